What follows belongs to an exercise in optimizing a design on an open flow for small area; a production flow would make more cautious choices.
The RTL was checked by simulation tests, not by an equivalence proof against the original design.
Order is by start time. A run may have started before the one above it ended, and the first run may already hold edits.
Not every run is shown, and edits may drop behaviour that the tests do not exercise.
No activity file was given, so power comes from the tool's default toggle rates.

<file path="design.v">
module Register_sync_rw #(
     parameter WIDTH=8)
    (
	  input  clk, reset,we,
	  input	[WIDTH-1:0] DATA,
	  output reg [WIDTH-1:0] OUT
    );
always@(posedge clk) begin
	if (reset == 1'b1)
		OUT<={WIDTH{1'b0}};
	else if(we==1'b1)	
		OUT<=DATA;
end
endmodule	 
module Decoder_4to16
    (
	  input [3:0] IN,
      output reg [15:0] OUT
    );
always @(*) begin
	case(IN)
		4'h0:OUT=16'h0001;
		4'h1:OUT=16'h0002;
		4'h2:OUT=16'h0004;
		4'h3:OUT=16'h0008;
		4'h4:OUT=16'h0010;
		4'h5:OUT=16'h0020;
		4'h6:OUT=16'h0040;
		4'h7:OUT=16'h0080;
		4'h8:OUT=16'h0100;
		4'h9:OUT=16'h0200;
		4'ha:OUT=16'h0400;
		4'hb:OUT=16'h0800;
		4'hc:OUT=16'h1000;
		4'hd:OUT=16'h2000;
		4'he:OUT=16'h4000;
		4'hf:OUT=16'h8000;
	endcase
end
endmodule
module Mux_16to1 #(parameter WIDTH=4)
    (
	  input [3:0] select,
	  input [WIDTH-1:0] input_0, input_1, input_2, input_3, input_4, input_5, input_6, input_7, input_8, input_9, input_10, input_11, input_12, input_13, input_14, input_15,
      output reg [WIDTH-1:0] output_value
    );
always@(*) begin
	case(select)
		4'b0000:output_value = input_0;
		4'b0001:output_value = input_1;
		4'b0010:output_value = input_2;
		4'b0011:output_value = input_3;
		4'b0100:output_value = input_4;
		4'b0101:output_value = input_5;
		4'b0110:output_value = input_6;
		4'b0111:output_value = input_7;
		4'b1000:output_value = input_8;
		4'b1001:output_value = input_9;
		4'b1010:output_value = input_10;
		4'b1011:output_value = input_11;
		4'b1100:output_value = input_12;
		4'b1101:output_value = input_13;
		4'b1110:output_value = input_14;
		4'b1111:output_value = input_15;
		default: output_value = {WIDTH{1'b0}};
	endcase
end
endmodule
module Register_file #(parameter WIDTH=32)
    (
	  input clk, write_enable, reset,
	  input [3:0] Source_select_0, Source_select_1, Destination_select,
	  input	[WIDTH-1:0] DATA, Reg_15,
	  output reg [WIDTH-1:0] out_0, out_1
    );
wire [WIDTH-1:0] Reg_Out [14:0];
wire [14:0] Reg_enable;
genvar i;
generate
    for (i = 0 ; i < 15 ; i = i + 1) begin : registers
        Register_sync_rw #(WIDTH) Reg (.clk(clk),.reset(reset),.we(Reg_enable[i]& write_enable),.DATA(DATA),.OUT(Reg_Out[i]));
    end
endgenerate
Decoder_4to16 dec (.IN(Destination_select),.OUT(Reg_enable));
Mux_16to1 #(WIDTH) mux_0 (.select(Source_select_0),
	.input_0 (Reg_Out[0]),
	.input_1 (Reg_Out[1]),
	.input_2 (Reg_Out[2]),
	.input_3 (Reg_Out[3]),
	.input_4 (Reg_Out[4]),
	.input_5 (Reg_Out[5]),
	.input_6 (Reg_Out[6]),
	.input_7 (Reg_Out[7]),
	.input_8 (Reg_Out[8]),
	.input_9 (Reg_Out[9]),
	.input_10(Reg_Out[10]),
	.input_11(Reg_Out[11]),
	.input_12(Reg_Out[12]),
	.input_13(Reg_Out[13]),
	.input_14(Reg_Out[14]),
	.input_15(Reg_15),
	.output_value(out_0)
    );
Mux_16to1 #(WIDTH) mux_1 (.select(Source_select_1),
	.input_0 (Reg_Out[0]),
	.input_1 (Reg_Out[1]),
	.input_2 (Reg_Out[2]),
	.input_3 (Reg_Out[3]),
	.input_4 (Reg_Out[4]),
	.input_5 (Reg_Out[5]),
	.input_6 (Reg_Out[6]),
	.input_7 (Reg_Out[7]),
	.input_8 (Reg_Out[8]),
	.input_9 (Reg_Out[9]),
	.input_10(Reg_Out[10]),
	.input_11(Reg_Out[11]),
	.input_12(Reg_Out[12]),
	.input_13(Reg_Out[13]),
	.input_14(Reg_Out[14]),
	.input_15(Reg_15),
	.output_value(out_1)
    );
endmodule
</file>
<file path="run.sh">
#!/bin/bash
# synth_recipe.tcl (not shown) runs the flow's synth.tcl, then flattens the netlist and writes it again
# the make line also repeats each setting of config.mk as NAME=value (left out here)
make -C /OpenROAD-flow-scripts/flow DESIGN_CONFIG=/design/flow/config.mk WORK_HOME=/design/flow/orfs CLKGATE_MAP_FILE= SYNTH_SCRIPT=/design/flow/synth_recipe.tcl finish
</file>
<file path="config.mk">
export PLATFORM = sky130hd
export DESIGN_NAME = Register_file
export DESIGN_NICKNAME = Register_file
export VERILOG_FILES = /design/flow/design.v
export SDC_FILE = /design/flow/constraint.sdc
export NUM_CORES = 4
export LEC_CHECK = 0
export CAP_MARGIN = 20
export CORE_MARGIN = 2
export CORE_UTILIZATION = 25
export PLACE_DENSITY = 0.5
export SLEW_MARGIN = 20
</file>
<file path="constraint.sdc">
create_clock -name core_clock -period 8.0 [get_ports {clk}]
set_input_delay 1.6000 -clock core_clock [delete_from_list [all_inputs] [get_ports {clk}]]
set_output_delay 1.6000 -clock core_clock [all_outputs]
set_load 0.01 [all_outputs]
</file>
==> key figures, run 1 <==
Run status
  – Status: finished clean

STA
  – Clock skew: 0 ns
  – Final setup viols: 0
  – Unrepaired setup endpoints after global routing: no
  – Final period util: 0.831
  – Fin. max-slew vios: 0
  – Relative slew slack: 0.139
  – Fin. Hold Viols: 0
  – Setup_tns: 0 ns
  – Period minus WS final: 6.65 ns
  – Final worst setup slack: 1.35 ns
  – Worst-margin pin slew: between 1 and 1.5 ns
  – Max Freq: around 0.15 GHz

Floorplan
  – Core area: a little under 100000 sq um
  – Die area: 101000 sq um
  – # IOs: 143
  – Die height: 318 um
  – Die X: 318 um
  – Initial Utilization: 0.251
  – Row cnt: roughly 120

Pwr
  – Pwr dens: 200 nW/um^2
  – Worst vdd ir: around 160 uV
  – Leak: 9.36 nW

Critical path
  – Crit Path Category: in2out
  – Setup crit start kind: input pin
  – Critical path peak fanout: 34
  – Critical Path AT: 5.05 ns
  – Worst EP required: around 6.4 ns
  – FF-to-FF Start: registers[0].Reg.OUT[0]
  – CP startpoint: Source_select_0[3]
  – Crit. End Element: output port

Final layout
  – Most frequent cells in the layout: nand2_1 (1028), a21oi_1 (508), dfxtp_1 (480)
  – Max reg flops: 480
  – Register name with the most flops: registers.Reg.OUT
  – Nets: 3330
  – Commonest non-fill, non-tap cell in the layout: nand2_1
  – Fin cells: 4583
  – Area growth, synth to finish: 18.2%
  – Biggest registers after layout: registers.Reg.OUT (480)
  – Share of cells above drive strength 1: 0.0856

Logic synthesis
  – Mean Syn Cell Area: around 7.5 sq um
  – Synth warn: 5
  – Adder-cell share of the synthesized area: 0
  – Post-Synthesis Cells: around 3.3k
  – Post-synth top area share: 0.389
  – Synth Flop Type: dfxtp_1
  – Post-synthesis compound-gate area fraction: 0.305
  – Post-synthesis mux area share: 0.0429
  – Synthesized cell area: 24700 sq um
  – Post-Synth XOR/XNOR Area: 0
  – Seq/Total Area, Yosys: 0.389
  – Synth cell types: 50
  – Cell taking the most area after synthesis: dfxtp_1
  – Flops & latches, synth: 480
  – Mapped Nets: about 3.4k
  – Main combinational cell family by area after synthesis: compound AO/OA/AOI/OAI gates
  – Post-synth EDFFs: 0
  – Largest cells by area after synthesis: dfxtp_1 (39%), nand2_1 (16%), a21oi_1 (10%)
  – Simple-Gate Fraction of Synth Area: 0.203
  – FFs w/ async S/R, synth: 0

Clock tree
  – Clock root cell: clkbuf_16
  – CTS max path bufs: 3
  – Clk latency of the worst-skew pair: between 0.6 and 0.7 ns
  – Postcts setup bufs: 0
  – CTS tree: done
  – CTS H-tree depth: 2
  – Clk slew on worst S/H paths: 0.06 ns
  – Num CTS Buffers: 53
  – Clk sinks: 480
  – Post-CTS sizing: 0
  – Post-CTS Hold Buffers: 0

Global routing
  – Pin count of the biggest net entering global routing: 165
  – GR Util All Layers: 0.255
  – Grt ovf: 0
  – Wire length of the first global-routing pass: about 190000 um
  – Vias in the first global route: 25.3k
  – Initial antenna violation count: 5

Detailed routing
  – Post-DR vias/cell: 5.88
  – Wire per inst: between 20 and 30 um
  – Iteration-0 DRC Markers: 4041
  – Residual DRC count: 0
  – Final WL: 136000 um
  – Antenna Nets Post-Route: 0
  – Total vias in the final route: 27.0k
  – First-pass iteration count of the detailed router: 9

Placement
  – Final HPWL DP: slightly above 80000 um
  – Worst slack at placement: ~1.5 ns
  – Post-Place Cells: 4482
  – Placer Congestion: around 0.94
  – Port bufs: 142

Job
  – Max-Cap Viols: 0

Worst hold path
  – Hold/Removal Path Class: reg2reg
  – Hold Crit Start: registers[8].Reg.OUT[27]
-- where the power goes --
part           total (mW)  switching, mW  leakage [nW]  internal [mW]
Combinational       0.742          0.526          4.58          0.215
Sequential           2.45         0.0264          3.87           2.42
Clock                2.66           1.12         0.908           1.54
Total                5.85           1.67          9.36           4.17
-- cells by family (layout without fill, tap and decap cells) --
| logic type | count (synthesis) | after routing |
|---|---|---|
| AND/OR/NAND/NOR | 1243 | 1243 |
| other | 0 | 3 |
| flip-flops | 480 | 480 |
| multiplexers | 102 | 102 |
| buffers and inverters | 341 | 341 |
| AO/OA/AOI/OAI | 1127 | 1127 |
-- synth_stat cells, types with 8 or more instances --
master and n:
a211oi_1 10, a21o_1 20, a21oi_1 508, a221oi_1 129
a222oi_1 20, a22o_1 79, a22oi_1 113, a31oi_1 9
a32oi_1 10, and3_1 8, buf_2 84, clkbuf_1 235
dfxtp_1 480, mux2_2 30, mux2i_1 72, nand2_1 1039
nand2b_1 34, nand3_1 17, nor2_1 64, nor2b_1 42
nor3_1 8, o21ai_0 44, o221ai_1 21, o22a_1 47
o22ai_1 44, o2bb2ai_1 27, o32ai_1 25
-- area by class of cell --
cell class	instances	area (sq um)
diodes	3	7.51
clock buffers	80	1600
clock inverters	17	239
fillers	10558	69000
inverters	5	18.8
multi-input cells	2472	13900
flip-flops and latches	480	9610
well taps	1287	1610
repair buffers	239	2210
-- worst max-delay path, cell delays in order --
cell and delay [ns]:
buf_2 0.68, nand3_1 0.82, nor2_4 0.71, a21o_1 0.20
o22a_1 0.38, clkdlybuf4s50_1 0.62
-- per-layer routing --
| metal | vias up | share of wire | global-route usage |
|---|---|---|---|
| met4 | 4 | 0.062 | 0.135 |
| li1 | 11671 | - | - |
| met2 | 1922 | 0.43 | 0.389 |
| met1 | 12870 | 0.40 | 0.337 |
| met5 | - | 0.00020 | 0 |
| met3 | 492 | 0.11 | 0.0528 |
-- path summary, 6_finish.rpt --
path / endpoint / slack [ns] / depth (start not counted)
max reg2reg: registers[0].Reg.OUT[0] / 7.25 / 2
max: out_0[31] / 1.35 / 6
min: registers[8].Reg.OUT[27] / 0.46 / 2
min reg2reg: registers[8].Reg.OUT[27] / 0.46 / 2
-- per-stage QoR --
step | util | hold WS, ns | instance area, sq um | total power [mW]
2_1_floorplan | - | 0.439 | 24700 | 2.84
3_3_place_gp | 0.277 | 0.453 | 27200 | 3.21
3_5_place_dp | 0.278 | 0.453 | 27300 | 3.21
4_1_cts | 0.297 | 0.461 | 29100 | 5.83
5_1_grt | 0.297 | 0.482 | 29200 | 5.96
6_report | 0.297 | 0.465 | 29200 | 5.85
==> inputs of run 2 (changes only) <==
==> design.v (replaced) <==
module Aoi222 (input a0, b0, a1, b1, a2, b2, output y);
assign y = ~((a0 & b0) | (a1 & b1) | (a2 & b2));
endmodule
module Oai21 (input a0, a1, b, output y);
assign y = ~((a0 | a1) & b);
endmodule
module Inv (input a, output y);
assign y = ~a;
endmodule
module Nand2 (input a, b, output y);
assign y = ~(a & b);
endmodule
module Nor2 (input a, b, output y);
assign y = ~(a | b);
endmodule
module Nand3 (input a, b, c, output y);
assign y = ~(a & b & c);
endmodule
module And3 (input a, b, c, output y);
assign y = a & b & c;
endmodule
module Nand4 (input a, b, c, d, output y);
assign y = ~(a & b & c & d);
endmodule
module Decoder_4to16 #(parameter HAS_EN=0, HAS_RST=0)
    (
	  input [3:0] IN,
	  input EN, RST_N,
      output [15:0] OUT
    );
wire [3:0] inv;
wire [3:0] lo_n, hi_n;    
genvar j, k;
generate
    for (j = 0; j < 4; j = j + 1) begin : iv
        Inv u (.a(IN[j]), .y(inv[j]));
    end
    for (j = 0; j < 4; j = j + 1) begin : pre
        Nand2 ul (.a(j & 1 ? IN[0] : inv[0]), .b(j & 2 ? IN[1] : inv[1]), .y(lo_n[j]));
        if (HAS_EN) begin : e
            Nand3 uh (.a(j & 1 ? IN[2] : inv[2]), .b(j & 2 ? IN[3] : inv[3]), .c(EN), .y(hi_n[j]));
        end else begin : ne
            Nand2 uh (.a(j & 1 ? IN[2] : inv[2]), .b(j & 2 ? IN[3] : inv[3]), .y(hi_n[j]));
        end
    end
    for (k = 0; k < 16; k = k + 1) begin : o
        if (HAS_RST) begin : r
            Oai21 u (.a0(lo_n[k % 4]), .a1(hi_n[k / 4]), .b(RST_N), .y(OUT[k]));
        end else begin : nr
            Nor2 u (.a(lo_n[k % 4]), .b(hi_n[k / 4]), .y(OUT[k]));
        end
    end
endgenerate
endmodule
module Mux_16to1 #(parameter WIDTH=4)
    (
	  input [15:0] sel,
	  input [16*WIDTH-1:0] in,
      output [WIDTH-1:0] out
    );
genvar b, g;
generate
    for (b = 0; b < WIDTH; b = b + 1) begin : bits
        wire [5:0] t;
        for (g = 0; g < 5; g = g + 1) begin : grp
            Aoi222 u (.a0(sel[3*g]),   .b0(in[(3*g)*WIDTH + b]),
                      .a1(sel[3*g+1]), .b1(in[(3*g+1)*WIDTH + b]),
                      .a2(sel[3*g+2]), .b2(in[(3*g+2)*WIDTH + b]), .y(t[g]));
        end
        Nand2 u15 (.a(sel[15]), .b(in[15*WIDTH + b]), .y(t[5]));
        wire t012;
        And3  ua (.a(t[0]), .b(t[1]), .c(t[2]), .y(t012));
        Nand4 uo (.a(t012), .b(t[3]), .c(t[4]), .d(t[5]), .y(out[b]));
    end
endgenerate
endmodule
module Register_file #(parameter WIDTH=32)
    (
	  input clk, write_enable, reset,
	  input [3:0] Source_select_0, Source_select_1, Destination_select,
	  input	[WIDTH-1:0] DATA, Reg_15,
	  output [WIDTH-1:0] out_0, out_1
    );
wire [WIDTH-1:0] wdata = DATA & {WIDTH{~reset}};
wire [15:0] dest, sel0, sel1;
Decoder_4to16 #(0, 0) dsel0 (.IN(Source_select_0), .EN(1'b1), .RST_N(1'b1), .OUT(sel0));
Decoder_4to16 #(0, 0) dsel1 (.IN(Source_select_1), .EN(1'b1), .RST_N(1'b1), .OUT(sel1));
wire reset_n;
Inv urn (.a(reset), .y(reset_n));
Decoder_4to16 #(1, 1) dec (.IN(Destination_select), .EN(write_enable), .RST_N(reset_n), .OUT(dest));
wire [16*WIDTH-1:0] rd;    
assign rd[15*WIDTH +: WIDTH] = Reg_15;
genvar i;
generate
    for (i = 0 ; i < 15 ; i = i + 1) begin : registers
        wire we = dest[i];
        reg [WIDTH-1:0] OUT;
        always @(posedge clk)
            if (we) OUT <= wdata;
        assign rd[i*WIDTH +: WIDTH] = OUT;
    end
endgenerate
Mux_16to1 #(WIDTH) mux_0 (.sel(sel0), .in(rd), .out(out_0));
Mux_16to1 #(WIDTH) mux_1 (.sel(sel1), .in(rd), .out(out_1));
endmodule
--- a/config.mk
+++ b/config.mk
@@ -9,4 +9,6 @@
 export CORE_MARGIN = 2
-export CORE_UTILIZATION = 25
-export PLACE_DENSITY = 0.5
+export CORE_UTILIZATION = 50
+export PLACE_DENSITY = 0.65
 export SLEW_MARGIN = 20
+export SYNTH_HIERARCHICAL = 1
+export SYNTH_MINIMUM_KEEP_SIZE = 0
==> run 2 against run 1 <==
Net effect:
- non-clock buffer count is 37 lower
- first-iteration DRC count is 14% lower
- core utilization is 32 points higher
- flip-flop and latch count stayed put
- highest routed layer is now met4
==> key figures, run 2 <==
Floorplan
  – # IOs: 143 (unchanged)
  – Die height: 200 um (was 318 um)
  – Row cnt: 71 (was 115)
  – Initial Utilization: 0.509 (was 0.251)
  – Core area: 37800 sq um (was 98100 sq um)
  – Die X: 200 um (was 318 um)
  – Die area: 40000 sq um (was 101000 sq um)

Critical path
  – Setup crit start kind: input pin (unchanged)
  – Critical Path AT: 4.79 ns (was 5.05 ns)
  – Crit. End Element: output port (unchanged)
  – Critical path peak fanout: 15 (was 34)
  – Worst EP required: 6.40 ns (about the same)
  – Crit Path Category: in2out (unchanged)

Final layout
  – Nets: 1439 (was 3330)
  – Max reg flops: 480 (unchanged)
  – Filler cells: 2789 (was 10.6k)
  – Register name with the most flops: registers.OUT (was registers.Reg.OUT)
  – Storage cell area: 14400 sq um (was 9610 sq um)
  – Most frequent cells in the layout: edfxtp_1 (480), a222oi_1 (320), clkdlybuf4s50_1 (141) (was nand2_1 (1028), a21oi_1 (508), dfxtp_1 (480))
  – Commonest non-fill, non-tap cell in the layout: edfxtp_1 (was nand2_1)
  – Biggest registers after layout: registers.OUT (480) (was registers.Reg.OUT (480))
  – ANT cells: 0 (was 3)
  – Area growth, synth to finish: 21.8% (was 18.2%)
  – Area of the multi-input gates: 5010 sq um (was 13900 sq um)
  – Share of cells above drive strength 1: 0.120 (was 0.0856)
  – Fin cells: 1901 (was 4583)

Clock tree
  – CTS tree: done (unchanged)
  – Clk sinks: 480 (unchanged)
  – Post-CTS sizing: 0 (unchanged)
  – CTS H-tree depth: 2 (unchanged)
  – Postcts setup bufs: 0 (unchanged)
  – Clk slew on worst S/H paths: 0.06 ns (about the same)
  – Num CTS Buffers: 48 (was 53)
  – Clock root cell: clkbuf_16 (unchanged)
  – Post-CTS Hold Buffers: 0 (unchanged)
  – CTS max path bufs: 3 (unchanged)

Placement
  – Final HPWL DP: 37100 um (was 80800 um)
  – Post-Place Cells: 1821 (was 4482)
  – Port bufs: 142 (unchanged)
  – Worst slack at placement: 1.72 ns (was 1.51 ns)
  – Placer Congestion: 0.814 (was 0.943)

Logic synthesis
  – Synth warn: 7 (was 5)
  – Mean Syn Cell Area: 17.3 sq um (was 7.49 sq um)
  – Post-Synthesis Cells: 1111 (was 3293)
  – Mapped Nets: 1190 (was 3372)
  – Synthesized cell area: 19200 sq um (was 24700 sq um)

STA
  – WHS: 1.90 ns (was 0.465 ns)
  – Final period util: 0.798 (was 0.831)
  – Max Freq: 0.157 GHz (was 0.150 GHz)
  – Final setup viols: 0 (unchanged)
  – Period minus WS final: 6.39 ns (was 6.65 ns)
  – Fin. max-slew vios: 0 (unchanged)
  – Relative slew slack: 0.264 (was 0.139)
  – Fin. Hold Viols: 0 (unchanged)
  – Worst-margin pin slew: 1.10 ns (was 1.29 ns)
  – Final worst setup slack: 1.61 ns (was 1.35 ns)
  – Unrepaired setup endpoints after global routing: no (unchanged)
  – Setup_tns: 0 ns (unchanged)

Pwr
  – Net Switching: 1.35 mW (was 1.67 mW)
  – Clock share of power: 0.359 (was 0.454)
  – Reg power frac: 0.538 (was 0.419)
  – Total power: 5.83 mW (was 5.85 mW)
  – Internal power: 4.47 mW (was 4.17 mW)
  – Worst vdd ir: 206 uV (was 157 uV)
  – Sw frac: 0.232 (was 0.286)
  – Pwr dens: 249 nW/um^2 (was 200 nW/um^2)
  – Gate power share: 0.103 (was 0.127)
  – Leak: 7.40 nW (was 9.36 nW)

Detailed routing
  – Total vias in the final route: 14.6k (was 27.0k)
  – Final WL: 64300 um (was 136000 um)
  – Wire per inst: 33.8 um (was 29.6 um)
  – Antenna Nets Post-Route: 0 (unchanged)
  – Residual DRC count: 0 (unchanged)
  – Post-DR vias/cell: 7.67 (was 5.88)
  – Iteration-0 DRC Markers: 3474 (was 4041)
  – First-pass iteration count of the detailed router: 10 (was 9)

Global routing
  – Initial antenna violation count: 1 (was 5)
  – GR Util All Layers: 0.319 (was 0.255)
  – Wire length of the first global-routing pass: 91600 um (was 189000 um)
  – Grt ovf: 0 (unchanged)
  – Vias in the first global route: 14.1k (was 25.3k)
  – Pin count of the biggest net entering global routing: 34 (was 165)

Job
  – Max-Cap Viols: 0 (unchanged)

Worst hold path
  – Hold/Removal Path Class: in2reg (was reg2reg)

Run status
  – Status: finished clean (unchanged)
## run 2: per-stage QoR
step / area [sq um] / util
floorplan: 19200 / -
global placement: 22000 / 0.582
detailed placement: 22000 / 0.582
CTS: 23400 / 0.620
global route: 23400 / 0.620
finish: 23400 / 0.620
## run 2: worst paths after layout
check / start / to / slack, ns / cells past startpoint
max: Source_select_0[2] / out_0[21] / 1.61 / 9
min: DATA[9] / registers[9].OUT[9] / 1.90 / 2
## run 2: routing by layer
layer	wire length, um	vias up	part of all wire	GRT usage
li1	-	5851	-	-
met3	10600	168	0.17	0.0825
met5	0	-	0	0
met2	28200	1369	0.44	0.472
met1	23600	7195	0.37	0.466
met4	1960	0	0.030	0.0996
## run 2: final cells by class
class,count,area share
sequential,480,0.615
multi-input combinational,615,0.214
timing repair buffer,202,0.0802
clock buffer,57,0.0536
tap,511,0.0273
clock inverter,23,0.00748
inverter,13,0.00208
## run 2: power groups by stage
stage / Sequential, mW / Combinational [mW] / Clock, mW
detailed placement: 3.18 / 0.589 / 0
finish: 3.13 / 0.602 / 2.09
global placement: 3.16 / 0.585 / 0
global route: 3.15 / 0.630 / 2.19
floorplan: 3.15 / 0.261 / 0
CTS: 3.13 / 0.593 / 2.10
## run 2: worst max-delay path, cell delays in order
cell	delay, ns
clkdlybuf4s50_1	0.45
inv_1	0.10
nand2_1	0.18
nor2_2	0.90
buf_4	0.35
a222oi_1	0.12
and3_1	0.24
nand4_1	0.24
clkdlybuf4s50_1	0.60
==> inputs of run 3 (changes only) <==
--- a/design.v
+++ b/design.v
@@ -3,7 +3,7 @@
 endmodule
-module Oai21 (input a0, a1, b, output y);
-assign y = ~((a0 | a1) & b);
-endmodule
 module Inv (input a, output y);
 assign y = ~a;
+endmodule
+module And2 (input a, b, output y);
+assign y = a & b;
 endmodule
@@ -24,3 +24,3 @@
 endmodule
-module Decoder_4to16 #(parameter HAS_EN=0, HAS_RST=0)
+module Decoder_4to16 #(parameter HAS_EN=0)
     (
@@ -31,3 +31,3 @@
 wire [3:0] inv;
-wire [3:0] lo_n, hi_n;    
+wire [3:0] lo, hi;    
 genvar j, k;
@@ -38,14 +38,13 @@
     for (j = 0; j < 4; j = j + 1) begin : pre
-        Nand2 ul (.a(j & 1 ? IN[0] : inv[0]), .b(j & 2 ? IN[1] : inv[1]), .y(lo_n[j]));
-        if (HAS_EN) begin : e
-            Nand3 uh (.a(j & 1 ? IN[2] : inv[2]), .b(j & 2 ? IN[3] : inv[3]), .c(EN), .y(hi_n[j]));
-        end else begin : ne
-            Nand2 uh (.a(j & 1 ? IN[2] : inv[2]), .b(j & 2 ? IN[3] : inv[3]), .y(hi_n[j]));
-        end
+        Nor2 ul (.a(j & 1 ? inv[0] : IN[0]), .b(j & 2 ? inv[1] : IN[1]), .y(lo[j]));
+        Nor2 uh (.a(j & 1 ? inv[2] : IN[2]), .b(j & 2 ? inv[3] : IN[3]), .y(hi[j]));
     end
     for (k = 0; k < 16; k = k + 1) begin : o
-        if (HAS_RST) begin : r
-            Oai21 u (.a0(lo_n[k % 4]), .a1(hi_n[k / 4]), .b(RST_N), .y(OUT[k]));
-        end else begin : nr
-            Nor2 u (.a(lo_n[k % 4]), .b(hi_n[k / 4]), .y(OUT[k]));
+        wire n;
+        if (HAS_EN) begin : e
+            Nand3 u  (.a(lo[k % 4]), .b(hi[k / 4]), .c(EN), .y(n));
+            Nand2 ud (.a(n), .b(RST_N), .y(OUT[k]));
+        end else begin : ne
+            Nand2 u  (.a(lo[k % 4]), .b(hi[k / 4]), .y(n));
+            Inv   ud (.a(n), .y(OUT[k]));
         end
@@ -83,18 +82,24 @@
     );
-wire [WIDTH-1:0] wdata = DATA & {WIDTH{~reset}};
+wire [WIDTH-1:0] wdata;
+wire [14:0] we;
 wire [15:0] dest, sel0, sel1;
-Decoder_4to16 #(0, 0) dsel0 (.IN(Source_select_0), .EN(1'b1), .RST_N(1'b1), .OUT(sel0));
-Decoder_4to16 #(0, 0) dsel1 (.IN(Source_select_1), .EN(1'b1), .RST_N(1'b1), .OUT(sel1));
 wire reset_n;
 Inv urn (.a(reset), .y(reset_n));
-Decoder_4to16 #(1, 1) dec (.IN(Destination_select), .EN(write_enable), .RST_N(reset_n), .OUT(dest));
+genvar i;
+generate
+    for (i = 0; i < WIDTH; i = i + 1) begin : wd
+        And2 u (.a(DATA[i]), .b(reset_n), .y(wdata[i]));
+    end
+endgenerate
+Decoder_4to16 #(0) dsel0 (.IN(Source_select_0), .EN(1'b1), .RST_N(1'b1), .OUT(sel0));
+Decoder_4to16 #(0) dsel1 (.IN(Source_select_1), .EN(1'b1), .RST_N(1'b1), .OUT(sel1));
+Decoder_4to16 #(1) dec (.IN(Destination_select), .EN(write_enable), .RST_N(reset_n), .OUT(dest));
+assign we = dest[14:0];
 wire [16*WIDTH-1:0] rd;    
 assign rd[15*WIDTH +: WIDTH] = Reg_15;
-genvar i;
 generate
     for (i = 0 ; i < 15 ; i = i + 1) begin : registers
-        wire we = dest[i];
         reg [WIDTH-1:0] OUT;
         always @(posedge clk)
-            if (we) OUT <= wdata;
+            if (we[i]) OUT <= wdata;
         assign rd[i*WIDTH +: WIDTH] = OUT;
==> flow/run.sh (new file) <==
#!/bin/bash
# The standard layout (standard.sh, standard synthesis included), with three changes:
#  - port buffers are the smallest buffer, buf_1, instead of the delay buffer buffer_ports picks;
#  - clock tree synthesis uses clkbuf_8 with larger sink clusters and no dummy loads;
#  - everything else is the ORFS default.
# Each make run's full output goes to a log file in the work folder; ORFS's own per-step logs
# are under orfs/logs/.
set -euo pipefail
CTS="-sink_clustering_enable -repair_clock_nets -dont_use_dummy_load -buf_list sky130_fd_sc_hd__clkbuf_8 -sink_clustering_size 16 -sink_clustering_max_diameter 60"
bash standard.sh \
  "BUFFER_PORTS_ARGS=-buffer_cell sky130_fd_sc_hd__buf_1" \
  "CTS_ARGS=$CTS" \
  finish > standard_flow.log 2>&1
==> standard.sh (new file) <==
#!/bin/bash
# synth_recipe.tcl (not shown) runs the flow's synth.tcl, then flattens the netlist and writes it again
# the make line also repeats each setting of config.mk as NAME=value (left out here)
make -C /OpenROAD-flow-scripts/flow DESIGN_CONFIG=/design/flow/config.mk WORK_HOME=/design/flow/orfs CLKGATE_MAP_FILE= SYNTH_SCRIPT=/design/flow/synth_recipe.tcl "${@:-finish}"
--- a/config.mk
+++ b/config.mk
@@ -9,4 +9,4 @@
 export CORE_MARGIN = 2
-export CORE_UTILIZATION = 50
-export PLACE_DENSITY = 0.65
+export CORE_UTILIZATION = 70
+export PLACE_DENSITY = 0.8
 export SLEW_MARGIN = 20
removed: run.sh
==> run 3 against run 2 <==
Net effect:
- count of clock-buffer cells in the layout is 21 lower
- via count is 2.2% higher
- global-route usage is 10 points higher
==> key figures, run 3 <==
Run status
  – Status: finished clean (unchanged)

Logic synthesis
  – Synth warn: 7 (unchanged)
  – Post-Synthesis Cells: 1155 (was 1111)
  – Mapped Nets: 1234 (was 1190)
  – Mean Syn Cell Area: 16.8 sq um (was 17.3 sq um)
  – Synthesized cell area: 19400 sq um (was 19200 sq um)

Clock tree
  – Clk slew on worst S/H paths: 0.09 ns (was 0.06 ns)
  – CTS max path bufs: 3 (unchanged)
  – Num CTS Buffers: 36 (was 48)
  – Clock root cell: clkbuf_8 (was clkbuf_16)
  – Post-CTS sizing: 0 (unchanged)
  – Clk sinks: 480 (unchanged)
  – CTS H-tree depth: 2 (unchanged)
  – CTS tree: done (unchanged)
  – Post-CTS Hold Buffers: 0 (unchanged)
  – Postcts setup bufs: 0 (unchanged)

Critical path
  – Slowest-stage cell, CP: clkinv_1 (was nor2_2)
  – Setup crit start kind: input pin (unchanged)
  – CP most frequent cell: buf_1 (was clkdlybuf4s50_1)
  – Worst stage delay on the critical path: 0.52 ns (was 0.90 ns)
  – Crit. End Element: output port (unchanged)
  – Critical path peak fanout: 20 (was 15)
  – Crit Path Category: in2out (unchanged)
  – CP Cell Sequence: buf_1 -> nor2_1 -> nand2_1 -> clkinv_1 -> buf_4 -> a222oi_1 -> nand4_1 -> buf_1 (was clkdlybuf4s50_1 -> inv_1 -> nand2_1 -> nor2_2 -> buf_4 -> a222oi_1 -> and3_1 -> nand4_1 -> clkdlybuf4s50_1)
  – Critical Path AT: 3.75 ns (was 4.79 ns)
  – Worst EP required: 6.40 ns (about the same)

Global routing
  – Wire length of the first global-routing pass: 88000 um (was 91600 um)
  – Pin count of the biggest net entering global routing: 48 (was 34)
  – GR Util All Layers: 0.423 (was 0.319)
  – Vias in the first global route: 14.4k (was 14.1k)
  – Grt ovf: 0 (unchanged)
  – Initial antenna violation count: 0 (was 1)

Floorplan
  – Row cnt: 60 (was 71)
  – Initial Utilization: 0.717 (was 0.509)
  – Core area: 27000 sq um (was 37800 sq um)
  – # IOs: 143 (unchanged)
  – Die X: 170 um (was 200 um)
  – Die height: 170 um (was 200 um)
  – Die area: 29000 sq um (was 40000 sq um)

Detailed routing
  – Iteration-0 DRC Markers: 4337 (was 3474)
  – Antenna Nets Post-Route: 0 (unchanged)
  – Final WL: 61800 um (was 64300 um)
  – Post-DR vias/cell: 8.84 (was 7.67)
  – Wire per inst: 36.7 um (was 33.8 um)
  – Residual DRC count: 0 (unchanged)
  – First-pass iteration count of the detailed router: 11 (was 10)
  – Total vias in the final route: 14.9k (was 14.6k)

Worst hold path
  – Hold/Removal Path Class: in2reg (unchanged)
  – Hold-critical path depth: 2 (unchanged)

Placement
  – Placed instance area: 20500 sq um (was 22000 sq um)
  – Placer Congestion: 0.808 (was 0.814)
  – Port bufs: 142 (unchanged)
  – Final HPWL DP: 29900 um (was 37100 um)

Final layout
  – Biggest registers after layout: registers.OUT (480) (unchanged)
  – Area growth, synth to finish: 8.40% (was 21.8%)
  – Filler cells: 1539 (was 2789)
  – Final Cell Area: 21000 sq um (was 23400 sq um)
  – Nets: 1425 (was 1439)
  – ANT cells: 0 (unchanged)
  – Most frequent cells in the layout: edfxtp_1 (480), a222oi_1 (320), buf_1 (142) (was edfxtp_1 (480), a222oi_1 (320), clkdlybuf4s50_1 (141))
  – Share of cells above drive strength 1: 0.0647 (was 0.120)
  – Commonest non-fill, non-tap cell in the layout: edfxtp_1 (unchanged)
  – Register name with the most flops: registers.OUT (unchanged)
  – Max reg flops: 480 (unchanged)

STA
  – Fin. Hold Viols: 0 (unchanged)
  – Setup_tns: 0 ns (unchanged)
  – Fin. max-slew vios: 0 (unchanged)
  – Final setup viols: 0 (unchanged)
  – Max Freq: 0.187 GHz (was 0.157 GHz)
  – Final period util: 0.669 (was 0.798)
  – Unrepaired setup endpoints after global routing: no (unchanged)
  – Period minus WS final: 5.35 ns (was 6.39 ns)
  – Worst-margin pin slew: 1.24 ns (was 1.10 ns)
  – Relative slew slack: 0.171 (was 0.264)

Pwr
  – Pwr dens: 226 nW/um^2 (was 249 nW/um^2)
  – Leak: 6.57 nW (was 7.40 nW)
  – Worst vdd ir: 192 uV (was 206 uV)

Job
  – Max-Cap Viols: 0 (unchanged)
-- run 3: layout make-up --
cell class	count	area [sq um]	area share
tap	341	427	0.0203
sequential	480	14400	0.687
inverter	45	170	0.00810
multi-input combinational	630	4840	0.230
timing repair buffer	153	653	0.0311
clock buffer	36	495	0.0236
-- run 3: worst max-delay path: cells and delay by family --
family | cells | cell delay (ns)
and+or+nand+nor | 3 | 0.34
AOI/OAI and AO/OA | 1 | 0.46
buffers and inverters | 4 | 1.33
-- run 3: where the power goes --
part	internal [mW]	switching, mW	total (mW)
logic	0.143	0.341	0.483
clock network	0.406	0.715	1.12
registers	3.02	0.115	3.13
-- run 3: per-layer routing --
layer | vias to the layer above | wire (um) | global-route usage
met5 | - | 164 | 0.0452
met4 | 5 | 2540 | 0.182
met3 | 234 | 12100 | 0.148
met2 | 1858 | 27500 | 0.625
met1 | 7015 | 19500 | 0.577
li1 | 5787 | - | -
-- run 3: path summary, 6_finish.rpt --
check	startpoint	end
min	DATA[16]	registers[14].OUT[16]
max	Source_select_0[0]	out_0[6]
-- run 3: through the flow --
step                      worst slack, ns  instances  total power [mW]  hold WS, ns  utilization
after floorplan                      3.52       1155              3.41         2.04            -
after global placement               2.88       1646              3.60         2.16        0.756
after detailed placement             2.82       1648              3.64         2.17        0.757
after CTS                            2.81       1684              4.69         1.58        0.776
after global routing                 2.60       1685              4.85         1.63        0.777
final                                2.65       1685              4.74         1.59        0.777
==> inputs of run 4 (changes only) <==
--- a/design.v
+++ b/design.v
@@ -2,2 +2,5 @@
 assign y = ~((a0 & b0) | (a1 & b1) | (a2 & b2));
+endmodule
+module Aoi31 (input a0, a1, a2, b, output y);
+assign y = ~((a0 & a1 & a2) | b);
 endmodule
@@ -24,11 +27,5 @@
 endmodule
-module Decoder_4to16 #(parameter HAS_EN=0)
-    (
-	  input [3:0] IN,
-	  input EN, RST_N,
-      output [15:0] OUT
-    );
+module Predecode_4 (input [3:0] IN, output [3:0] lo, hi);    
 wire [3:0] inv;
-wire [3:0] lo, hi;    
-genvar j, k;
+genvar j;
 generate
@@ -41,11 +38,34 @@
     end
+endgenerate
+endmodule
+module Decoder_4to16
+    (
+	  input [3:0] IN,
+      output [15:0] OUT
+    );
+wire [3:0] lo, hi;
+Predecode_4 pd (.IN(IN), .lo(lo), .hi(hi));
+genvar k;
+generate
     for (k = 0; k < 16; k = k + 1) begin : o
         wire n;
-        if (HAS_EN) begin : e
-            Nand3 u  (.a(lo[k % 4]), .b(hi[k / 4]), .c(EN), .y(n));
-            Nand2 ud (.a(n), .b(RST_N), .y(OUT[k]));
-        end else begin : ne
-            Nand2 u  (.a(lo[k % 4]), .b(hi[k / 4]), .y(n));
-            Inv   ud (.a(n), .y(OUT[k]));
-        end
+        Nand2 u  (.a(lo[k % 4]), .b(hi[k / 4]), .y(n));
+        Inv   ud (.a(n), .y(OUT[k]));
+    end
+endgenerate
+endmodule
+module Decoder_write
+    (
+	  input [3:0] IN,
+	  input EN, RST,
+      output [14:0] OUT
+    );
+wire [3:0] lo, hi;
+Predecode_4 pd (.IN(IN), .lo(lo), .hi(hi));
+genvar k;
+generate
+    for (k = 0; k < 15; k = k + 1) begin : o
+        wire n;
+        Aoi31 u  (.a0(lo[k % 4]), .a1(hi[k / 4]), .a2(EN), .b(RST), .y(n));
+        Inv   ud (.a(n), .y(OUT[k]));
     end
@@ -84,3 +104,3 @@
 wire [14:0] we;
-wire [15:0] dest, sel0, sel1;
+wire [15:0] sel0, sel1;
 wire reset_n;
@@ -93,6 +113,5 @@
 endgenerate
-Decoder_4to16 #(0) dsel0 (.IN(Source_select_0), .EN(1'b1), .RST_N(1'b1), .OUT(sel0));
-Decoder_4to16 #(0) dsel1 (.IN(Source_select_1), .EN(1'b1), .RST_N(1'b1), .OUT(sel1));
-Decoder_4to16 #(1) dec (.IN(Destination_select), .EN(write_enable), .RST_N(reset_n), .OUT(dest));
-assign we = dest[14:0];
+Decoder_4to16 dsel0 (.IN(Source_select_0), .OUT(sel0));
+Decoder_4to16 dsel1 (.IN(Source_select_1), .OUT(sel1));
+Decoder_write dec (.IN(Destination_select), .EN(write_enable), .RST(reset), .OUT(we));
 wire [16*WIDTH-1:0] rd;    
==> flow/run.sh (replaced) <==
#!/bin/bash
# The standard layout (standard.sh, standard synthesis included), with these changes:
#  - port buffers are the smallest buffer, buf_1, instead of the delay buffer buffer_ports picks;
#  - clock tree synthesis uses clkbuf_8 with larger sink clusters and no dummy loads;
#  - after global routing, gates off the critical paths are downsized (RECOVER_POWER);
#  - everything else is the ORFS default.
# The make run's full output goes to standard_flow.log in the work folder; ORFS's own per-step
# logs are under orfs/logs/.
set -euo pipefail
CTS="-sink_clustering_enable -repair_clock_nets -dont_use_dummy_load -buf_list sky130_fd_sc_hd__clkbuf_8 -sink_clustering_size 16 -sink_clustering_max_diameter 60"
bash standard.sh \
  "BUFFER_PORTS_ARGS=-buffer_cell sky130_fd_sc_hd__buf_1" \
  "CTS_ARGS=$CTS" \
  "RECOVER_POWER=100" \
  finish > standard_flow.log 2>&1
==> run 4 against run 3 <==
Net effect:
- the layout now fails its checks (max-capacitance violations, max-slew violations)
- flip-flop and latch count unchanged
- count of clock-buffer cells in the layout unchanged
- via count down 0.38%
- setup slack worse by 0.61 ns
==> key figures, run 4 <==
Pwr
  – Worst vdd ir: 172 uV (was 192 uV)
  – Total power: 4.74 mW (about the same)
  – Gate power share: 0.100 (was 0.102)
  – Pwr dens: 225 nW/um^2 (was 226 nW/um^2)
  – Clock share of power: 0.238 (was 0.237)
  – Reg power frac: 0.661 (about the same)
  – Internal power: 3.57 mW (about the same)
  – Net Switching: 1.17 mW (about the same)
  – Leak: 6.65 nW (was 6.57 nW)
  – Sw frac: 0.247 (about the same)

Detailed routing
  – Total vias in the final route: 14.8k (was 14.9k)
  – Final WL: 60800 um (was 61800 um)
  – Residual DRC count: 0 (unchanged)
  – Routed length on met2: 27100 um (was 27500 um)
  – Wire per inst: 35.0 um (was 36.7 um)
  – Max Used Layer: met4 (was met5)
  – Post-DR vias/cell: 8.53 (was 8.84)
  – First-pass iteration count of the detailed router: 14 (was 11)
  – DR WL met3: 11600 um (was 12100 um)
  – Met1 WL: 19300 um (was 19500 um)
  – Iteration-0 DRC Markers: 4437 (was 4337)
  – Antenna Nets Post-Route: 0 (unchanged)

Logic synthesis
  – Most common library cells after synthesis: edfxtp_1 (480), a222oi_1 (320), nand2_1 (96)
  – Synth warn: 7 (unchanged)
  – Post-synth top area share: 0.743
  – Cell with the most instances after synthesis: edfxtp_1
  – Adder-cell share of the synthesized area: 0
  – Post-Synthesis Cells: 1155 (unchanged)
  – Post-Synth XOR/XNOR Area: 0
  – Simple-Gate Fraction of Synth Area: 0.0749
  – Cell taking the most area after synthesis: edfxtp_1
  – FFs w/ async S/R, synth: 0
  – Synthesized cell area: 19400 sq um (about the same)
  – Main combinational cell family by area after synthesis: compound AO/OA/AOI/OAI gates
  – Post-synthesis mux area share: 0
  – Mean Syn Cell Area: 16.8 sq um (about the same)
  – Post-synthesis compound-gate area fraction: 0.170
  – Synth cell types: 9
  – Post-synth EDFFs: 480
  – Flops & latches, synth: 480
  – Synth Flop Type: edfxtp_1
  – Mapped Nets: 1234 (unchanged)
  – Seq/Total Area, Yosys: 0.743
  – Largest cells by area after synthesis: edfxtp_1 (74%), a222oi_1 (17%), and3_1 (2.1%)

Clock tree
  – CTS max path bufs: 3 (unchanged)
  – Clk sinks: 480 (unchanged)
  – Clk slew on worst S/H paths: 0.10 ns (was 0.09 ns)
  – CTS H-tree depth: 2 (unchanged)
  – CTS tree: done (unchanged)
  – Post-CTS Hold Buffers: 0 (unchanged)
  – Post-CTS sizing: 0 (unchanged)
  – Clock root cell: clkbuf_8 (unchanged)
  – Postcts setup bufs: 0 (unchanged)
  – Num CTS Buffers: 36 (unchanged)

Global routing
  – Wire length of the first global-routing pass: 87500 um (was 88000 um)
  – GR Util All Layers: 0.418 (was 0.423)
  – Grt ovf: 0 (unchanged)
  – Pin count of the biggest net entering global routing: 33 (was 48)
  – Initial antenna violation count: 1 (was 0)
  – Vias in the first global route: 14.3k (was 14.4k)

Placement
  – Port bufs: 142 (unchanged)
  – Placer Congestion: 0.833 (was 0.808)
  – Post-Place Cells: 1704 (was 1648)
  – Worst slack at placement: 2.80 ns (was 2.82 ns)
  – Placed instance area: 20600 sq um (was 20500 sq um)
  – Final HPWL DP: 32400 um (was 29900 um)

Final layout
  – Area growth, synth to finish: 8.75% (was 8.40%)
  – Most frequent cells in the layout: edfxtp_1 (480), a222oi_1 (320), buf_1 (140) (was edfxtp_1 (480), a222oi_1 (320), buf_1 (142))
  – Max reg flops: 480 (unchanged)
  – Core Util, Final: 0.778 (was 0.777)
  – Commonest non-fill, non-tap cell in the layout: edfxtp_1 (unchanged)
  – Final Cell Area: 21100 sq um (was 21000 sq um)
  – Filler cells: 1586 (was 1539)
  – Share of cells above drive strength 1: 0.0482 (was 0.0647)
  – Biggest registers after layout: registers.OUT (480) (unchanged)
  – ANT cells: 0 (unchanged)
  – Fin cells: 1740 (was 1685)
  – Nets: 1449 (was 1425)
  – Register name with the most flops: registers.OUT (unchanged)

Critical path
  – Crit. End Element: output port (unchanged)
  – Critical Path AT: 4.37 ns (was 3.75 ns)
  – Worst EP required: 6.40 ns (about the same)
  – Critical path peak fanout: 32 (was 20)
  – Crit Path Category: in2out (unchanged)
  – Setup crit start kind: input pin (unchanged)

STA
  – WHS: 1.70 ns (was 1.59 ns)
  – Fin. Hold Viols: 0 (unchanged)
  – Unrepaired setup endpoints after global routing: no (unchanged)
  – Setup_tns: 0 ns (unchanged)
  – Max Freq: 0.168 GHz (was 0.187 GHz)
  – Period minus WS final: 5.97 ns (was 5.35 ns)
  – Final worst setup slack: 2.03 ns (was 2.65 ns)
  – Relative slew slack: -0.799 (was 0.171)
  – Fin. max-slew vios: 464 (was 0)
  – Final setup viols: 0 (unchanged)
  – Worst-margin pin slew: 2.70 ns (was 1.24 ns)
  – Final period util: 0.746 (was 0.669)

Floorplan
  – Initial Utilization: 0.715 (was 0.717)
  – Row cnt: 60 (unchanged)
  – Die area: 29000 sq um (about the same)
  – Die height: 170 um (about the same)
  – Die X: 170 um (about the same)
  – Core area: 27100 sq um (was 27000 sq um)
  – # IOs: 143 (unchanged)

Run status
  – Status: failed layout checks (was finished clean)
  – Layout violations: max-capacitance violations, max-slew violations

Worst hold path
  – Hold-critical path depth: 2 (unchanged)
  – Hold/Removal Path Class: in2reg (unchanged)

Job
  – Max-Cap Viols: 15 (was 0)
run 4: power by group through the flow:
stage	sequential, mW	clock (mW)	combinational, mW
2_1_floorplan	3.14	0	0.262
3_3_place_gp	3.16	0	0.452
3_5_place_dp	3.18	0	0.460
4_1_cts	3.12	1.12	0.461
5_1_grt	3.16	1.20	0.495
6_report	3.14	1.13	0.476
run 4: area by class of cell:
type	count	area (sq um)	share of cell area
clock buffers	36	495	0.0235
inverters	60	225	0.0107
multi-input cells	615	4750	0.225
flip-flops and latches	480	14400	0.684
well taps	372	465	0.0221
repair buffers	177	736	0.0349
run 4: cells by family after synthesis:
group / count (synthesis)
flops: 480
compound gates: 335
simple gates: 280
buf+inv: 60
run 4: layer usage:
metal	up-vias	track usage
met2	1763	0.623
met5	-	0
met3	222	0.117
met4	0	0.191
met1	7026	0.587
li1	5832	-
run 4: modules after synthesis, one instance, submodules excluded, excerpt:
module         flops+latches  times used  area, sq um  cells inside
And3                       0          64         6.26             1
And2                       0          32         6.26             1
Nand4                      0          64         6.26             1
Nand2                      0          96         3.75             1
Register_file            480           1        14400           480
Aoi222                     0         320         10.0             1
Inv                        0          60         3.75             1
Aoi31                      0          15         6.26             1
Nor2                       0          24         3.75             1
run 4: worst paths after layout:
kind / start / to
min: DATA[2] / registers[14].OUT[2]
max: Source_select_1[1] / out_1[12]
run 4: worst max-delay path, stage by stage:
cell and delay, ns:
buf_1 0.11, inv_1 0.07, nor2_1 0.28, nand2_1 0.09, inv_1 1.29, a222oi_1 0.31
and3_1 0.31, nand4_1 0.10, buf_1 0.17
==> inputs of run 5 (changes only) <==
--- a/design.v
+++ b/design.v
@@ -2,5 +2,2 @@
 assign y = ~((a0 & b0) | (a1 & b1) | (a2 & b2));
-endmodule
-module Aoi31 (input a0, a1, a2, b, output y);
-assign y = ~((a0 & a1 & a2) | b);
 endmodule
@@ -27,5 +24,11 @@
 endmodule
-module Predecode_4 (input [3:0] IN, output [3:0] lo, hi);    
+module Decoder_4to16 #(parameter HAS_EN=0)
+    (
+	  input [3:0] IN,
+	  input EN, RST_N,
+      output [15:0] OUT
+    );
 wire [3:0] inv;
-genvar j;
+wire [3:0] lo, hi;    
+genvar j, k;
 generate
@@ -38,34 +41,11 @@
     end
-endgenerate
-endmodule
-module Decoder_4to16
-    (
-	  input [3:0] IN,
-      output [15:0] OUT
-    );
-wire [3:0] lo, hi;
-Predecode_4 pd (.IN(IN), .lo(lo), .hi(hi));
-genvar k;
-generate
     for (k = 0; k < 16; k = k + 1) begin : o
         wire n;
-        Nand2 u  (.a(lo[k % 4]), .b(hi[k / 4]), .y(n));
-        Inv   ud (.a(n), .y(OUT[k]));
-    end
-endgenerate
-endmodule
-module Decoder_write
-    (
-	  input [3:0] IN,
-	  input EN, RST,
-      output [14:0] OUT
-    );
-wire [3:0] lo, hi;
-Predecode_4 pd (.IN(IN), .lo(lo), .hi(hi));
-genvar k;
-generate
-    for (k = 0; k < 15; k = k + 1) begin : o
-        wire n;
-        Aoi31 u  (.a0(lo[k % 4]), .a1(hi[k / 4]), .a2(EN), .b(RST), .y(n));
-        Inv   ud (.a(n), .y(OUT[k]));
+        if (HAS_EN) begin : e
+            Nand3 u  (.a(lo[k % 4]), .b(hi[k / 4]), .c(EN), .y(n));
+            Nand2 ud (.a(n), .b(RST_N), .y(OUT[k]));
+        end else begin : ne
+            Nand2 u  (.a(lo[k % 4]), .b(hi[k / 4]), .y(n));
+            Inv   ud (.a(n), .y(OUT[k]));
+        end
     end
@@ -104,3 +84,3 @@
 wire [14:0] we;
-wire [15:0] sel0, sel1;
+wire [15:0] dest, sel0, sel1;
 wire reset_n;
@@ -113,5 +93,6 @@
 endgenerate
-Decoder_4to16 dsel0 (.IN(Source_select_0), .OUT(sel0));
-Decoder_4to16 dsel1 (.IN(Source_select_1), .OUT(sel1));
-Decoder_write dec (.IN(Destination_select), .EN(write_enable), .RST(reset), .OUT(we));
+Decoder_4to16 #(0) dsel0 (.IN(Source_select_0), .EN(1'b1), .RST_N(1'b1), .OUT(sel0));
+Decoder_4to16 #(0) dsel1 (.IN(Source_select_1), .EN(1'b1), .RST_N(1'b1), .OUT(sel1));
+Decoder_4to16 #(1) dec (.IN(Destination_select), .EN(write_enable), .RST_N(reset_n), .OUT(dest));
+assign we = dest[14:0];
 wire [16*WIDTH-1:0] rd;    
==> flow/run.sh (replaced) <==
#!/bin/bash
# The standard layout (standard.sh, standard synthesis included), with three changes:
#  - port buffers are the smallest buffer, buf_1, instead of the delay buffer buffer_ports picks;
#  - clock tree synthesis uses clkbuf_8 with larger sink clusters (18 sinks, 70 um) and no dummy loads;
#  - everything else is the ORFS default.
# Each make run's full output goes to a log file in the work folder; ORFS's own per-step logs
# are under orfs/logs/.
set -euo pipefail
CTS="-sink_clustering_enable -repair_clock_nets -dont_use_dummy_load -buf_list sky130_fd_sc_hd__clkbuf_8 -sink_clustering_size 18 -sink_clustering_max_diameter 70"
bash standard.sh \
  "BUFFER_PORTS_ARGS=-buffer_cell sky130_fd_sc_hd__buf_1" \
  "CTS_ARGS=$CTS" \
  finish > standard_flow.log 2>&1
==> run 5 against run 4 <==
Net effect:
- now clean on timing, DRC and antenna
- setup slack better by 0.65 ns
- cell count shrank 3.3%
- total power down 2.0%
- clock power decreased by 9%
- combinational power is 2% higher
- non-clock buffer count shrank 21
- sequential share of layout area rose by 0.34 points
- synthesized cell count stayed put
- maximum frequency rose by 12%
- critical path type unchanged
- largest cell class unchanged
- largest power group unchanged
==> key figures, run 5 <==
STA
  – Relative slew slack: 0.212 (was -0.799)
  – Worst-margin pin slew: 1.18 ns (was 2.70 ns)
  – Fin. max-slew vios: 0 (was 464)
  – Setup_tns: 0 ns (unchanged)
  – Max Freq: 0.188 GHz (was 0.168 GHz)
  – Fin. Hold Viols: 0 (unchanged)
  – Final worst setup slack: 2.69 ns (was 2.03 ns)
  – Final period util: 0.664 (was 0.746)
  – Period minus WS final: 5.31 ns (was 5.97 ns)
  – Unrepaired setup endpoints after global routing: no (unchanged)
  – WHS: 1.52 ns (was 1.70 ns)
  – Final setup viols: 0 (unchanged)

Pwr
  – Pwr dens: 222 nW/um^2 (was 225 nW/um^2)
  – Worst vdd ir: 151 uV (was 172 uV)
  – Leak: 6.56 nW (was 6.65 nW)

Worst hold path
  – Hold-critical path depth: 2 (unchanged)
  – Hold Crit Start: DATA[16] (was DATA[2])
  – Hold/Removal Path Class: in2reg (unchanged)
  – WHS Endpoint: registers[1].OUT[16] (was registers[14].OUT[2])

Critical path
  – Setup crit start kind: input pin (unchanged)
  – Critical path peak fanout: 20 (was 32)
  – Critical Path AT: 3.71 ns (was 4.37 ns)
  – Crit. End Element: output port (unchanged)
  – Slowest-stage cell, CP: buf_4 (was inv_1)
  – CP Cell Sequence: buf_1 -> inv_1 -> nor2_1 -> nand2_1 -> clkinv_1 -> buf_4 -> a222oi_1 -> nand4_1 -> buf_1 (was buf_1 -> inv_1 -> nor2_1 -> nand2_1 -> inv_1 -> a222oi_1 -> and3_1 -> nand4_1 -> buf_1)
  – Worst stage delay on the critical path: 0.51 ns (was 1.29 ns)
  – Crit Path Category: in2out (unchanged)
  – Worst EP required: 6.40 ns (about the same)
  – CP most frequent cell: buf_1

Floorplan
  – Die X: 170 um (about the same)
  – Core area: 27000 sq um (was 27100 sq um)
  – Row cnt: 60 (unchanged)
  – # IOs: 143 (unchanged)
  – Die area: 29000 sq um (about the same)
  – Die height: 170 um (about the same)
  – Initial Utilization: 0.717 (was 0.715)

Global routing
  – Grt ovf: 0 (unchanged)
  – GR Util All Layers: 0.418 (about the same)
  – Wire length of the first global-routing pass: 87300 um (was 87500 um)
  – Vias in the first global route: 14.3k (about the same)
  – Pin count of the biggest net entering global routing: 48 (was 33)
  – Initial antenna violation count: 0 (was 1)

Final layout
  – Final Cell Area: 21000 sq um (was 21100 sq um)
  – Nets: 1422 (was 1449)
  – Fin cells: 1682 (was 1740)
  – Share of cells above drive strength 1: 0.0626 (was 0.0482)
  – Register name with the most flops: registers.OUT (unchanged)
  – Most frequent cells in the layout: edfxtp_1 (480), a222oi_1 (320), buf_1 (142) (was edfxtp_1 (480), a222oi_1 (320), buf_1 (140))
  – Max reg flops: 480 (unchanged)
  – Commonest non-fill, non-tap cell in the layout: edfxtp_1 (unchanged)
  – Biggest registers after layout: registers.OUT (480) (unchanged)
  – Area growth, synth to finish: 8.32% (was 8.75%)
  – Filler cells: 1530 (was 1586)
  – ANT cells: 0 (unchanged)

Clock tree
  – Clk slew on worst S/H paths: 0.11 ns (was 0.10 ns)
  – CTS max path bufs: 3 (unchanged)
  – Clock root cell: clkbuf_8 (unchanged)
  – Post-CTS Hold Buffers: 0 (unchanged)
  – Post-CTS sizing: 0 (unchanged)
  – CTS H-tree depth: 1 (was 2)
  – Num CTS Buffers: 30 (was 36)
  – Clk sinks: 480 (unchanged)
  – Postcts setup bufs: 0 (unchanged)
  – CTS tree: done (unchanged)

Detailed routing
  – Residual DRC count: 0 (unchanged)
  – Wire per inst: 36.3 um (was 35.0 um)
  – Total vias in the final route: 14.8k (about the same)
  – Post-DR vias/cell: 8.78 (was 8.53)
  – Antenna Nets Post-Route: 0 (unchanged)
  – First-pass iteration count of the detailed router: 14 (unchanged)
  – Final WL: 61100 um (was 60800 um)
  – Iteration-0 DRC Markers: 4312 (was 4437)

Logic synthesis
  – Mean Syn Cell Area: 16.8 sq um (about the same)
  – Post-Synthesis Cells: 1155 (unchanged)
  – Synthesized cell area: 19400 sq um (about the same)
  – Synth warn: 7 (unchanged)
  – Mapped Nets: 1234 (unchanged)

Placement
  – Port bufs: 142 (unchanged)
  – Worst slack at placement: 2.82 ns (was 2.80 ns)
  – Post-Place Cells: 1648 (was 1704)
  – Placed instance area: 20500 sq um (was 20600 sq um)
  – Placer Congestion: 0.808 (was 0.833)
  – Final HPWL DP: 29900 um (was 32400 um)

Run status
  – Status: finished clean (was failed layout checks)

Job
  – Max-Cap Viols: 0 (was 15)
==> run 5: cell count changes in the layout (fill, tap and decap cells not counted), moves of 8 or more <==
cell,delta
and2_0,-32
and2_1,+32
inv_1,-30
clkbuf_1,-18
inv_2,+16
a31oi_1,-15
nand3_1,+15
buf_4,-11
nand2_2,+8
==> run 5: stage by stage <==
stage	total power, mW	util
finish	4.65	0.776
global route	4.76	0.776
CTS	4.60	0.772
detailed placement	3.64	0.757
global placement	3.60	0.756
floorplan	3.41	-
==> run 5: cell type report <==
| type | count | area, sq um | share of cell area |
|---|---|---|---|
| Sequential cell | 480 | 14400 | 0.687 |
| Multi-Input combinational cell | 630 | 4840 | 0.230 |
| Timing Repair Buffer | 156 | 721 | 0.0344 |
| Tap cell | 341 | 427 | 0.0203 |
| Clock buffer | 30 | 413 | 0.0197 |
| Inverter | 45 | 170 | 0.00811 |
==> run 5: worst max-delay path: cells and delay by family <==
kind | cells | cell delay [ns]
AO/OA/AOI/OAI | 1 | 0.47
buffers and inverters | 5 | 1.34
AND/OR/NAND/NOR | 3 | 0.30
==> run 5: layer usage <==
| layer | track usage | part of all wire | up-vias |
|---|---|---|---|
| met5 | 0.0417 | 0.00065 | - |
| met4 | 0.180 | 0.042 | 2 |
| met3 | 0.134 | 0.20 | 236 |
| met2 | 0.619 | 0.44 | 1772 |
| met1 | 0.579 | 0.32 | 6972 |
| li1 | - | - | 5781 |
==> run 5: how the worst max path moves through the flow <==
stage	to	start	cells past startpoint
after floorplan	out_0[0]	Source_select_0[1]	7
after global placement	out_1[15]	Source_select_1[3]	9
after detailed placement	out_0[26]	Source_select_0[2]	9
after CTS	out_1[31]	Source_select_1[1]	9
after global routing	out_1[15]	Source_select_1[1]	9
final	out_0[26]	Source_select_0[2]	9
==> run 5: where the power goes <==
| group | total (mW) | switching, mW | leakage (nW) | internal, mW |
|---|---|---|---|---|
| sequential | 3.13 | 0.114 | 4.65 | 3.02 |
| combinational | 0.485 | 0.339 | 1.69 | 0.147 |
| clock | 1.03 | 0.697 | 0.216 | 0.335 |
==> inputs of run 6 (changes only) <==
==> flow/run.sh (replaced) <==
#!/bin/bash
# The standard layout (standard.sh, standard synthesis included), with three changes:
#  - port buffers are the smallest buffer, buf_1, instead of the delay buffer buffer_ports picks;
#  - clock tree synthesis uses clkbuf_8 with larger sink clusters and no dummy loads;
#  - everything else is the ORFS default.
# Each make run's full output goes to a log file in the work folder; ORFS's own per-step logs
# are under orfs/logs/.
set -euo pipefail
CTS="-sink_clustering_enable -repair_clock_nets -dont_use_dummy_load -buf_list sky130_fd_sc_hd__clkbuf_8 -sink_clustering_size 16 -sink_clustering_max_diameter 60"
bash standard.sh \
  "BUFFER_PORTS_ARGS=-buffer_cell sky130_fd_sc_hd__buf_1" \
  "CTS_ARGS=$CTS" \
  finish > standard_flow.log 2>&1
--- a/config.mk
+++ b/config.mk
@@ -7,3 +7,3 @@
 export LEC_CHECK = 0
-export CAP_MARGIN = 20
+export CAP_MARGIN = 10
 export CORE_MARGIN = 2
@@ -11,3 +11,3 @@
 export PLACE_DENSITY = 0.8
-export SLEW_MARGIN = 20
+export SLEW_MARGIN = 10
 export SYNTH_HIERARCHICAL = 1
==> run 6 against run 5 <==
Net effect:
- still clean on timing, DRC and antenna
- via count up 0.48%
- synthesized area unchanged
- non-clock buffer count down 6
- critical path depth unchanged
- sequential power about the same
- combinational power down 2%
- global-route usage up 0.18 points
- critical endpoint is now out_0[21]
==> key figures, run 6 <==
Run status
  – Status: finished clean (unchanged)

Pwr
  – Leak: 6.54 nW (was 6.56 nW)
  – Reg power frac: 0.662 (was 0.673)
  – Worst vdd ir: 197 uV (was 151 uV)
  – Pwr dens: 226 nW/um^2 (was 222 nW/um^2)
  – Internal power: 3.56 mW (was 3.50 mW)
  – Gate power share: 0.101 (was 0.104)
  – Net Switching: 1.17 mW (was 1.15 mW)
  – Sw frac: 0.247 (about the same)
  – Total power: 4.73 mW (was 4.65 mW)
  – Clock share of power: 0.237 (was 0.222)

Clock tree
  – Clk sinks: 480 (unchanged)
  – Post-CTS sizing: 0 (unchanged)
  – Postcts setup bufs: 0 (unchanged)
  – Clk slew on worst S/H paths: 0.09 ns (was 0.11 ns)
  – Num CTS Buffers: 36 (was 30)
  – Post-CTS Hold Buffers: 0 (unchanged)
  – CTS max path bufs: 3 (unchanged)
  – CTS H-tree depth: 2 (was 1)
  – CTS tree: done (unchanged)
  – Clock root cell: clkbuf_8 (unchanged)

STA
  – WHS: 1.59 ns (was 1.52 ns)
  – Max Freq: 0.188 GHz (about the same)
  – Unrepaired setup endpoints after global routing: no (unchanged)
  – Relative slew slack: 0.132 (was 0.212)
  – Fin. max-slew vios: 0 (unchanged)
  – Fin. Hold Viols: 0 (unchanged)
  – Final setup viols: 0 (unchanged)
  – Setup_tns: 0 ns (unchanged)
  – Final period util: 0.666 (was 0.664)
  – Period minus WS final: 5.33 ns (was 5.31 ns)
  – Worst-margin pin slew: 1.30 ns (was 1.18 ns)

Placement
  – Placer Congestion: 0.808 (unchanged)
  – Final HPWL DP: 29600 um (was 29900 um)
  – Port bufs: 142 (unchanged)
  – Post-Place Cells: 1646 (was 1648)

Final layout
  – Most frequent cells in the layout: edfxtp_1 (480), a222oi_1 (320), buf_1 (142) (unchanged)
  – Area growth, synth to finish: 8.00% (was 8.32%)
  – Storage cell area: 14400 sq um (unchanged)
  – Register name with the most flops: registers.OUT (unchanged)
  – Biggest registers after layout: registers.OUT (480) (unchanged)
  – Fin cells: 1682 (unchanged)
  – Nets: 1422 (unchanged)
  – Filler cells: 1553 (was 1530)
  – Area of the multi-input gates: 4820 sq um (was 4840 sq um)
  – Max reg flops: 480 (unchanged)
  – Share of cells above drive strength 1: 0.0626 (unchanged)
  – ANT cells: 0 (unchanged)
  – Commonest non-fill, non-tap cell in the layout: edfxtp_1 (unchanged)

Critical path
  – Setup crit start kind: input pin (unchanged)
  – Critical Path AT: 3.73 ns (was 3.71 ns)
  – Crit. End Element: output port (unchanged)
  – Critical path peak fanout: 32 (was 20)
  – Crit Path Category: in2out (unchanged)
  – Worst EP required: 6.40 ns (about the same)
  – CP most frequent cell: buf_1 (unchanged)
  – Worst stage delay on the critical path: 0.71 ns (was 0.51 ns)
  – Slowest-stage cell, CP: inv_2 (was buf_4)
  – CP Cell Sequence: buf_1 -> inv_1 -> nor2_1 -> nand2_1 -> inv_2 -> a222oi_1 -> and3_1 -> nand4_1 -> buf_1 (was buf_1 -> inv_1 -> nor2_1 -> nand2_1 -> clkinv_1 -> buf_4 -> a222oi_1 -> nand4_1 -> buf_1)

Global routing
  – Vias in the first global route: 14.4k (was 14.3k)
  – Grt ovf: 0 (unchanged)
  – Wire length of the first global-routing pass: 87200 um (was 87300 um)
  – Initial antenna violation count: 0 (unchanged)
  – Pin count of the biggest net entering global routing: 48 (unchanged)
  – GR Util All Layers: 0.420 (was 0.418)

Worst hold path
  – Hold/Removal Path Class: in2reg (unchanged)

Floorplan
  – # IOs: 143 (unchanged)
  – Core area: 27000 sq um (unchanged)
  – Die X: 170 um (unchanged)
  – Die height: 170 um (unchanged)
  – Row cnt: 60 (unchanged)
  – Die area: 29000 sq um (unchanged)
  – Initial Utilization: 0.717 (unchanged)

Detailed routing
  – Final WL: 61000 um (was 61100 um)
  – Post-DR vias/cell: 8.82 (was 8.78)
  – Total vias in the final route: 14.8k (about the same)
  – Iteration-0 DRC Markers: 4459 (was 4312)
  – Residual DRC count: 0 (unchanged)
  – First-pass iteration count of the detailed router: 14 (unchanged)
  – Wire per inst: 36.3 um (about the same)
  – Antenna Nets Post-Route: 0 (unchanged)

Logic synthesis
  – Synth warn: 7 (unchanged)
  – Post-Synthesis Cells: 1155 (unchanged)
  – Synthesized cell area: 19400 sq um (unchanged)
  – Mean Syn Cell Area: 16.8 sq um (unchanged)
  – Mapped Nets: 1234 (unchanged)

Job
  – Max-Cap Viols: 0 (unchanged)
-- run 6: area by class of cell --
type / instances / share of cell area
clock buffer: 36 / 0.0237
inverter: 45 / 0.00807
multi-input combinational: 630 / 0.230
sequential: 480 / 0.689
tap: 341 / 0.0204
timing repair buffer: 150 / 0.0284
-- run 6: worst paths after layout --
path	startpoint	end	slack, ns	depth (start not counted)
max	Source_select_0[1]	out_0[21]	2.67	9
min	DATA[9]	registers[11].OUT[9]	1.59	2
-- run 6: layer usage --
| layer | track usage | share of wire | vias to the layer above |
|---|---|---|---|
| met3 | 0.140 | 0.20 | 251 |
| met4 | 0.178 | 0.040 | 2 |
| met1 | 0.586 | 0.32 | 7000 |
| met2 | 0.617 | 0.44 | 1803 |
| met5 | 0 | 0.00033 | - |
| li1 | - | - | 5778 |
-- run 6: through the flow --
stage | area, sq um | util | worst slack [ns]
final | 20900 | 0.774 | 2.67
after global routing | 20900 | 0.774 | 2.61
after detailed placement | 20400 | 0.756 | 2.82
after CTS | 20900 | 0.774 | 2.81
after global placement | 20400 | 0.756 | 2.88
after floorplan | 19400 | - | 3.52
-- run 6: critical path: cells and delay by family --
kind | cells | cell delay, ns
buffers and inverters | 4 | 1.06
AOI/OAI and AO/OA | 1 | 0.30
and+or+nand+nor | 4 | 0.75
-- run 6: power groups by stage --
stage / clock network [mW] / registers (mW) / logic (mW)
after floorplan: 0 / 3.15 / 0.261
after global placement: 0 / 3.16 / 0.446
after detailed placement: 0 / 3.18 / 0.454
after CTS: 1.11 / 3.12 / 0.456
after global routing: 1.20 / 3.15 / 0.495
final: 1.12 / 3.13 / 0.477
==> inputs of run 7 (changes only) <==
--- a/flow/run.sh
+++ b/flow/run.sh
@@ -3,3 +3,3 @@
 #  - port buffers are the smallest buffer, buf_1, instead of the delay buffer buffer_ports picks;
-#  - clock tree synthesis uses clkbuf_8 with larger sink clusters and no dummy loads;
+#  - clock tree synthesis uses clkbuf_8 with larger sink clusters (18 sinks, 70 um) and no dummy loads;
 #  - everything else is the ORFS default.
@@ -8,3 +8,3 @@
 set -euo pipefail
-CTS="-sink_clustering_enable -repair_clock_nets -dont_use_dummy_load -buf_list sky130_fd_sc_hd__clkbuf_8 -sink_clustering_size 16 -sink_clustering_max_diameter 60"
+CTS="-sink_clustering_enable -repair_clock_nets -dont_use_dummy_load -buf_list sky130_fd_sc_hd__clkbuf_8 -sink_clustering_size 18 -sink_clustering_max_diameter 70"
 bash standard.sh \
==> run 7 against run 6 <==
Net effect:
- total power shrank 1.8%
- non-clock buffer count unchanged
- maximum frequency decreased by 0.82%
- count of clock-buffer cells in the layout fell by 6
- design area is 0.39% lower
- die area stayed put
- flip-flop and latch count is the same
- largest power group unchanged
==> key figures, run 7 <==
Final layout
  – Share of cells above drive strength 1: 0.0584 (was 0.0626)
  – Biggest registers after layout: registers.OUT (480) (unchanged)
  – Core Util, Final: 0.771 (was 0.774)
  – Commonest non-fill, non-tap cell in the layout: edfxtp_1 (unchanged)
  – Filler cells: 1554 (was 1553)
  – Nets: 1416 (was 1422)
  – Area growth, synth to finish: 7.58% (was 8.00%)
  – Max reg flops: 480 (unchanged)
  – ANT cells: 0 (unchanged)
  – Fin cells: 1676 (was 1682)
  – Register name with the most flops: registers.OUT (unchanged)
  – Most frequent cells in the layout: edfxtp_1 (480), a222oi_1 (320), buf_1 (142) (unchanged)

STA
  – Final setup viols: 0 (unchanged)
  – Final period util: 0.672 (was 0.666)
  – Setup_tns: 0 ns (unchanged)
  – Fin. max-slew vios: 0 (unchanged)
  – Unrepaired setup endpoints after global routing: no (unchanged)
  – Relative slew slack: 0.151 (was 0.132)
  – Max Freq: 0.186 GHz (was 0.188 GHz)
  – Worst-margin pin slew: 1.27 ns (was 1.30 ns)
  – Fin. Hold Viols: 0 (unchanged)
  – Period minus WS final: 5.37 ns (was 5.33 ns)

Placement
  – Port bufs: 142 (unchanged)
  – Post-Place Cells: 1646 (unchanged)
  – Placer Congestion: 0.808 (unchanged)
  – Final HPWL DP: 29600 um (unchanged)

Detailed routing
  – First-pass iteration count of the detailed router: 10 (was 14)
  – Antenna Nets Post-Route: 0 (unchanged)
  – Residual DRC count: 0 (unchanged)
  – Post-DR vias/cell: 8.88 (was 8.82)
  – Final WL: 60900 um (was 61000 um)
  – Total vias in the final route: 14.9k (was 14.8k)
  – Wire per inst: 36.3 um (about the same)
  – Iteration-0 DRC Markers: 4462 (was 4459)

Clock tree
  – Postcts setup bufs: 0 (unchanged)
  – Clk sinks: 480 (unchanged)
  – CTS max path bufs: 3 (unchanged)
  – CTS tree: done (unchanged)
  – Clk slew on worst S/H paths: 0.11 ns (was 0.09 ns)
  – Post-CTS Hold Buffers: 0 (unchanged)
  – Post-CTS sizing: 0 (unchanged)
  – Num CTS Buffers: 30 (was 36)
  – Clock root cell: clkbuf_8 (unchanged)
  – CTS H-tree depth: 1 (was 2)

Critical path
  – Worst EP required: 6.40 ns (about the same)
  – Crit. End Element: output port (unchanged)
  – Critical Path AT: 3.77 ns (was 3.73 ns)
  – Crit Path Category: in2out (unchanged)
  – Setup crit start kind: input pin (unchanged)
  – Critical path peak fanout: 20 (was 32)

Pwr
  – Total power: 4.65 mW (was 4.73 mW)
  – Pwr dens: 223 nW/um^2 (was 226 nW/um^2)
  – Leak: 6.50 nW (was 6.54 nW)
  – Worst vdd ir: 195 uV (was 197 uV)

Floorplan
  – Row cnt: 60 (unchanged)
  – Die height: 170 um (unchanged)
  – Initial Utilization: 0.717 (unchanged)
  – Core area: 27000 sq um (unchanged)
  – Die area: 29000 sq um (unchanged)
  – Die X: 170 um (unchanged)
  – # IOs: 143 (unchanged)

Worst hold path
  – Hold/Removal Path Class: in2reg (unchanged)
  – Hold-critical path depth: 2 (unchanged)

Global routing
  – Grt ovf: 0 (unchanged)
  – Initial antenna violation count: 0 (unchanged)
  – GR Util All Layers: 0.416 (was 0.420)
  – Wire length of the first global-routing pass: 86600 um (was 87200 um)
  – Pin count of the biggest net entering global routing: 48 (unchanged)
  – Vias in the first global route: 14.3k (was 14.4k)

Run status
  – Status: finished clean (unchanged)

Logic synthesis
  – Synthesized cell area: 19400 sq um (unchanged)
  – Mapped Nets: 1234 (unchanged)
  – Post-Synthesis Cells: 1155 (unchanged)
  – Mean Syn Cell Area: 16.8 sq um (unchanged)
  – Synth warn: 7 (unchanged)

Job
  – Max-Cap Viols: 0 (unchanged)
run 7: stage by stage:
step / setup WS (ns) / hold WS (ns) / area (sq um)
6_report: 2.63 / 1.50 / 20800
5_1_grt: 2.61 / 1.55 / 20800
4_1_cts: 2.81 / 1.51 / 20800
3_5_place_dp: 2.82 / 2.17 / 20400
3_3_place_gp: 2.88 / 2.16 / 20400
2_1_floorplan: 3.52 / 2.04 / 19400
run 7: report_power, final:
part           total (mW)  internal (mW)  switching (mW)
clock                1.04          0.335           0.705
combinational       0.477          0.139           0.338
sequential           3.13           3.02           0.114
total                4.65           3.49            1.16
run 7: area by class of cell:
class	instances	area (sq um)	area share
clock buffers	30	413	0.0198
inverters	45	169	0.00811
multi-input cells	630	4820	0.231
flip-flops and latches	480	14400	0.692
well taps	341	427	0.0205
repair buffers	150	593	0.0285
run 7: worst paths after layout:
path                            from             endpoint  slack (ns)
hold / removal               DATA[9]  registers[3].OUT[9]        1.50
setup / recovery  Source_select_0[3]             out_0[6]        2.63
run 7: per-layer routing:
metal	vias up	share of wire	global-route usage	wire length, um
li1	5765	-	-	-
met1	7033	0.32	0.581	19500
met2	1844	0.44	0.615	26700
met3	246	0.20	0.138	12300
met4	0	0.041	0.168	2490
met5	-	0	0	0
run 7: critical path, cell delays in order:
cell and delay (ns):
buf_1 0.10, inv_1 0.07, nor2_1 0.07, nand2_1 0.07
clkinv_1 0.52, buf_4 0.52, a222oi_1 0.48, nand4_1 0.15
buf_1 0.16
==> inputs of run 8 (changes only) <==
--- a/config.mk
+++ b/config.mk
@@ -7,3 +7,3 @@
 export LEC_CHECK = 0
-export CAP_MARGIN = 10
+export CAP_MARGIN = 3
 export CORE_MARGIN = 2
@@ -11,3 +11,3 @@
 export PLACE_DENSITY = 0.8
-export SLEW_MARGIN = 10
+export SLEW_MARGIN = 3
 export SYNTH_HIERARCHICAL = 1
==> run 8 against run 7 <==
Net effect:
- maximum frequency rose by 0.86%
- routed wire length rose by 0.22%
- non-clock buffer count did not move
- clock power barely moved
- setup slack improved by 0.046 ns
- die area did not move
- total power barely moved
- synthesized cell count did not move
- sequential share of layout area barely moved
- design area barely moved
==> key figures, run 8 <==
Run status
  – Status: finished clean (unchanged)

Final layout
  – Share of cells above drive strength 1: 0.0584 (unchanged)
  – Fin cells: 1677 (was 1676)
  – Most frequent cells in the layout: edfxtp_1 (480), a222oi_1 (320), buf_1 (142) (unchanged)
  – Register name with the most flops: registers.OUT (unchanged)
  – Nets: 1416 (unchanged)
  – Area growth, synth to finish: 7.56% (was 7.58%)
  – Commonest non-fill, non-tap cell in the layout: edfxtp_1 (unchanged)
  – Biggest registers after layout: registers.OUT (480) (unchanged)
  – Max reg flops: 480 (unchanged)

Clock tree
  – CTS max path bufs: 3 (unchanged)
  – Postcts setup bufs: 0 (unchanged)
  – CTS tree: done (unchanged)
  – CTS H-tree depth: 1 (unchanged)
  – Clk slew on worst S/H paths: 0.10 ns (was 0.11 ns)
  – Clk sinks: 480 (unchanged)
  – Clock root cell: clkbuf_8 (unchanged)
  – Post-CTS sizing: 0 (unchanged)
  – Num CTS Buffers: 30 (unchanged)
  – Post-CTS Hold Buffers: 0 (unchanged)

Detailed routing
  – Iteration-0 DRC Markers: 4392 (was 4462)
  – Wire per inst: 36.4 um (was 36.3 um)
  – Total vias in the final route: 14.9k (about the same)
  – Antenna Nets Post-Route: 0 (unchanged)
  – First-pass iteration count of the detailed router: 13 (was 10)
  – Final WL: 61000 um (was 60900 um)
  – Post-DR vias/cell: 8.90 (was 8.88)
  – Residual DRC count: 0 (unchanged)

Pwr
  – Worst vdd ir: 202 uV (was 195 uV)
  – Total power: 4.65 mW (about the same)
  – Net Switching: 1.15 mW (was 1.16 mW)
  – Reg power frac: 0.674 (about the same)
  – Sw frac: 0.248 (was 0.249)
  – Clock share of power: 0.223 (was 0.224)
  – Pwr dens: 223 nW/um^2 (about the same)
  – Gate power share: 0.103 (about the same)
  – Internal power: 3.49 mW (about the same)
  – Leak: 6.49 nW (was 6.50 nW)

Placement
  – Post-Place Cells: 1646 (unchanged)
  – Placer Congestion: 0.808 (unchanged)
  – Port bufs: 142 (unchanged)
  – Worst slack at placement: 2.82 ns (unchanged)
  – Final HPWL DP: 29600 um (unchanged)

Global routing
  – Vias in the first global route: 14.3k (unchanged)
  – Initial antenna violation count: 0 (unchanged)
  – Grt ovf: 0 (unchanged)
  – GR Util All Layers: 0.416 (unchanged)
  – Pin count of the biggest net entering global routing: 48 (unchanged)
  – Wire length of the first global-routing pass: 86600 um (unchanged)

Logic synthesis
  – Mapped Nets: 1234 (unchanged)
  – Synthesized cell area: 19400 sq um (unchanged)
  – Synth warn: 7 (unchanged)
  – Mean Syn Cell Area: 16.8 sq um (unchanged)
  – Post-Synthesis Cells: 1155 (unchanged)

STA
  – Final worst setup slack: 2.67 ns (was 2.63 ns)
  – Fin. max-slew vios: 0 (unchanged)
  – Max Freq: 0.188 GHz (was 0.186 GHz)
  – Setup_tns: 0 ns (unchanged)
  – Relative slew slack: 0.0853 (was 0.151)
  – Final setup viols: 0 (unchanged)
  – Worst-margin pin slew: 1.37 ns (was 1.27 ns)
  – Period minus WS final: 5.33 ns (was 5.37 ns)
  – Final period util: 0.666 (was 0.672)
  – Unrepaired setup endpoints after global routing: no (unchanged)
  – Fin. Hold Viols: 0 (unchanged)

Floorplan
  – Initial Utilization: 0.717 (unchanged)
  – Row cnt: 60 (unchanged)
  – Die X: 170 um (unchanged)
  – Die height: 170 um (unchanged)
  – Core area: 27000 sq um (unchanged)
  – # IOs: 143 (unchanged)
  – Die area: 29000 sq um (unchanged)

Critical path
  – CP startpoint: Source_select_0[3] (unchanged)
  – Crit Path Category: in2out (unchanged)
  – Worst EP required: 6.40 ns (about the same)
  – Critical Path AT: 3.73 ns (was 3.77 ns)
  – Setup crit start kind: input pin (unchanged)
  – Crit. End Element: output port (unchanged)
  – Critical path peak fanout: 21 (was 20)

Worst hold path
  – WHS Endpoint: registers[3].OUT[9] (unchanged)
  – Hold/Removal Path Class: in2reg (unchanged)
  – Hold Crit Start: DATA[9] (unchanged)
  – Hold-critical path depth: 2 (unchanged)

Job
  – Max-Cap Viols: 0 (unchanged)
[run 8: worst max path at each step]
stage                 to  slack (ns)  depth (start not counted)
2_1_floorplan   out_0[0]        3.52                          7
3_3_place_gp   out_1[15]        2.88                          9
3_5_place_dp   out_0[26]        2.82                          9
4_1_cts        out_0[26]        2.81                          9
5_1_grt        out_0[28]        2.61                          9
6_report       out_0[26]        2.67                          9
[run 8: through the flow]
| step | hold slack (ns) | cell area [sq um] | util |
|---|---|---|---|
| 2_1_floorplan | 2.04 | 19400 | - |
| 3_3_place_gp | 2.16 | 20400 | 0.756 |
| 3_5_place_dp | 2.17 | 20400 | 0.756 |
| 4_1_cts | 1.51 | 20800 | 0.771 |
| 5_1_grt | 1.55 | 20800 | 0.771 |
| 6_report | 1.52 | 20800 | 0.771 |
[run 8: routing by layer]
layer  GRT usage  vias up  routed length, um
li1            -     5768                  -
met1       0.581     7144              19700
met2       0.615     1757              26900
met3       0.138      262              11900
met4       0.168        0               2540
met5           0        -                  0
[run 8: critical path, cell delays in order]
cell and delay (ns):
buf_1 0.10, inv_1 0.07, nor2_1 0.07, nand2_1 0.07, clkinv_1 0.50, buf_4 0.51
a222oi_1 0.45, nand4_1 0.16, buf_1 0.16
[run 8: power groups by stage]
| stage | clock network, mW | registers [mW] | logic (mW) |
|---|---|---|---|
| after floorplan | 0 | 3.15 | 0.261 |
| after global placement | 0 | 3.16 | 0.446 |
| after detailed placement | 0 | 3.18 | 0.454 |
| after CTS | 1.02 | 3.12 | 0.456 |
| after global routing | 1.11 | 3.15 | 0.495 |
| final | 1.04 | 3.13 | 0.477 |
[run 8: area by class of cell]
class                           count  area (sq um)
Timing Repair Buffer              150           593
Inverter                           45           169
Fill cell                        1554          6190
Clock buffer                       30           413
Antenna cell                        1          2.50
Sequential cell                   480         14400
Multi-Input combinational cell    630          4820
Tap cell                          341           427

==> port drivers added, routing unchanged <==
In the flow no input, the clock included, has a driving cell. The finished layouts below were timed again as built, in two steps. Step 1 assumes that a clkbuf_16 drives the clock port and a buf_2 every other input. Step 2 moves the port delays by t, midway between the first and last clock arrival at a register: inputs arrive t later, outputs are due t later. That takes back most of the time a late clock gives input paths. Three values: ideal ports, drivers, drivers and shift; two values: the first two.
run | t, ns | setup WS [ns] | hold WS [ns] | worst setup path at the end
run 1 | 0.698 | 1.355 / 1.305 / 1.305 | 0.465 / 0.465 / 0.465 | input to output
run 2 | 0.593 | 1.612 / 1.588 / 1.588 | 1.903 / 1.876 / 2.468 | input to output
run 3 | 0.597 | 2.646 / 2.623 / 2.623 | 1.593 / 1.565 / 2.162 | input to output
run 4 | 0.613 | 2.034 / 2.011 / 2.011 | 1.696 / 1.673 / 2.230 | input to output
run 5 | 0.674 | 2.689 / 2.666 / 2.666 | 1.515 / 1.487 / 2.162 | input to output
run 6 | 0.601 | 2.670 / 2.644 / 2.644 | 1.592 / 1.563 / 2.163 | input to output
run 7 | 0.677 | 2.626 / 2.606 / 2.606 | 1.503 / 1.476 / 2.153 | input to output
run 8 | 0.670 | 2.672 / 2.652 / 2.652 | 1.516 / 1.489 / 2.159 | input to output
The setup slack of run 1, which loses most, moves by -0.050 ns with the drivers and by -0.050 ns with both steps.
